This is an optimization exercise on Yosys and OpenROAD, whose aim is small area, not a production implementation.
Only simulation tests tie the RTL to the original design; equivalence was not proved.
Runs are listed by start time; runs that overlapped did not see each other's results, and the first one shown may already differ from the original design.
Not every run is shown, and edits may drop behaviour that the tests do not exercise.
No driver is modelled on the clock port, so clocking that relies on it looks cheaper here than on a real chip.
Power and IR drop assume default switching activity.

==> design/flow/design.v <==
module hvsync_generator(
input       clk,
input       reset,
input [11:0]h_fporch,
input [11:0]h_sync,
input [11:0]h_bporch,
input [11:0]v_fporch,
input [11:0]v_sync,
input [11:0]v_bporch,
output     vga_hs,
output     vga_vs,
output     vga_blank,
output  reg[11:0]CounterY,
output  reg[11:0]CounterX
);
wire [11:0]h_total;
assign h_total = 11'd640+h_fporch+h_sync+h_bporch;
reg [11:0]h_counter;
reg VGA_HS_o;
reg VGA_BLANK_HS_o;
always @(posedge clk)begin
if (reset) h_counter <= 0;
else begin
if (h_counter  < (h_total-1) ) h_counter <= h_counter+1;
else h_counter <= 0;
end
end
reg hs_next, blank_hs_next;
always @(*)begin
{blank_hs_next,hs_next} = {VGA_BLANK_HS_o,VGA_HS_o};
case(h_counter)
                        0:{blank_hs_next,hs_next}=2'b01;
                 h_fporch:{blank_hs_next,hs_next}=2'b00;
          h_fporch+h_sync:{blank_hs_next,hs_next}=2'b01;
 h_fporch+h_sync+h_bporch:{blank_hs_next,hs_next}=2'b11;
endcase
end
always @(posedge clk)begin
if (reset) {VGA_BLANK_HS_o,VGA_HS_o} <= 2'b00;
else {VGA_BLANK_HS_o,VGA_HS_o} <= {blank_hs_next,hs_next};
end
wire hs_en = hs_next & ~VGA_HS_o;
wire [11:0]v_total;
assign v_total = 11'd480+v_fporch+v_sync+v_bporch;
reg [11:0]v_counter;
reg VGA_VS_o;
reg VGA_BLANK_VS_o;
always @(posedge clk)begin
if (reset) v_counter <= 0;
else if (hs_en) begin
if (v_counter < (v_total-1)) v_counter <= v_counter+1; 
else v_counter <= 0;
end
end
reg vs_next, blank_vs_next;
always @(*)begin
{blank_vs_next,vs_next} = {VGA_BLANK_VS_o,VGA_VS_o};
case(v_counter)
                        0:{blank_vs_next,vs_next}=2'b01;
                 v_fporch:{blank_vs_next,vs_next}=2'b00;
          v_fporch+v_sync:{blank_vs_next,vs_next}=2'b01;
 v_fporch+v_sync+v_bporch:{blank_vs_next,vs_next}=2'b11;
endcase
end
always @(posedge clk)begin
if (reset) {VGA_BLANK_VS_o,VGA_VS_o} <= 2'b00;
else if (hs_en) {VGA_BLANK_VS_o,VGA_VS_o} <= {blank_vs_next,vs_next};
end
assign vga_hs=VGA_HS_o;
assign vga_vs=VGA_VS_o;
assign vga_blank=VGA_BLANK_VS_o & VGA_BLANK_HS_o;
always @(posedge clk)begin
if (reset) CounterX <= 0;
else begin
if(!VGA_BLANK_HS_o)CounterX <= 0;
else CounterX <= CounterX+1;
end
end
always @(posedge clk)begin
if (reset) CounterY <= 0;
else if (hs_en) begin
if(!VGA_BLANK_VS_o)CounterY <= 0;
else CounterY <= CounterY+1;
end
end
endmodule
module main(
	output [3:0]VGA_R,
	output [3:0]VGA_G,
	output [3:0]VGA_B,
	input CLOCK_25,
	input reset,
	input [3:0]KEY,
	output VGA_HS,
	output VGA_VS
);
reg [9:0] ballX;
reg [8:0] ballY;
reg [8:0] PaddlePosition;
wire inDisplayArea;
wire [11:0] CounterX;
wire [11:0] CounterY;
	hvsync_generator vga0(
		.clk      (CLOCK_25),
		.reset    (reset),
		.h_fporch (12'd16),
		.h_sync   (12'd96),
		.h_bporch (12'd48),
		.v_fporch (12'd10),
		.v_sync   (12'd10),
		.v_bporch (12'd33),
		.vga_hs   (VGA_HS),
		.vga_vs   (VGA_VS),
		.vga_blank(inDisplayArea),
		.CounterY(CounterY),
		.CounterX(CounterX)
	);
wire paddle = (CounterX>=PaddlePosition+8) && (CounterX<=PaddlePosition+120) && (CounterY[8:3]==59);
wire border = (CounterX[9:3]==0) || (CounterX[9:3]==79) || (CounterY[8:3]==0) ;
wire BouncingObject = border | paddle;
reg start;
localparam stpoint = 180;
wire p =  CounterX >= stpoint +   0 && CounterX <= stpoint +   5 &&  CounterY >= 100 && CounterY <= 130 || CounterX >= stpoint + 5 &&  CounterX <= stpoint + 25 && ( CounterY >= 100 && CounterY <=105 || CounterY >=115 && CounterY <=120) ||(CounterX>= stpoint + 20 && CounterX <= stpoint + 25 && CounterY>=100 && CounterY <=120 );
wire a = (CounterX >= stpoint +  60 && CounterX <= stpoint +  65 ||  CounterX >= stpoint + 80 && CounterX <= stpoint + 85) && CounterY >= 100 && CounterY <= 130 || CounterX >= stpoint +60 &&  CounterX<=stpoint +85 && ( CounterY >=100 && CounterY <=105 || CounterY >=115 && CounterY <=120);
wire u = (CounterX >= stpoint + 120 && CounterX <= stpoint + 125 ||  CounterX >= stpoint + 140 && CounterX <= stpoint + 145) && CounterY >= 100 && CounterY <= 130 || CounterX >= stpoint + 125 &&  CounterX<= stpoint +145 &&  CounterY >=125 && CounterY <=130;
wire s =  CounterX >= stpoint + 180 && CounterX <= stpoint + 205 && (CounterY >= 100 && CounterY <=105 || CounterY >= 115 && CounterY <=120 || CounterY >= 125 && CounterY <= 130) || CounterX >= stpoint + 180 &&  CounterX<= stpoint + 185 && CounterY >=105 && CounterY <=115 || CounterX >= stpoint + 200 &&  CounterX<= stpoint + 205 && CounterY >=115 && CounterY <=125;
wire e =  CounterX >= stpoint + 240 && CounterX <= stpoint + 265 && (CounterY >= 100 && CounterY <=105 || CounterY >= 115 && CounterY <=120 || CounterY >= 125 && CounterY <= 130) || CounterX >= stpoint + 240 && CounterX <= stpoint + 245 && CounterY >= 100 && CounterY <= 130;
wire pause = (p | a | u | s | e ) & !start;
reg [16:0]speed;
wire nextpos = (speed == 0);
reg over;
always @(posedge CLOCK_25)
begin
	if (reset) begin
		speed <= 0;
		start <= 0;
	end else begin
		speed <= speed + 1;
		if(over) start <= 0;
		else if(~KEY[3]) start <= 1;
	end
end
reg [6:0]boost;  
reg [21:0]clock06s;
always @(posedge CLOCK_25)
begin
	if (reset) begin
		clock06s <= 0;
		boost <= 7'd1;
	end else begin
		clock06s <= clock06s + 1;
		if(clock06s == 0)
			if(boost != 5'd31)
				if(~KEY[0] & KEY[1] | KEY[0] & ~KEY[1] )
					boost <= boost + 1;
				else
					boost <= 1;
	end
end
reg [8:0] paddle_up;
reg [8:0] paddle_next;
always @(*)
begin
	paddle_up = PaddlePosition;
	if(~KEY[0])
		if(PaddlePosition  > (9'd511 - boost))
			paddle_up = 9'd511;
		else
			paddle_up = PaddlePosition + boost;
	paddle_next = paddle_up;
	if(~KEY[1])
		if(paddle_up  < boost)
			paddle_next = 0;
		else
			paddle_next = paddle_up - boost;
end
always @(posedge CLOCK_25)
begin
	if (reset)
		PaddlePosition <= 255;
	else if (nextpos) begin
		if(over)
			PaddlePosition <= 255;
		else if(start)
			PaddlePosition <= paddle_next;
	end
end
reg ball_inX, ball_inY;
always @(posedge CLOCK_25)
if (reset) ball_inX <= 0;
else begin
	if(ball_inX==0) ball_inX <= (CounterX==ballX) & ball_inY; else ball_inX <= !(CounterX==ballX+16);
end
always @(posedge CLOCK_25)
if (reset) ball_inY <= 0;
else begin
	if(ball_inY==0) ball_inY <= (CounterY==ballY); else ball_inY <= !(CounterY==ballY+16);
end
wire ball = ball_inX & ball_inY;
reg CollisionX1, CollisionX2, CollisionY1, CollisionY2;
always @(posedge CLOCK_25) if(reset | nextpos | over) CollisionX1<=0; else if(BouncingObject & (CounterX==ballX   ) & (CounterY==ballY+ 8)) CollisionX1<=1;
always @(posedge CLOCK_25) if(reset | nextpos | over) CollisionX2<=0; else if(BouncingObject & (CounterX==ballX+16) & (CounterY==ballY+ 8)) CollisionX2<=1;
always @(posedge CLOCK_25) if(reset | nextpos | over) CollisionY1<=0; else if(BouncingObject & (CounterX==ballX+ 8) & (CounterY==ballY   )) CollisionY1<=1;
always @(posedge CLOCK_25) if(reset | nextpos | over) CollisionY2<=0; else if(BouncingObject & (CounterX==ballX+ 8) & (CounterY==ballY+16)) CollisionY2<=1;
reg ball_dirX, ball_dirY;
always @(posedge CLOCK_25) 
begin
	if (reset)
	begin
		ballY <= 456; ballX <= 310; over <= 0;
		ball_dirX <= 0; ball_dirY <= 0;
	end
	else if (nextpos)
	begin
	if(ballY > 460)
	begin
		ballY <= 456; ballX <= 310; over <= 1;
	end
	else
	begin
		over <= 0;
		if(start)
		begin
			if(~(CollisionX1 & CollisionX2))
			begin
			if(CollisionY2)  
				ballX <= ballX + (ball_dirX ? -boost : boost);
			else
				ballX <= ballX + (ball_dirX ? -1 : 1);
				if(CollisionX2) ball_dirX <= 1; else if(CollisionX1) ball_dirX <= 0;
			end
			if(~(CollisionY1 & CollisionY2))
			begin
				ballY <= ballY + (ball_dirY ? -1 : 1);
				if(CollisionY2) ball_dirY <= 1; else if(CollisionY1) ball_dirY <= 0;
			end
		end
	end
	end
end
wire R = BouncingObject | ball | pause;
wire G = BouncingObject;
wire B = BouncingObject;
assign  VGA_R = {4{R}} & {4{inDisplayArea}};
assign  VGA_G = {4{G}} & {4{inDisplayArea}};
assign  VGA_B = {4{B}} & {4{inDisplayArea}};
endmodule
==> design/flow/run.sh <==
#!/bin/bash
# synth_recipe.tcl (not shown) runs the flow's synth.tcl, then flattens the netlist and writes it again
# the make line also repeats each setting of config.mk as NAME=value (left out here)
make -C /OpenROAD-flow-scripts/flow DESIGN_CONFIG=/design/flow/config.mk WORK_HOME=/design/flow/orfs CLKGATE_MAP_FILE= SYNTH_SCRIPT=/design/flow/synth_recipe.tcl finish
==> design/flow/config.mk <==
export PLATFORM = sky130hd
export DESIGN_NAME = main
export DESIGN_NICKNAME = main
export VERILOG_FILES = /design/flow/design.v
export SDC_FILE = /design/flow/constraint.sdc
export NUM_CORES = 4
export LEC_CHECK = 0
export CAP_MARGIN = 20
export CORE_MARGIN = 2
export CORE_UTILIZATION = 40
export SLEW_MARGIN = 20
==> design/flow/constraint.sdc <==
create_clock -name core_clock -period 40.0 [get_ports {CLOCK_25}]
set_input_delay 8.0000 -clock core_clock [delete_from_list [all_inputs] [get_ports {CLOCK_25}]]
set_output_delay 8.0000 -clock core_clock [all_outputs]
set_load 0.01 [all_outputs]
==> out/metrics.csv, run 1 <==
metric;value;unit
synthesis.area;9740;µm²
grt_setup_unrepaired;false;
grt_pass1_wl;38700;µm
wl_per_cell;14.7;µm
crit_family;compound AO/OA/AOI/OAI gates;
worst_pin_slew;0.942;ns
wl_met1;11200;µm
synth_top_family_by_area;simple AND/OR/NAND/NOR gates;
crit_type;flip-flop to primary output;
yosysSeqAreaShare;0.280;
grt_pass1_vias;8003;
cts_setup_buffers;0;
dr_wl_met3;731;µm
crit_buf_inv;2;
io_buffers;18;
p_per_area;34.5;nW/µm²
fmaxAchievable;83.5;MHz
grt_max_degree;73;
start_kind;flip-flop;
r2r_setup_slack;35.81;ns
grt_overflow;0;
clk_latency;0.43;ns
cp_slowest_cell;clkdlybuf4s50_1;
async_flop_share;0;
crit_path_max_fanout;8;
crit_chain;inv_1 -> ha_1 -> nand3_1 -> nand3_1 -> ha_1 -> nand4_1 -> nor2_1 -> a211oi_1 -> a22oi_1 -> o31ai_1 -> and2_1 -> clkdlybuf4s50_1;
p_int;0.255;mW
fillers;2462;
instances_no_fill;1562;
fin_nets;1311;
yosysTopAreaCell;dfxtp_1;
synth_top_area_frac;0.280;
critical_path_arrival;3.97;ns
p_leak;4.07;nW
drv_slew;0;
avgSynthCellArea;7.81;µm²
drc_errors;0;
antenna_found_initial;0;
switching_share;0.307;
pwr-share-clk;0.428;
numCtsBuffers;17;
period_minus_slack;11.97;ns
synth-xor-area-share;0.115;
numClockSinks;136;
ir_drop;0.0275;mV
yosys.area_share.simple;0.254;
start_util;0.404;
finalCritPeriodShare;0.299;
top_layer;met4;
die_w;160;µm
avgViaCountPerCell;5.48;
endpoint_kind;primary output;
hold_viol_final;0;
status;timing/DRC/antenna clean;
synth_compound_area_frac;0.178;
yosys-top-cells-area;dfxtp_1 28%, ha_1 9.8%, xnor2_1 7.3%, nor2_1 6.2%, xor2_1 4.2%;
critPathMaxStageDelay;0.60;ns
wl_met2;10600;µm
drtIter0Drc;508;
dp.cells;1530;
vias;8561;
slew_headroom;0.365;
maxCapViolCount;0;
synth_adder_area_share;0.106;
finClkSkew;0.0165;ns
rows;57;
fp.dieH;160;µm
postCtsHoldBufs;0;
n_antenna_cell;0;
htreeDepth;4;
r2r_start;boost[4]$_SDFFE_PP0P_;
holdWs;0.461;ns
cts_buffer_depth;2;
setup-violations-final;0;
seqPwrFrac;0.389;
switching_power;0.113;mW
synth_edf_count;0;
core;24100;µm²
die_area;25600;µm²
regArea;2720;µm²
gp_congestion;0.835;
cts_resized;0;
combPwrFrac;0.183;
cp.required;32.00;ns
syn-instance-count;1247;
grtUsageTotal;0.181;
root_buffer;clkbuf_16;
reg2regPathDepth;16;
synth_mux_area_frac;0.0104;
ys_warn_count;2;
worst-path-stages;12;
drtAntennaViolNets;0;
worstReg2RegEnd;PaddlePosition[8]$_SDFFE_PP0P_;
wirelength;23000;µm
ioPinCount;20;
crit_path_end;VGA_G[0];
dr.pass1.iters;6;
tritoncts;done;
critical_path.startpoint;PaddlePosition[3]$_SDFFE_PP1P_;
synth_seq_cells;136;
area_growth;9.48;%
path_clk_slew;0.06;ns
dp_hpwl;16600;µm
ys.flop_type;dfxtp_1;
ys_types;77;
p_total;0.368;mW
drive_gt1_frac;0.0444;
hp-class;flip-flop to flip-flop;
multi_input_area;6490;µm²
final.setup.tns;0;ns
-- sequential cells by signal, summed over array words and instances, names as in the netlist, 7 cells and up --
name / flops
boost: 7
vga0.v_counter: 12
ballY: 9
vga0.h_counter: 12
PaddlePosition: 9
ballX: 10
clock06s: 22
speed: 17
vga0.CounterX: 12
vga0.CounterY: 12
-- synth_stat cells (all sizes together) (12+ instances only) --
library cell  count
xor2             47
inv              72
nand4            32
nand2b           13
nor3             38
nand3            56
ha               76
or3              22
xnor2            81
o21ai            61
a211oi           14
and2             13
a21oi            51
clkbuf           42
and3             14
buf              20
a22oi            15
dfxtp           136
nand2            94
nor2            162
a21o             12
nor4             15
-- per-layer routing --
layer / track usage / vias up
met5: 0 / -
met4: 0.0606 / 0
met3: 0.0281 / 27
met2: 0.295 / 135
met1: 0.244 / 4007
li1: - / 4392
-- power groups by stage --
stage / logic (mW) / clock network, mW / registers [mW]
floorplan: 0.0543 / 0 / 0.144
global placement: 0.0656 / 0 / 0.146
detailed placement: 0.0670 / 0 / 0.146
CTS: 0.0673 / 0.161 / 0.143
global route: 0.0764 / 0.166 / 0.144
finish: 0.0674 / 0.158 / 0.143
-- cells by family after synthesis --
logic type / Yosys count
simple gates: 504
flops: 136
mux: 10
buf+inv: 134
xor+xnor: 128
fa+ha+maj: 80
compound gates: 254
other cells: 1
-- metrics by stage --
step            util  instance area [µm²]  setup WS, ns
2_1_floorplan      -                 9740         29.34
3_3_place_gp   0.418                10100         28.48
3_5_place_dp   0.418                10100         28.46
4_1_cts        0.442                10600         27.98
5_1_grt        0.442                10700         27.75
6_report       0.442                10700         28.03
-- worst min-delay path by stage --
| stage | start | to | slack, ns | depth (start not counted) |
|---|---|---|---|---|
| global route | speed[16]$_SDFF_PP0_ | speed[16]$_SDFF_PP0_ | 0.50 | 2 |
| floorplan | clock06s[0]$_SDFF_PP0_ | clock06s[0]$_SDFF_PP0_ | 0.43 | 1 |
| CTS | clock06s[0]$_SDFF_PP0_ | clock06s[0]$_SDFF_PP0_ | 0.47 | 1 |
| finish | clock06s[0]$_SDFF_PP0_ | clock06s[0]$_SDFF_PP0_ | 0.46 | 1 |
| detailed placement | clock06s[0]$_SDFF_PP0_ | clock06s[0]$_SDFF_PP0_ | 0.45 | 1 |
| global placement | clock06s[0]$_SDFF_PP0_ | clock06s[0]$_SDFF_PP0_ | 0.44 | 1 |
-- final cells by class --
type | count | area share
Clock inverter | 15 | 0.0147
Multi-Input combinational cell | 978 | 0.609
Tap cell | 324 | 0.0380
Clock buffer | 17 | 0.0399
Sequential cell | 136 | 0.255
Inverter | 72 | 0.0254
Timing Repair Buffer | 20 | 0.0178
-- cells in the final DEF, fill, tap and decap left out, types with 47 or more instances in the layout --
| cell type | count |
|---|---|
| xor2_1 | 47 |
| nor2_1 | 162 |
| ha_1 | 76 |
| nand2_1 | 94 |
| nand3_1 | 55 |
| inv_1 | 72 |
| a21oi_1 | 51 |
| dfxtp_1 | 136 |
| xnor2_1 | 81 |
| o21ai_0 | 57 |
==> run 2: changes to the inputs <==
==> design/flow/design.v (replaced) <==
module hvsync_generator(
	input            clk,
	input            reset,
	output reg [9:0] x,
	output reg [9:0] y,
	output           hblank,    
	output           vblank,    
	output           display,   
	output           hs,
	output           vs
);
function [9:0] inc10(input [9:0] v);
	integer i;
	reg c;
	begin
		c = 1'b1;
		for (i = 0; i < 10; i = i + 1) begin
			inc10[i] = v[i] ^ c;
			c = c & v[i];
		end
	end
endfunction
wire x640  = (x == 10'd640);
wire ystep = (x == 10'd975);
wire y480  = (y == 10'd480);
always @(posedge clk) begin
	if (reset) x <= 10'd639;
	else if (x640) x <= 10'd865;
	else x <= inc10(x);
end
always @(posedge clk) begin
	if (reset) y <= 10'd480;
	else if (ystep) begin
		if (y480) y <= 10'd972;
		else y <= inc10(y);
	end
end
assign hblank = x[9] & x[8];
assign vblank = y[9];
assign display = !(x[9] & (x[8] | x[7])) & !y[9] & !(y[8] & y[7] & y[6] & y[5]);
assign hs = !(x[9] & x[8] & ((x[7:4] == 4'b0111) | (x[7:6] == 2'b10) | (x[7:4] == 4'b1100)));
assign vs = !(y[9:5] == 5'b11110 && y[4:0] >= 5'd21 && y[4:0] <= 5'd30);
endmodule
module main(
	output [3:0]VGA_R,
	output [3:0]VGA_G,
	output [3:0]VGA_B,
	input CLOCK_25,
	input reset,
	input [3:0]KEY,
	output VGA_HS,
	output VGA_VS
);
function [10:0] add10(input [9:0] a, input [9:0] b, input ci);    
	integer i;
	reg c;
	begin
		c = ci;
		for (i = 0; i < 10; i = i + 1) begin
			add10[i] = a[i] ^ b[i] ^ c;
			c = (a[i] & b[i]) | (c & (a[i] ^ b[i]));
		end
		add10[10] = c;
	end
endfunction
function [7:0] sub7(input [6:0] a, input [6:0] b);    
	integer i;
	reg c;
	begin
		c = 1'b1;
		for (i = 0; i < 7; i = i + 1) begin
			sub7[i] = a[i] ^ ~b[i] ^ c;
			c = (a[i] & ~b[i]) | (c & (a[i] ^ ~b[i]));
		end
		sub7[7] = c;
	end
endfunction
function [6:0] sub6(input [5:0] a, input [5:0] b);
	integer i;
	reg c;
	begin
		c = 1'b1;
		for (i = 0; i < 6; i = i + 1) begin
			sub6[i] = a[i] ^ ~b[i] ^ c;
			c = (a[i] & ~b[i]) | (c & (a[i] ^ ~b[i]));
		end
		sub6[6] = c;
	end
endfunction
function [16:0] inc17(input [16:0] v, input ci);
	integer i;
	reg c;
	begin
		c = ci;
		for (i = 0; i < 17; i = i + 1) begin
			inc17[i] = v[i] ^ c;
			c = c & v[i];
		end
	end
endfunction
function [4:0] inc5(input [4:0] v, input ci);
	integer i;
	reg c;
	begin
		c = ci;
		for (i = 0; i < 5; i = i + 1) begin
			inc5[i] = v[i] ^ c;
			c = c & v[i];
		end
	end
endfunction
function ge10(input [9:0] v, input [9:0] k);
	integer i;
	reg r;
	begin
		r = 1'b1;
		for (i = 0; i < 10; i = i + 1)
			r = k[i] ? (v[i] & r) : (v[i] | r);
		ge10 = r;
	end
endfunction
function le10(input [9:0] v, input [9:0] k);
	integer i;
	reg r;
	begin
		r = 1'b1;
		for (i = 0; i < 10; i = i + 1)
			r = k[i] ? (!v[i] | r) : (!v[i] & r);
		le10 = r;
	end
endfunction
function rng(input [9:0] v, input [9:0] lo, input [9:0] hi);
	rng = ge10(v, lo) & le10(v, hi);
endfunction
wire [9:0] x, y;
wire hblank, vblank, display;
hvsync_generator vga0(
	.clk    (CLOCK_25),
	.reset  (reset),
	.x      (x),
	.y      (y),
	.hblank (hblank),
	.vblank (vblank),
	.display(display),
	.hs     (VGA_HS),
	.vs     (VGA_VS)
);
reg [9:0] ballX;
reg [8:0] ballY;
reg [8:0] PaddlePosition;
reg start, over;
reg [4:0] boost;
reg [16:0] tmr;
wire xl31 = &x[4:0];
wire nextpos = xl31 & (&tmr[11:0]);      
wire boosttick = xl31 & (&tmr);          
always @(posedge CLOCK_25) begin
	if (reset) tmr <= 17'h1ffff;
	else tmr <= inc17(tmr, xl31);
end
wire       eqxl = (x[2:0] == ballX[2:0]);
wire [7:0] dx   = sub7(x[9:3], ballX[9:3]);      
wire       dxz  = (dx[6:2] == 5'd0) & dx[7] & eqxl;
wire       ballX0 = (ballX == 10'd0);
wire ex0  = hblank ? ballX0 : (dxz & (dx[1:0] == 2'd0));
wire ex8  = !hblank & dxz & (dx[1:0] == 2'd1);
wire ex16 = !hblank & dxz & (dx[1:0] == 2'd2);
wire       eqyl = (y[2:0] == ballY[2:0]);
wire [6:0] dy   = sub6(y[8:3], ballY[8:3]);
wire       dyz  = (dy[5:2] == 4'd0) & dy[6] & eqyl;
wire       ballY0 = (ballY == 9'd0);
wire ey0  = vblank ? ballY0 : (dyz & (dy[1:0] == 2'd0));
wire ey8  = !vblank & dyz & (dy[1:0] == 2'd1);
wire ey16 = !vblank & dyz & (dy[1:0] == 2'd2);
wire [10:0] dps = add10(x, ~{1'b0, PaddlePosition}, 1'b1);
wire [9:0] dp = dps[9:0];
wire paddle = !hblank && !vblank && (y[8:3] == 6'd59) && dps[10] && ge10(dp, 10'd8) && le10(dp, 10'd120);
wire border = hblank || vblank || (x[9:3] == 7'd0) || (x[9:3] == 7'd79) || (y[8:3] == 6'd0);
wire BouncingObject = border | paddle;
wire [9:0] X = x;
wire [9:0] Y = y;
wire y100_130 = rng(Y, 100, 130);
wire y100_105 = rng(Y, 100, 105);
wire y115_120 = rng(Y, 115, 120);
wire y125_130 = rng(Y, 125, 130);
wire y100_120 = rng(Y, 100, 120);
wire y105_115 = rng(Y, 105, 115);
wire y115_125 = rng(Y, 115, 125);
wire p = rng(X, 180, 185) & y100_130 | rng(X, 185, 205) & (y100_105 | y115_120) | rng(X, 200, 205) & y100_120;
wire a = (rng(X, 240, 245) | rng(X, 260, 265)) & y100_130 | rng(X, 240, 265) & (y100_105 | y115_120);
wire u = (rng(X, 300, 305) | rng(X, 320, 325)) & y100_130 | rng(X, 305, 325) & y125_130;
wire s = rng(X, 360, 385) & (y100_105 | y115_120 | y125_130) | rng(X, 360, 365) & y105_115 | rng(X, 380, 385) & y115_125;
wire e = rng(X, 420, 445) & (y100_105 | y115_120 | y125_130) | rng(X, 420, 425) & y100_130;
wire pause = (p | a | u | s | e) & !start;
always @(posedge CLOCK_25)
	start <= !reset & !over & (start | ~KEY[3]);
wire btick = boosttick & (boost != 5'd31);
wire bkeep = KEY[0] ^ KEY[1];
wire [4:0] boost_inc = inc5(boost, btick & bkeep);
always @(posedge CLOCK_25)
	if (reset | (btick & !bkeep)) boost <= 5'd1;
	else boost <= boost_inc;
wire pen = nextpos & !over & start;
wire up = ~KEY[0] & pen;
wire dn = ~KEY[1] & pen;
wire psub = dn & ~up;
wire [4:0] pop = (boost & {5{up | dn}}) ^ {5{psub}};
wire [10:0] pa = add10({1'b0, PaddlePosition}, {{5{psub}}, pop}, psub);
wire pov = pa[9];    
wire [8:0] pclamp = {{4{up}}, {5{up}} & ~({5{dn}} & boost)};
wire [8:0] paddle_next = pov ? pclamp : ((up & dn) ? PaddlePosition : pa[8:0]);
always @(posedge CLOCK_25)
	if (reset | (nextpos & over)) PaddlePosition <= 9'd255;
	else PaddlePosition <= paddle_next;
reg ball_inX, ball_inY;
always @(posedge CLOCK_25)
	ball_inX <= !reset & (ball_inX ? !ex16 : (ex0 & ball_inY));
always @(posedge CLOCK_25)
	ball_inY <= !reset & (ball_inY ? !ey16 : ey0);
wire ball = ball_inX & ball_inY;
reg CollisionX1, CollisionX2, CollisionY1, CollisionY2;
wire cclr = nextpos | over;
always @(posedge CLOCK_25) CollisionX1 <= !cclr & (CollisionX1 | (BouncingObject & ex0  & ey8 ));
always @(posedge CLOCK_25) CollisionX2 <= !cclr & (CollisionX2 | (BouncingObject & ex16 & ey8 ));
always @(posedge CLOCK_25) CollisionY1 <= !cclr & (CollisionY1 | (BouncingObject & ex8  & ey0 ));
always @(posedge CLOCK_25) CollisionY2 <= !cclr & (CollisionY2 | (BouncingObject & ex8  & ey16));
reg ball_dirX, ball_dirY;
wire lost = ge10({1'b0, ballY}, 10'd461);
wire bload = reset | (nextpos & lost);
wire bmove = nextpos & !lost & start;
wire mvX = bmove & ~(CollisionX1 & CollisionX2);
wire mvY = bmove & ~(CollisionY1 & CollisionY2);
wire dmX = mvX & ball_dirX;
wire dmY = mvY & ball_dirY;
wire [4:0] stepx = (CollisionY2 ? boost : 5'd1) & {5{mvX}};
wire [10:0] bx = add10(ballX, {{5{dmX}}, stepx ^ {5{dmX}}}, dmX);
wire [10:0] by = add10({1'b0, ballY}, {1'b0, {8{dmY}}, mvY}, 1'b0);
always @(posedge CLOCK_25) begin
	if (bload) begin
		ballX <= 10'd310;
		ballY <= 9'd456;
	end else begin
		ballX <= bx[9:0];
		ballY <= by[8:0];
	end
end
always @(posedge CLOCK_25) begin
	if (reset) over <= 0;
	else if (nextpos) over <= lost;
end
always @(posedge CLOCK_25) begin
	if (reset) begin
		ball_dirX <= 0; ball_dirY <= 0;
	end else begin
		if (mvX) begin
			if (CollisionX2) ball_dirX <= 1; else if (CollisionX1) ball_dirX <= 0;
		end
		if (mvY) begin
			if (CollisionY2) ball_dirY <= 1; else if (CollisionY1) ball_dirY <= 0;
		end
	end
end
wire R = BouncingObject | ball | pause;
wire G = BouncingObject;
wire B = BouncingObject;
assign VGA_R = {4{R & display}};
assign VGA_G = {4{G & display}};
assign VGA_B = {4{B & display}};
endmodule
==> run 2 against run 1 <==
Against the previous run:
- clock power down 42%
- synthesized area down 42%
- power down 25%
- still clean
- cell area down 42%
- critical path depth up 6
- sequential cell count down 56
==> out/metrics.csv, run 2 <==
metric;value;unit
crit_family;adder cells;
syn-instance-count;633;
grt_pass1_wl;21400;µm
slew_headroom;0.466;
finClkSkew;0.00397;ns
fmaxAchievable;74.5;MHz
drive_gt1_frac;0.0744;
final_common_cell;dfxtp_1;
hp-class;flip-flop to flip-flop;
yosysTopAreaCell;dfxtp_1;
ys.flop_type;dfxtp_1;
drc_errors;0;
start_kind;flip-flop;
avgSynthCellArea;8.93;µm²
grt_pass1_vias;4420;
drv_slew;0;
cp_slowest_cell;clkdlybuf4s50_1;
gp_congestion;0.900;
hold_viol_final;0;
finalCritPeriodShare;0.335;
start_util;0.409;
setup-violations-final;0;
ir_drop;0.0374;mV
synth_top_area_frac;0.283;
p_total;0.276;mW
endpoint_kind;primary output;
cp.required;32.00;ns
numClockSinks;80;
path_clk_slew;0.06;ns
drtIter0Drc;234;
cts_setup_buffers;0;
area_growth;10.0;%
core;13800;µm²
root_buffer;clkbuf_16;
fin_nets;721;
regMostFlops;tmr;
rows;43;
yosysSeqAreaShare;0.283;
tritoncts;done;
grt_max_degree;35;
status;timing/DRC/antenna clean;
fp.dieH;123;µm
crit_path_max_fanout;8;
p_leak;2.59;nW
synth_commonest_cells;80 x dfxtp_1, 59 x nand2_1, 52 x inv_1;
cts_buffer_depth;2;
postCtsHoldBufs;0;
die_area;15100;µm²
async_flop_share;0;
avgViaCountPerCell;5.35;
grt_setup_unrepaired;false;
largest_reg_flops;17;
clk_latency;0.35;ns
pwr-share-clk;0.334;
io_buffers;18;
combPwrFrac;0.280;
yosysMostFrequentCell;dfxtp_1;
p_int;0.186;mW
yosys-top-cells-area;dfxtp_1 28%, fa_1 15%, ha_1 10%, nand2_1 3.9%, inv_1 3.5%;
critPathMaxStageDelay;0.66;ns
crit_buf_inv;4;
die_w;123;µm
maxCapViolCount;0;
htreeDepth;3;
grt_overflow;0;
final_cell_mix;80 x dfxtp_1, 59 x nand2_1, 52 x inv_1;
seqPwrFrac;0.386;
worst_path_most_repeated_cell;fa_1;
drtAntennaViolNets;0;
critical_path_arrival;5.41;ns
ys_warn_count;2;
crit_type;flip-flop to primary output;
wirelength;12400;µm
numCtsBuffers;9;
ys_types;62;
wl_per_cell;15.2;µm
switching_power;0.0904;mW
final.setup.tns;0;ns
switching_share;0.328;
worst_pin_slew;0.794;ns
synth_seq_cells;80;
dp_hpwl;9560;µm
grtUsageTotal;0.183;
period_minus_slack;13.41;ns
synth_edf_count;0;
crit_chain;inv_1 -> ha_1 -> inv_1 -> fa_1 -> fa_1 -> fa_1 -> fa_1 -> inv_1 -> fa_1 -> fa_1 -> fa_1 -> fa_1 -> ha_1 -> nand4b_1 -> nor3_1 -> nand3_1 -> a31oi_1 -> clkdlybuf4s50_1;
antenna_found_initial;0;
ioPinCount;20;
dr.pass1.iters;5;
synthesis.area;5650;µm²
p_per_area;44.4;nW/µm²
n_antenna_cell;0;
cts_resized;0;
vias;4346;
run 2: cell count changes after synthesis, sizes merged, moves of 23 or more:
cell    change
nor2      -115
xnor2      -67
dfxtp      -56
nand3      -42
xor2       -39
fa         +38
o21ai      -36
nand2      -35
ha         -30
a21oi      -25
clkbuf     -23
run 2: routing by layer:
metal / GRT usage / vias up / part of all wire
li1: - / 2162 / -
met1: 0.229 / 2099 / 0.47
met2: 0.310 / 71 / 0.48
met3: 0.0418 / 14 / 0.037
met4: 0.0632 / 0 / 0.018
met5: 0 / - / 0
run 2: stage by stage:
stage / instances / worst slack [ns] / hold WS, ns / instance area [µm²] / utilization
floorplan: 633 / 27.71 / 0.399 / 5650 / -
global placement: 796 / 26.87 / 0.444 / 5880 / 0.425
detailed placement: 796 / 26.80 / 0.444 / 5880 / 0.425
CTS: 812 / 26.52 / 0.457 / 6220 / 0.450
global route: 812 / 26.07 / 0.480 / 6220 / 0.450
finish: 812 / 26.59 / 0.447 / 6220 / 0.450
run 2: final timing paths:
check                            start                             end  slack, ns  cells after the start
hold reg to reg   vga0.x[0]$_SDFF_PP1_            vga0.x[0]$_SDFF_PP1_       0.45                      1
setup / recovery  vga0.x[0]$_SDFF_PP1_                        VGA_G[1]      26.59                     18
setup reg to reg  vga0.x[3]$_SDFF_PP1_  PaddlePosition[3]$_SDFFE_PP1P_      33.89                     20
hold / removal    vga0.x[0]$_SDFF_PP1_            vga0.x[0]$_SDFF_PP1_       0.45                      1
run 2: cells by family after synthesis:
family / Yosys count / synth area share
simple gates: 245 / 0.234
compound gates: 102 / 0.118
buf+inv: 89 / 0.0678
fa+ha+maj: 88 / 0.251
flops: 80 / 0.283
xor+xnor: 22 / 0.0341
mux: 7 / 0.0126
run 2: final cells by class:
class	instances	area [µm²]
Clock inverter	4	76.3
Clock buffer	12	256
Multi-Input combinational cell	464	3670
Tap cell	180	225
Inverter	52	195
Timing Repair Buffer	20	195
Fill cell	1332	7610
Sequential cell	80	1600
run 2: power groups by stage:
stage / Combinational, mW / Sequential (mW) / Clock [mW]
2_1_floorplan: 0.0647 / 0.100 / 0
3_3_place_gp: 0.0733 / 0.108 / 0
3_5_place_dp: 0.0775 / 0.108 / 0
4_1_cts: 0.0784 / 0.107 / 0.0947
5_1_grt: 0.0924 / 0.109 / 0.0979
6_report: 0.0773 / 0.106 / 0.0923
==> run 3: changes to the inputs <==
--- a/design/flow/config.mk
+++ b/design/flow/config.mk
@@ -7,5 +7,5 @@
 export LEC_CHECK = 0
 export CAP_MARGIN = 20
 export CORE_MARGIN = 2
-export CORE_UTILIZATION = 40
+export CORE_UTILIZATION = 70
 export SLEW_MARGIN = 20
==> run 3 against run 2 <==
Against the previous run:
- routed wire length shrank 5.3%
- clock power shrank 34%
- power shrank 11%
- critical path type unchanged
- synthesized area is the same
- utilization grew 32 points
==> out/metrics.csv, run 3 <==
metric;value;unit
status;timing/DRC/antenna clean;
yosysSeqAreaShare;0.283;
gp_congestion;0.909;
syn-instance-count;633;
ys_warn_count;2;
antenna_found_initial;0;
p_total;0.246;mW
fmaxAchievable;74.1;MHz
die_w;93.8;µm
crit_type;flip-flop to primary output;
wl_met1;5180;µm
fp.dieH;93.8;µm
slew_headroom;0.460;
root_buffer;clkbuf_8;
n_antenna_cell;0;
dp_hpwl;8930;µm
multi_input_area;3670;µm²
avgSynthCellArea;8.93;µm²
switching_share;0.381;
fin_nets;721;
wl_met2;5740;µm
numClockSinks;80;
cts_resized;0;
avgViaCountPerCell;6.02;
drv_slew;0;
final_cell_mix;80 x dfxtp_1, 59 x nand2_1, 52 x inv_1;
synth_top_area_frac;0.283;
clk_latency;0.36;ns
switching_power;0.0939;mW
instances_no_fill;734;
grt_overflow;0;
setup-violations-final;0;
combPwrFrac;0.323;
p_leak;2.53;nW
top_layer;met4;
setup_ws;26.50;ns
postCtsHoldBufs;0;
maxCapViolCount;0;
grt_setup_unrepaired;false;
path_clk_slew;0.09;ns
hp-class;flip-flop to flip-flop;
dp.cells;718;
drc_errors;0;
regArea;1600;µm²
io_buffers;18;
final_area;5980;µm²
synthesis.area;5650;µm²
htreeDepth;3;
final.setup.tns;0;ns
pre_cts_ws;26.83;ns
largest_reg_flops;17;
period_minus_slack;13.50;ns
synth_seq_cells;80;
drtIter0Drc;253;
synth_edf_count;0;
vias;4416;
fillers;566;
pwr-share-clk;0.247;
finClkSkew;0.0142;ns
start_util;0.727;
grt_pass1_vias;4228;
dr.pass1.iters;5;
cts_setup_buffers;0;
wl_per_cell;16.0;µm
wirelength;11700;µm
rows;32;
ir_drop;0.0346;mV
ys.flop_type;dfxtp_1;
worst_pin_slew;0.803;ns
yosys-top-cells-area;dfxtp_1 28%, fa_1 15%, ha_1 10%, nand2_1 3.9%, inv_1 3.5%;
area_growth;5.89;%
dr_wl_met3;470;µm
tritoncts;done;
holdWs;0.460;ns
async_flop_share;0;
endpoint_kind;primary output;
hold_viol_final;0;
die_area;8810;µm²
ys_types;62;
core;7770;µm²
postPlaceCellArea;5790;µm²
drive_gt1_frac;0.0759;
post-route-util;0.770;
critical_path_arrival;5.50;ns
start_kind;flip-flop;
grtUsageTotal;0.284;
yosysMostFrequentCell;dfxtp_1;
regMostFlops;tmr;
yosysTopAreaCell;dfxtp_1;
cp.required;32.00;ns
ioPinCount;20;
finalCritPeriodShare;0.337;
grt_max_degree;36;
crit_path_max_fanout;8;
final_common_cell;dfxtp_1;
numCtsBuffers;9;
p_int;0.153;mW
p_per_area;41.2;nW/µm²
seqPwrFrac;0.430;
cts_buffer_depth;2;
grt_pass1_wl;19700;µm
synth_commonest_cells;80 x dfxtp_1, 59 x nand2_1, 52 x inv_1;
drtAntennaViolNets;0;
## run 3: power by group through the flow
stage                     clock network [mW]  registers [mW]  logic (mW)
after floorplan                            0           0.100      0.0647
after global placement                     0           0.107      0.0730
after detailed placement                   0           0.108      0.0788
after CTS                             0.0621           0.106      0.0797
after global routing                  0.0650           0.109      0.0925
final                                 0.0609           0.106      0.0796
## run 3: layer usage
metal,global-route usage,vias to the layer above
met3,0.0449,25
met5,0,-
met1,0.362,2108
met2,0.483,115
met4,0.109,0
li1,-,2168
## run 3: final timing paths
check / from / to / slack (ns) / cells past startpoint
setup / recovery: vga0.x[0]$_SDFF_PP1_ / VGA_G[1] / 26.50 / 18
setup reg to reg: vga0.x[3]$_SDFF_PP1_ / PaddlePosition[2]$_SDFFE_PP1P_ / 33.91 / 20
hold / removal: vga0.x[0]$_SDFF_PP1_ / vga0.x[0]$_SDFF_PP1_ / 0.46 / 1
hold reg to reg: vga0.x[0]$_SDFF_PP1_ / vga0.x[0]$_SDFF_PP1_ / 0.46 / 1
## run 3: area by class of cell
| class | count | share of cell area |
|---|---|---|
| clock buffers | 9 | 0.0207 |
| well taps | 102 | 0.0213 |
| clock inverters | 7 | 0.0123 |
| multi-input cells | 464 | 0.613 |
| repair buffers | 20 | 0.0326 |
| inverters | 52 | 0.0326 |
| flip-flops and latches | 80 | 0.268 |
## run 3: cells by family after synthesis
group / Yosys count / synth area share
simple gates: 245 / 0.234
compound gates: 102 / 0.118
buf+inv: 89 / 0.0678
fa+ha+maj: 88 / 0.251
flops: 80 / 0.283
xor+xnor: 22 / 0.0341
mux: 7 / 0.0126
## run 3: critical path, cell delays in order (launching register included)
cell and delay (ns):
dfxtp_1 0.42, inv_1 0.09, ha_1 0.21, inv_1 0.07, fa_1 0.19, fa_1 0.20, fa_1 0.19, fa_1 0.16
inv_1 0.05, fa_1 0.38, fa_1 0.41, fa_1 0.40, fa_1 0.39, ha_1 0.30, nand4b_1 0.08, nor3_1 0.22
nand3_1 0.15, a31oi_1 0.55, clkdlybuf4s50_1 0.66
==> run 4: changes to the inputs <==
==> design/flow/flow/run.sh (new file) <==
#!/bin/bash
# Layout flow: the standard layout (standard.sh), except for the logic
# mapping in synthesis. Synthesis is the standard flow's own script (synth_recipe.tcl, so
# the registers keep their names and cells), with two changes:
#  - ABC maps the logic with flow/own.scr (deep AIG optimisation, then area
#    mapping) instead of ORFS's delay-oriented script;
#  - adders are not extracted into fa/ha cells first (ADDER_MAP_FILE empty),
#    so ABC sees and optimises all of the logic.
# Every tool's output goes to a log file in this folder.
set -euo pipefail
W=$(pwd)
export OWN_ABC_SCRIPT="$W/flow/own.scr"
{ head -n 1 synth_recipe.tcl; cat flow/abc_override.tcl; tail -n +2 synth_recipe.tcl; } > own_synth.tcl
make -C "$FLOW_HOME" DESIGN_CONFIG="$W/config.mk" WORK_HOME="$W/orfs" CLKGATE_MAP_FILE= \
	SYNTH_SCRIPT="$W/own_synth.tcl" ADDER_MAP_FILE= synth > "$W/synth_make.log" 2>&1
cp "$W/orfs/logs/sky130hd/main/base/1_2_yosys.log" "$W/own_synth_yosys.log" || true
bash standard.sh > "$W/standard_make.log" 2>&1
==> design/flow/flow/abc_override.tcl (new file) <==
# Run ABC's logic mapping with this flow's script instead of the one ORFS picks.
proc abc {args} {
  set i [lsearch -exact $args -script]
  if { $i >= 0 } {
    lset args [expr {$i + 1}] $::env(OWN_ABC_SCRIPT)
  }
  yosys abc {*}$args
}
==> design/flow/flow/own.scr (new file) <==
strash
&get -n
&deepsyn -I 4 -T 60
&put
dch -f
amap
topo
==> design/flow/standard.sh (new file) <==
#!/bin/bash
# synth_recipe.tcl (not shown) runs the flow's synth.tcl, then flattens the netlist and writes it again
# the make line also repeats each setting of config.mk as NAME=value (left out here)
make -C /OpenROAD-flow-scripts/flow DESIGN_CONFIG=/design/flow/config.mk WORK_HOME=/design/flow/orfs CLKGATE_MAP_FILE= SYNTH_SCRIPT=/design/flow/synth_recipe.tcl "${@:-finish}"
removed: design/flow/run.sh
==> run 4 against run 3 <==
Against the previous run:
- worst setup slack improved by 1.0 ns
- register-to-register slack got worse by 0.48 ns
- cell area decreased by 14%
- synthesized cell count increased by 11%
- synthesized area decreased by 17%
- clock skew decreased by 0.0067 ns
- via count increased by 19%
- sequential cell count unchanged
- combinational power decreased by 45%
==> out/metrics.csv, run 4 <==
metric;value;unit
start_util;0.731;
drc_errors;0;
grt_max_degree;35;
avgViaCountPerCell;6.54;
grt_pass1_vias;4833;
finalCritPeriodShare;0.313;
fillers;463;
synthesis.area;4700;µm²
start_kind;flip-flop;
cts_buffer_depth;2;
postCtsHoldBufs;0;
die_w;85.9;µm
hold_viol_final;0;
numCtsBuffers;9;
syn-instance-count;701;
rows;29;
clk_latency;0.36;ns
synth_top_area_frac;0.341;
ys_types;44;
largest_reg_flops;17;
htreeDepth;3;
gp_congestion;1.02;
worst_pin_slew;0.954;ns
dp_hpwl;9860;µm
cts_setup_buffers;0;
period_minus_slack;12.50;ns
grt_setup_unrepaired;false;
crit_type;flip-flop to primary output;
p_per_area;40.7;nW/µm²
synth_commonest_cells;161 x nor2_1, 96 x clkinv_1, 80 x dfxtp_1;
grt_overflow;0;
root_buffer;clkbuf_8;
p_total;0.209;mW
setup-violations-final;0;
maxCapViolCount;0;
yosysTopAreaCell;dfxtp_1;
io_buffers;18;
final_cell_mix;161 x nor2_1, 96 x clkinv_1, 80 x dfxtp_1;
final_common_cell;nor2_1;
crit_path_max_fanout;10;
status;timing/DRC/antenna clean;
cp.required;32.00;ns
yosysMostFrequentCell;nor2_1;
wirelength;13400;µm
final.setup.tns;0;ns
crit_chain;clkinv_1 -> nor2_1 -> nor2_1 -> o221ai_1 -> nor3b_1 -> nor2_1 -> a21oi_1 -> o211ai_1 -> and4b_1 -> a31oi_1 -> clkinv_1 -> a211oi_1 -> nor2_1 -> clkdlybuf4s50_1;
avgSynthCellArea;6.70;µm²
ys_warn_count;2;
grtUsageTotal;0.367;
ys.flop_type;dfxtp_1;
drv_slew;0;
numClockSinks;80;
drtAntennaViolNets;0;
dp.cells;786;
setup_ws;27.50;ns
synth_seq_cells;80;
tritoncts;done;
n_antenna_cell;0;
antenna_found_initial;0;
die_area;7380;µm²
fp.dieH;85.9;µm
regMostFlops;tmr;
cts_resized;0;
async_flop_share;0;
ir_drop;0.0314;mV
slew_headroom;0.360;
area_growth;9.40;%
pre_cts_ws;28.16;ns
synth_edf_count;0;
yosysSeqAreaShare;0.341;
p_leak;1.84;nW
fmaxAchievable;80.0;MHz
critPathMaxStageDelay;0.59;ns
cp_slowest_cell;dfxtp_1;
core;6420;µm²
endpoint_kind;primary output;
instances_no_fill;802;
grt_pass1_wl;21900;µm
path_clk_slew;0.08;ns
holdWs;0.494;ns
wl_per_cell;16.7;µm
yosys-top-cells-area;dfxtp_1 34%, nor2_1 13%, clkinv_1 7.7%, o21ai_0 7.6%, a21oi_1 4.0%;
finClkSkew;0.00756;ns
hp-class;flip-flop to flip-flop;
fin_nets;726;
vias;5249;
ioPinCount;20;
drive_gt1_frac;0.0221;
drtIter0Drc;475;
dr.pass1.iters;6;
worst_path_most_repeated_cell;nor2_1;
critical_path_arrival;4.50;ns
## run 4: changes by cell type after synthesis, sizes merged, moves of 13 or more
| cell | before | now |
|---|---|---|
| xnor2 | 14 | 1 |
| inv | 52 | 0 |
| clkinv | 0 | 96 |
| nor2 | 47 | 161 |
| o22ai | 1 | 24 |
| o21ai | 25 | 71 |
| fa | 42 | 0 |
| clkbuf | 19 | 0 |
| ha | 46 | 0 |
## run 4: area by class of cell
| class | instances | area, µm² | area share |
|---|---|---|---|
| sequential | 80 | 1600 | 0.312 |
| inverter | 96 | 360 | 0.0701 |
| clock inverter | 4 | 75.1 | 0.0146 |
| timing repair buffer | 18 | 180 | 0.0351 |
| multi-input combinational | 515 | 2660 | 0.518 |
| tap | 77 | 96.3 | 0.0187 |
| clock buffer | 12 | 165 | 0.0321 |
## run 4: kinds of logic (layout without fill, tap and decap cells)
| group | Yosys count | in the layout | share of synthesized area |
|---|---|---|---|
| simple gates | 300 | 300 | 0.280 |
| flops | 80 | 80 | 0.341 |
| compound gates | 214 | 214 | 0.284 |
| xor+xnor | 1 | 1 | 0.00187 |
| buf+inv | 106 | 130 | 0.0927 |
## run 4: final timing paths
check	slack [ns]	start	cells after the start	to
worst max-delay path	27.50	vga0.x[3]$_SDFF_PP1_	14	VGA_R[3]
worst min-delay path	0.49	over$_SDFFE_PP0N_	1	start$_DFF_P_
worst max register to register	33.43	vga0.x[3]$_SDFF_PP1_	28	PaddlePosition[5]$_SDFFE_PP1P_
worst min register to register	0.49	over$_SDFFE_PP0N_	1	start$_DFF_P_
## run 4: worst max-delay path, delay by kind of cell, from the launching register on
family	cells	cell delay (ns)
simple gates	6	1.27
compound gates	5	1.27
buf+inv	3	1.00
flops	1	0.59
## run 4: report_power, final
part,total [mW],internal (mW),switching (mW)
sequential,0.0944,0.0867,0.00774
clock,0.0714,0.0403,0.0311
combinational,0.0436,0.0152,0.0284
## run 4: metrics by stage
stage | utilization | area, µm²
3_3_place_gp | 0.763 | 4900
4_1_cts | 0.800 | 5140
6_report | 0.800 | 5140
5_1_grt | 0.800 | 5140
3_5_place_dp | 0.763 | 4900
2_1_floorplan | - | 4700
## run 4: routing by layer
layer | track usage | vias to the layer above | wire [µm]
met5 | 0 | - | 0
met4 | 0.157 | 0 | 505
met3 | 0.0770 | 66 | 947
met2 | 0.664 | 296 | 6610
met1 | 0.413 | 2386 | 5350
li1 | - | 2501 | -
==> run 5: changes to the inputs <==
--- a/design/flow/design.v
+++ b/design/flow/design.v
@@ -20,9 +20,9 @@
 		end
 	end
 endfunction
-wire x640  = (x == 10'd640);
+wire x640  = x[9] & ~x[8] & x[7];       
 wire ystep = (x == 10'd975);
-wire y480  = (y == 10'd480);
+wire y480  = ~y[9] & (&y[8:5]);         
 always @(posedge clk) begin
 	if (reset) x <= 10'd639;
 	else if (x640) x <= 10'd865;
--- a/design/flow/flow/run.sh
+++ b/design/flow/flow/run.sh
@@ -6,6 +6,8 @@
 #    mapping) instead of ORFS's delay-oriented script;
 #  - adders are not extracted into fa/ha cells first (ADDER_MAP_FILE empty),
 #    so ABC sees and optimises all of the logic.
+# The layout steps are standard.sh's, with two arguments set: clock tree
+# synthesis inserts no dummy loads, and the port buffers are buf_1 cells.
 # Every tool's output goes to a log file in this folder.
 set -euo pipefail
 W=$(pwd)
@@ -14,4 +16,6 @@
 make -C "$FLOW_HOME" DESIGN_CONFIG="$W/config.mk" WORK_HOME="$W/orfs" CLKGATE_MAP_FILE= \
 	SYNTH_SCRIPT="$W/own_synth.tcl" ADDER_MAP_FILE= synth > "$W/synth_make.log" 2>&1
 cp "$W/orfs/logs/sky130hd/main/base/1_2_yosys.log" "$W/own_synth_yosys.log" || true
+export CTS_ARGS="-sink_clustering_enable -repair_clock_nets -dont_use_dummy_load"
+export BUFFER_PORTS_ARGS="-buffer_cell sky130_fd_sc_hd__buf_1"
 bash standard.sh > "$W/standard_make.log" 2>&1
==> run 5 against run 4 <==
Against the previous run:
- non-clock buffer count rose by 1
- first-iteration DRC count grew 22%
- die area hardly changed
- utilization decreased by 3.5 points
- maximum frequency is 7.2% higher
- critical path type is now input port to flip-flop
- largest cell class unchanged
- highest routed layer unchanged
==> out/metrics.csv, run 5 <==
metric;value;unit
wl_per_cell;16.1;µm
hold_viol_final;0;
root_buffer;clkbuf_8;
multi_input_area;2650;µm²
worst_pin_slew;0.900;ns
numClockSinks;80;
avgViaCountPerCell;6.47;
maxCapViolCount;0;
drive_gt1_frac;0.0138;
cts_setup_buffers;0;
critical_path_arrival;11.91;ns
synthesis.area;4690;µm²
setup-violations-final;0;
ys.flop_type;dfxtp_1;
final_cell_mix;166 x nor2_1, 97 x clkinv_1, 80 x dfxtp_1;
grtUsageTotal;0.359;
n_antenna_cell;0;
drtAntennaViolNets;0;
fp.dieH;85.9;µm
fillers;505;
async_flop_share;0;
r2r_start;vga0.x[2]$_SDFF_PP1_;
io_buffers;18;
syn-instance-count;706;
wl_met2;6070;µm
grt_pass1_vias;4701;
avgSynthCellArea;6.65;µm²
crit_path_max_fanout;7;
tritoncts;done;
period_minus_slack;11.67;ns
synth_commonest_cells;166 x nor2_1, 97 x clkinv_1, 80 x dfxtp_1;
htreeDepth;3;
dr_wl_met3;1170;µm
crit_path_end;PaddlePosition[2]$_SDFFE_PP1P_;
drtIter0Drc;580;
instances_no_fill;801;
area_growth;4.69;%
drv_slew;0;
gp_congestion;0.975;
ys_warn_count;2;
grt_max_degree;28;
vias;5185;
start_kind;input port;
crit_type;input port to flip-flop;
ioPinCount;20;
largest_reg_flops;17;
endpoint_kind;flip-flop;
status;timing/DRC/antenna clean;
finClkSkew;0.0280;ns
top_layer;met4;
dp.cells;792;
numCtsBuffers;9;
dr.pass1.iters;22;
antenna_found_initial;0;
synth_seq_cells;80;
synth_top_area_frac;0.341;
r2r_setup_slack;32.95;ns
start_util;0.731;
regArea;1600;µm²
final.setup.tns;0;ns
clk_latency;0.37;ns
drc_errors;0;
yosysSeqAreaShare;0.341;
ir_drop;0.0480;mV
p_per_area;60.4;nW/µm²
slew_headroom;0.395;
grt_pass1_wl;21400;µm
cts_resized;0;
wirelength;12900;µm
dp_hpwl;9620;µm
critical_path.startpoint;KEY[0];
p_leak;1.73;nW
synth_edf_count;0;
ys_types;43;
hp-class;flip-flop to flip-flop;
yosysMostFrequentCell;nor2_1;
die_area;7380;µm²
cts_buffer_depth;2;
fmaxAchievable;85.7;MHz
rows;29;
wl_met1;5250;µm
die_w;85.9;µm
cp.required;40.24;ns
fin_nets;732;
core;6420;µm²
yosys-top-cells-area;dfxtp_1 34%, nor2_1 13%, clkinv_1 7.8%, o21ai_0 6.7%, nand2_1 4.3%;
grt_overflow;0;
postCtsHoldBufs;0;
worstReg2RegEnd;ballX[9]$_SDFF_PP0_;
yosysTopAreaCell;dfxtp_1;
final_common_cell;nor2_1;
finalCritPeriodShare;0.292;
grt_setup_unrepaired;false;
reg2regPathDepth;28;
path_clk_slew;0.08;ns
regMostFlops;tmr;
[run 5: changes by cell type in the layout (fill, tap and decap cells not counted), sizes merged, moves of 4 or more]
cell,change
buf,+19
clkdlybuf4s50,-18
nor3,+14
o21a,-11
o21ai,-8
o22ai,-6
o31ai,+6
a211oi,-5
nand2,+5
nor2,+5
o211ai,-4
[run 5: worst min path at each step]
stage | from | to | slack (ns) | depth (start not counted)
6_report | CollisionY1$_DFF_P_ | CollisionY1$_DFF_P_ | 0.46 | 2
5_1_grt | CollisionY1$_DFF_P_ | CollisionY1$_DFF_P_ | 0.48 | 2
4_1_cts | CollisionY1$_DFF_P_ | CollisionY1$_DFF_P_ | 0.46 | 2
3_5_place_dp | CollisionY1$_DFF_P_ | CollisionY1$_DFF_P_ | 0.44 | 2
3_3_place_gp | CollisionY1$_DFF_P_ | CollisionY1$_DFF_P_ | 0.44 | 2
2_1_floorplan | start$_DFF_P_ | start$_DFF_P_ | 0.43 | 2
[run 5: layer usage]
layer	track usage	vias to the layer above
li1	-	2521
met1	0.453	2299
met2	0.610	297
met3	0.0703	68
met4	0.131	0
met5	0	-
[run 5: cells by family (layout without fill, tap and decap cells)]
logic type             Yosys count  count (layout)  synth area share
AND/OR/NAND/NOR                323             323             0.300
AO/OA/AOI/OAI                  195             195             0.263
buffers and inverters          107             125            0.0935
flip-flops                      80              80             0.341
XOR/XNOR                         1               1           0.00187
[run 5: power by group]
group          internal (mW)  total (mW)  switching (mW)
combinational         0.0461       0.129          0.0831
clock                 0.0201      0.0469          0.0267
sequential            0.0987       0.121          0.0219
[run 5: cell type report]
cell class	instances	area share
multi-input combinational	519	0.540
sequential	80	0.326
inverter	97	0.0741
clock buffer	9	0.0252
tap	77	0.0196
timing repair buffer	19	0.0153
[run 5: through the flow]
stage | util | setup WS (ns) | cell area, µm² | total power [mW] | hold WS, ns
5_1_grt | 0.765 | 28.00 | 4910 | 0.317 | 0.483
3_5_place_dp | 0.746 | 28.25 | 4790 | 0.246 | 0.444
4_1_cts | 0.765 | 28.59 | 4910 | 0.292 | 0.462
6_report | 0.765 | 28.33 | 4910 | 0.297 | 0.464
2_1_floorplan | - | 29.26 | 4690 | 0.212 | 0.426
3_3_place_gp | 0.746 | 28.43 | 4790 | 0.240 | 0.444
[run 5: critical path: stages]
cell	delay, ns
buf_1	0.21
nor2_1	0.15
nor2_1	0.27
nand3_1	0.21
o22ai_1	0.25
o21ai_0	0.22
nor4_1	0.31
a21oi_1	0.11
nor2_1	0.13
o21ai_0	0.12
nor2_1	0.16
o21ai_0	0.17
nor3_1	0.65
a21oi_1	0.13
nor3_1	0.35
clkinv_1	0.24
o32a_1	0.23
==> run 6: changes to the inputs <==
--- a/design/flow/design.v
+++ b/design/flow/design.v
@@ -175,7 +175,7 @@
 wire [10:0] dps = add10(x, ~{1'b0, PaddlePosition}, 1'b1);
 wire [9:0] dp = dps[9:0];
 wire paddle = !hblank && !vblank && (y[8:3] == 6'd59) && dps[10] && ge10(dp, 10'd8) && le10(dp, 10'd120);
-wire border = hblank || vblank || (x[9:3] == 7'd0) || (x[9:3] == 7'd79) || (y[8:3] == 6'd0);
+wire border = hblank || vblank || (x[9:3] == 7'd0) || (x[9] & (&x[6:3])) || (y[8:3] == 6'd0);
 wire BouncingObject = border | paddle;
 wire [9:0] X = x;
 wire [9:0] Y = y;
@@ -201,17 +201,16 @@
 	if (reset | (btick & !bkeep)) boost <= 5'd1;
 	else boost <= boost_inc;
 wire pen = nextpos & !over & start;
-wire up = ~KEY[0] & pen;
-wire dn = ~KEY[1] & pen;
+wire up = ~KEY[0];
+wire dn = ~KEY[1];
 wire psub = dn & ~up;
-wire [4:0] pop = (boost & {5{up | dn}}) ^ {5{psub}};
-wire [10:0] pa = add10({1'b0, PaddlePosition}, {{5{psub}}, pop}, psub);
+wire [10:0] pa = add10({1'b0, PaddlePosition}, {{5{psub}}, boost ^ {5{psub}}}, psub);
 wire pov = pa[9];    
 wire [8:0] pclamp = {{4{up}}, {5{up}} & ~({5{dn}} & boost)};
-wire [8:0] paddle_next = pov ? pclamp : ((up & dn) ? PaddlePosition : pa[8:0]);
+wire [8:0] paddle_next = !(up | dn) ? PaddlePosition : pov ? pclamp : (up & dn) ? PaddlePosition : pa[8:0];
 always @(posedge CLOCK_25)
 	if (reset | (nextpos & over)) PaddlePosition <= 9'd255;
-	else PaddlePosition <= paddle_next;
+	else if (pen) PaddlePosition <= paddle_next;
 reg ball_inX, ball_inY;
 always @(posedge CLOCK_25)
 	ball_inX <= !reset & (ball_inX ? !ex16 : (ex0 & ball_inY));
@@ -230,18 +229,16 @@
 wire bmove = nextpos & !lost & start;
 wire mvX = bmove & ~(CollisionX1 & CollisionX2);
 wire mvY = bmove & ~(CollisionY1 & CollisionY2);
-wire dmX = mvX & ball_dirX;
-wire dmY = mvY & ball_dirY;
-wire [4:0] stepx = (CollisionY2 ? boost : 5'd1) & {5{mvX}};
-wire [10:0] bx = add10(ballX, {{5{dmX}}, stepx ^ {5{dmX}}}, dmX);
-wire [10:0] by = add10({1'b0, ballY}, {1'b0, {8{dmY}}, mvY}, 1'b0);
+wire [4:0] stepx = CollisionY2 ? boost : 5'd1;
+wire [10:0] bx = add10(ballX, {{5{ball_dirX}}, stepx ^ {5{ball_dirX}}}, ball_dirX);
+wire [10:0] by = add10({1'b0, ballY}, {1'b0, {8{ball_dirY}}, 1'b1}, 1'b0);
 always @(posedge CLOCK_25) begin
 	if (bload) begin
 		ballX <= 10'd310;
 		ballY <= 9'd456;
 	end else begin
-		ballX <= bx[9:0];
-		ballY <= by[8:0];
+		if (mvX) ballX <= bx[9:0];
+		if (mvY) ballY <= by[8:0];
 	end
 end
 always @(posedge CLOCK_25) begin
==> design/flow/flow/own.scr (replaced) <==
strash
&get -n
&deepsyn -T 600
&put
balance -l
resub -K 6 -l
rewrite -l
resub -K 6 -N 2 -l
refactor -l
resub -K 8 -l
balance -l
resub -K 8 -N 2 -l
rewrite -l
resub -K 10 -l
rewrite -z -l
resub -K 10 -N 2 -l
balance -l
resub -K 12 -l
refactor -z -l
resub -K 12 -N 2 -l
rewrite -z -l
balance -l
dch -f
amap
topo
==> run 6 against run 5 <==
Against the previous run:
- highest routed layer unchanged
- final cell count down 3.5%
- critical endpoint is now VGA_R[3]
- first-iteration DRC count down 5.7%
- combinational power down 27%
- global-route usage down 1.1 points
- sequential power down 11%
- register-to-register slack better by 2.0 ns
- worst hold slack better by 0.016 ns
- still clean on timing, DRC and antenna
- die area down 2.9%
- power down 16%
- largest power group is now registers
- sequential share of layout area up 0.97 points
- utilization down 0.94 points
==> out/metrics.csv, run 6 <==
metric;value;unit
ys.flop_type;dfxtp_1;
cp_slowest_cell;dfxtp_1;
hold_depth;2;
grt_pass1_wl;20500;µm
finalCritPeriodShare;0.307;
grt_pass1_vias;4457;
status;timing/DRC/antenna clean;
gp_congestion;1.01;
drtIter0Drc;547;
fin_nets;704;
period_minus_slack;12.26;ns
numClockSinks;80;
r2r_start;vga0.x[3]$_SDFF_PP1_;
clk_latency;0.36;ns
async_flop_share;0;
vias;5040;
hp-start;CollisionX2$_DFF_P_;
maxCapViolCount;0;
avgViaCountPerCell;6.52;
syn-instance-count;678;
setup_ws;27.74;ns
drc_errors;0;
core;6310;µm²
critPathMaxStageDelay;0.66;ns
yosysMostFrequentCell;nor2_1;
ys_warn_count;2;
largest_reg_flops;17;
yosys-top-cells-area;dfxtp_1 35%, nor2_1 14%, clkinv_1 8.0%, o21ai_0 7.7%, nand2_1 3.9%;
antenna_found_initial;0;
p_leak;1.69;nW
dr.pass1.iters;8;
rows;29;
pwr-share-clk;0.188;
grtUsageTotal;0.349;
cts_resized;0;
numCtsBuffers;9;
reg2regPathDepth;18;
worstReg2RegEnd;ballX[9]$_SDFFE_PP0P_;
combPwrFrac;0.380;
die_area;7160;µm²
final_cell_mix;173 x nor2_1, 97 x clkinv_1, 80 x dfxtp_1;
endpoint_kind;primary output;
die_w;84.6;µm
p_int;0.145;mW
synth_top_area_frac;0.352;
synth_seq_cells;80;
area_growth;4.84;%
wl_per_cell;15.7;µm
cts_setup_buffers;0;
p_per_area;52.2;nW/µm²
regMostFlops;tmr;
cts_buffer_depth;2;
final_common_cell;nor2_1;
cp.required;32.00;ns
postCtsHoldBufs;0;
pre_cts_ws;27.75;ns
switching_share;0.419;
yosysTopAreaCell;dfxtp_1;
htreeDepth;3;
start_kind;flip-flop;
start_util;0.721;
yosysSeqAreaShare;0.352;
synth_edf_count;0;
critical_path_arrival;4.26;ns
tritoncts;done;
r2r_setup_slack;34.97;ns
worst_pin_slew;0.983;ns
ys_types;38;
crit_chain;clkinv_1 -> nor2_1 -> nor2_1 -> o311ai_0 -> o21ai_0 -> o21ai_0 -> nor4_1 -> a2111oi_0 -> nor2b_1 -> a31oi_1 -> buf_1;
io_buffers;18;
fmaxAchievable;81.6;MHz
crit_type;flip-flop to primary output;
finClkSkew;0.0315;ns
instances_no_fill;773;
grt_max_degree;28;
dp_hpwl;9040;µm
hp-class;flip-flop to flip-flop;
fp.dieH;84.6;µm
fillers;523;
drive_gt1_frac;0.0144;
path_clk_slew;0.08;ns
grt_setup_unrepaired;false;
ir_drop;0.0489;mV
avgSynthCellArea;6.71;µm²
wirelength;12100;µm
synth_commonest_cells;173 x nor2_1, 97 x clkinv_1, 80 x dfxtp_1;
seqPwrFrac;0.433;
setup-violations-final;0;
switching_power;0.104;mW
drtAntennaViolNets;0;
grt_overflow;0;
hold-path-endpoint;CollisionX2$_DFF_P_;
final.setup.tns;0;ns
drv_slew;0;
post-route-util;0.756;
holdWs;0.480;ns
root_buffer;clkbuf_8;
hold_viol_final;0;
crit_path_max_fanout;13;
synthesis.area;4550;µm²
slew_headroom;0.328;
ioPinCount;20;
dp.cells;764;
n_antenna_cell;0;
## run 6: final cells by class
class	instances	area [µm²]	share of cell area
tap	77	96.3	0.0202
clock buffer	9	124	0.0260
timing repair buffer	19	75.1	0.0157
multi-input combinational	491	2510	0.526
sequential	80	1600	0.336
inverter	97	364	0.0763
## run 6: worst max-delay path, delay by kind of cell (launching register included)
family / cells / cell delay, ns
compound gates: 5 / 1.85
simple gates: 4 / 0.78
flops: 1 / 0.66
buf+inv: 2 / 0.60
## run 6: cells by family (layout without fill, tap and decap cells)
kind of cell           Yosys count  in the layout  synth area share
and+or+nand+nor                290            290             0.271
buffers and inverters          107            125            0.0965
DFF                             80             80             0.352
AOI/OAI and AO/OA              201            201             0.280
## run 6: layer usage
layer	share of wire	GRT usage	wire length, µm	up-vias
met5	0	0	0	-
met4	0.040	0.133	484	0
met3	0.098	0.0728	1190	66
met2	0.44	0.547	5270	282
met1	0.43	0.474	5170	2261
li1	-	-	-	2431
## run 6: worst max path at each step
stage	end	slack, ns	depth (start not counted)	from
after floorplan	PaddlePosition[7]$_SDFFE_PP1P_	28.54	19	KEY[0]
after global placement	PaddlePosition[7]$_SDFFE_PP1P_	27.90	21	KEY[0]
after detailed placement	PaddlePosition[7]$_SDFFE_PP1P_	27.75	21	KEY[0]
after CTS	VGA_R[2]	27.95	11	vga0.x[4]$_SDFF_PP1_
after global routing	PaddlePosition[7]$_SDFFE_PP1P_	27.35	21	KEY[0]
final	VGA_R[3]	27.74	11	vga0.x[4]$_SDFF_PP1_
## run 6: power groups by stage
stage               clock network [mW]  registers (mW)  logic (mW)
floorplan                            0           0.104      0.0708
global placement                     0           0.108      0.0871
detailed placement                   0           0.109      0.0903
CTS                             0.0465           0.107      0.0910
global route                    0.0491           0.109       0.105
finish                          0.0467           0.108      0.0945
## run 6: through the flow
stage,area [µm²],power (mW)
2_1_floorplan,4550,0.174
3_3_place_gp,4650,0.195
3_5_place_dp,4650,0.199
4_1_cts,4770,0.244
5_1_grt,4770,0.263
6_report,4770,0.249
==> run 7: changes to the inputs <==
--- a/design/flow/flow/run.sh
+++ b/design/flow/flow/run.sh
@@ -3,7 +3,8 @@
 # mapping in synthesis. Synthesis is the standard flow's own script (synth_recipe.tcl, so
 # the registers keep their names and cells), with two changes:
 #  - ABC maps the logic with flow/own.scr (deep AIG optimisation, then area
-#    mapping) instead of ORFS's delay-oriented script;
+#    mapping) instead of ORFS's delay-oriented script, four times with
+#    different random seeds, keeping the smallest result;
 #  - adders are not extracted into fa/ha cells first (ADDER_MAP_FILE empty),
 #    so ABC sees and optimises all of the logic.
 # The layout steps are standard.sh's, with two arguments set: clock tree
@@ -11,7 +12,12 @@
 # Every tool's output goes to a log file in this folder.
 set -euo pipefail
 W=$(pwd)
-export OWN_ABC_SCRIPT="$W/flow/own.scr"
+OWN_ABC_SCRIPTS=""
+for seed in 0 1 2 3; do
+	sed "s/SEED/$seed/" flow/own.scr > "$W/own_abc_$seed.scr"
+	OWN_ABC_SCRIPTS="$OWN_ABC_SCRIPTS $W/own_abc_$seed.scr"
+done
+export OWN_ABC_SCRIPTS
 { head -n 1 synth_recipe.tcl; cat flow/abc_override.tcl; tail -n +2 synth_recipe.tcl; } > own_synth.tcl
 make -C "$FLOW_HOME" DESIGN_CONFIG="$W/config.mk" WORK_HOME="$W/orfs" CLKGATE_MAP_FILE= \
 	SYNTH_SCRIPT="$W/own_synth.tcl" ADDER_MAP_FILE= synth > "$W/synth_make.log" 2>&1
==> design/flow/flow/abc_override.tcl (replaced) <==
# Run ABC's logic mapping with this flow's scripts instead of the one ORFS
# picks: once per script in OWN_ABC_SCRIPTS (the same optimisation with
# different random seeds), keeping the result with the smallest cell area.
proc abc {args} {
  set i [lsearch -exact $args -script]
  if { $i < 0 } {
    yosys abc {*}$args
    return
  }
  set best -1
  yosys design -save own_abc_in
  foreach script $::env(OWN_ABC_SCRIPTS) {
    yosys design -load own_abc_in
    lset args [expr {$i + 1}] $script
    yosys abc {*}$args
    set rpt [tee -q -s result.string stat -liberty [lindex $::env(LIB_FILES) 0]]
    if { ![regexp {Chip area for module[^:]*:\s*([0-9.]+)} $rpt -> area] } {
      error "no area in stat output"
    }
    puts "own abc: $script gives area $area"
    if { $best < 0 || $area < $best } {
      set best $area
      yosys design -save own_abc_best
    }
  }
  yosys design -load own_abc_best
  puts "own abc: kept area $best"
}
--- a/design/flow/flow/own.scr
+++ b/design/flow/flow/own.scr
@@ -1,6 +1,6 @@
 strash
 &get -n
-&deepsyn -T 600
+&deepsyn -T 150 -S SEED
 &put
 balance -l
 resub -K 6 -l
@@ -20,6 +20,6 @@
 resub -K 12 -N 2 -l
 rewrite -z -l
 balance -l
-dch -f
-amap
+dch -f -p
+amap -A 8 -F 2
 topo
==> run 7 against run 6 <==
Against the previous run:
- highest routed layer unchanged
- worst hold slack got worse by 0.016 ns
- utilization grew 0.18 points
- sequential power hardly changed
- power is 2.4% lower
- largest power group unchanged
- combinational power down 7.2%
- non-clock buffer count is 1 higher
- count of clock-buffer cells in the layout unchanged
- synthesized cell count decreased by 1.6%
- synthesized area up 0.69%
- register-to-register slack improved by 0.25 ns
- critical path type is now input port to flip-flop
- critical path depth increased by 9
- clock power is 1% higher
- largest cell class unchanged
==> out/metrics.csv, run 7 <==
metric;value;unit
status;timing/DRC/antenna clean;
final_common_cell;nor2_1;
largest_reg_flops;17;
seqPwrFrac;0.444;
dr.pass1.iters;7;
async_flop_share;0;
yosysTopAreaCell;dfxtp_1;
post-route-util;0.758;
tritoncts;done;
grt_overflow;0;
p_per_area;50.5;nW/µm²
start_kind;input port;
ioPinCount;20;
slew_headroom;0.430;
final_cell_mix;149 x nor2_1, 90 x clkinv_1, 80 x dfxtp_1;
dp.cells;754;
ir_drop;0.0462;mV
start_util;0.722;
numClockSinks;80;
rows;29;
root_buffer;clkbuf_8;
drv_slew;0;
antenna_found_initial;0;
hold_depth;1;
ys_warn_count;2;
avgViaCountPerCell;6.56;
hp-class;flip-flop to flip-flop;
drtIter0Drc;551;
reg2regPathDepth;18;
cts_resized;0;
grt_max_degree;26;
pre_cts_ws;28.24;ns
postPlaceCellArea;4690;µm²
cts_setup_buffers;0;
finalCritPeriodShare;0.288;
fin_nets;694;
grt_pass1_wl;20700;µm
p_leak;1.71;nW
dp_hpwl;9270;µm
cp_slowest_cell;a221oi_1;
wl_per_cell;16.6;µm
finClkSkew;0.00969;ns
regMostFlops;tmr;
endpoint_kind;flip-flop;
io_buffers;18;
yosysSeqAreaShare;0.349;
hold_viol_final;0;
setup-violations-final;0;
worst-path-stages;20;
instances_no_fill;763;
synth_commonest_cells;149 x nor2_1, 90 x clkinv_1, 80 x dfxtp_1;
final_area;4810;µm²
clk_latency;0.35;ns
p_int;0.143;mW
avgSynthCellArea;6.87;µm²
setup_ws;28.47;ns
htreeDepth;3;
regArea;1600;µm²
grt_setup_unrepaired;false;
holdWs;0.464;ns
switching_share;0.413;
postCtsHoldBufs;0;
crit_family;compound AO/OA/AOI/OAI gates;
period_minus_slack;11.53;ns
combPwrFrac;0.361;
path_clk_slew;0.08;ns
worst_path_most_repeated_cell;nor2_1;
fillers;523;
synth_top_area_frac;0.349;
die_area;7210;µm²
cp.required;40.23;ns
p_total;0.243;mW
critical_path_arrival;11.76;ns
gp_congestion;1.01;
fp.dieH;84.9;µm
critPathMaxStageDelay;0.48;ns
ys.flop_type;dfxtp_1;
syn-instance-count;667;
maxCapViolCount;0;
cts_buffer_depth;2;
synth_seq_cells;80;
crit_path_max_fanout;13;
drc_errors;0;
die_w;84.9;µm
synthesis.area;4580;µm²
ys_types;43;
crit_buf_inv;4;
wirelength;12600;µm
vias;5006;
final.setup.tns;0;ns
multi_input_area;2570;µm²
drive_gt1_frac;0.0160;
drtAntennaViolNets;0;
worst_pin_slew;0.846;ns
yosys-top-cells-area;dfxtp_1 35%, nor2_1 12%, clkinv_1 7.4%, o21ai_0 7.1%, a21oi_1 3.8%;
yosysMostFrequentCell;nor2_1;
switching_power;0.100;mW
n_antenna_cell;0;
grtUsageTotal;0.352;
crit_chain;buf_1 -> nor2_1 -> a21oi_1 -> nor2_1 -> a21oi_1 -> a21oi_1 -> or2_0 -> o221ai_1 -> clkinv_1 -> o22ai_1 -> nor2_1 -> o21a_1 -> a221oi_1 -> clkinv_1 -> nand2_1 -> nor2_1 -> clkinv_1 -> nor2_1 -> nor3_1 -> a21oi_1;
numCtsBuffers;9;
synth_edf_count;0;
grt_pass1_vias;4551;
pwr-share-clk;0.195;
crit_type;input port to flip-flop;
fmaxAchievable;86.7;MHz
core;6350;µm²
area_growth;4.97;%
==> run 7: routing by layer <==
layer | share of wire | track usage | vias to the layer above
met5 | 0 | 0 | -
met4 | 0.037 | 0.160 | 0
met3 | 0.076 | 0.0613 | 41
met2 | 0.48 | 0.600 | 251
met1 | 0.41 | 0.435 | 2291
li1 | - | - | 2423
==> run 7: path summary, 6_finish.rpt <==
path | slack (ns) | to | startpoint
worst max-delay path | 28.47 | PaddlePosition[6]$_SDFFE_PP1P_ | KEY[0]
worst min-delay path | 0.46 | vga0.x[0]$_SDFF_PP1_ | vga0.x[0]$_SDFF_PP1_
worst max register to register | 35.22 | boost[2]$_SDFF_PP0_ | vga0.x[3]$_SDFF_PP1_
worst min register to register | 0.46 | vga0.x[0]$_SDFF_PP1_ | vga0.x[0]$_SDFF_PP1_
==> run 7: power groups by stage <==
stage	registers (mW)	clock network, mW	logic (mW)
global route	0.109	0.0501	0.0972
floorplan	0.103	0	0.0660
CTS	0.107	0.0471	0.0849
global placement	0.108	0	0.0812
detailed placement	0.109	0	0.0844
finish	0.108	0.0474	0.0877
==> run 7: kinds of logic after synthesis <==
kind of cell    synth area share
flops                      0.349
compound gates             0.303
buf+inv                   0.0901
simple gates               0.257
==> run 7: layout make-up <==
class,instances,area share
multi-input combinational,487,0.534
sequential,80,0.333
inverter,90,0.0702
clock buffer,9,0.0257
tap,77,0.0200
timing repair buffer,20,0.0172
==> run 8: changes to the inputs <==
==> design/flow/flow/run.sh (replaced) <==
#!/bin/bash
# Layout flow: the standard layout (standard.sh), except for the logic
# mapping in synthesis. Synthesis is the standard flow's own script (synth_recipe.tcl, so
# the registers keep their names and cells), with two changes:
#  - ABC maps the logic with flow/own.scr (deep AIG optimisation, then area
#    mapping) instead of ORFS's delay-oriented script;
#  - adders are not extracted into fa/ha cells first (ADDER_MAP_FILE empty),
#    so ABC sees and optimises all of the logic.
# The synthesis runs four times in parallel, each with its own random seed
# for the AIG optimisation, and the run with the smallest cell area is kept
# as the synthesis of the layout.
# The layout steps are standard.sh's, with two arguments set: clock tree
# synthesis inserts no dummy loads, and the port buffers are buf_1 cells.
# Every tool's output goes to a log file in this folder.
set -euo pipefail
W=$(pwd)
{ head -n 1 synth_recipe.tcl; cat flow/abc_override.tcl; tail -n +2 synth_recipe.tcl; } > own_synth.tcl
SEEDS="0 1 2 3"
pids=""
for seed in $SEEDS; do
	sed "s/SEED/$seed/" flow/own.scr > "$W/own_abc_$seed.scr"
	OWN_ABC_SCRIPT="$W/own_abc_$seed.scr" make -C "$FLOW_HOME" DESIGN_CONFIG="$W/config.mk" \
		WORK_HOME="$W/synth_$seed" CLKGATE_MAP_FILE= SYNTH_SCRIPT="$W/own_synth.tcl" \
		ADDER_MAP_FILE= synth > "$W/synth_make_$seed.log" 2>&1 &
	pids="$pids $!"
done
for p in $pids; do wait "$p" || true; done
best=""
best_area=""
for seed in $SEEDS; do
	d="$W/synth_$seed"
	[ -f "$d/results/sky130hd/main/base/1_synth.odb" ] || continue
	a=$(grep "Chip area for module" "$d/reports/sky130hd/main/base/synth_stat.txt" | awk '{print $NF}')
	echo "seed $seed: synthesis area $a" >> "$W/synth_choice.log"
	if [ -z "$best" ] || awk -v a="$a" -v b="$best_area" 'BEGIN { exit !(a < b) }'; then
		best=$seed
		best_area=$a
	fi
done
[ -n "$best" ] || { echo "no synthesis run finished" >> "$W/synth_choice.log"; exit 1; }
echo "kept seed $best" >> "$W/synth_choice.log"
cp -a "$W/synth_$best" "$W/orfs"
export CTS_ARGS="-sink_clustering_enable -repair_clock_nets -dont_use_dummy_load"
export BUFFER_PORTS_ARGS="-buffer_cell sky130_fd_sc_hd__buf_1"
bash standard.sh > "$W/standard_make.log" 2>&1
==> design/flow/flow/abc_override.tcl (replaced) <==
# Run ABC's logic mapping with this flow's script instead of the one ORFS picks.
proc abc {args} {
  set i [lsearch -exact $args -script]
  if { $i >= 0 } {
    lset args [expr {$i + 1}] $::env(OWN_ABC_SCRIPT)
  }
  yosys abc {*}$args
}
--- a/design/flow/flow/own.scr
+++ b/design/flow/flow/own.scr
@@ -1,6 +1,6 @@
 strash
 &get -n
-&deepsyn -T 150 -S SEED
+&deepsyn -T 600 -S SEED
 &put
 balance -l
 resub -K 6 -l
==> run 8 against run 7 <==
Against the previous run:
- worst setup slack got worse by 1.2 ns
- via count is 1.2% lower
- clock skew is 0.015 ns higher
- cell area down 0.68%
- non-clock buffer count shrank 1
- synthesized area decreased by 0.55%
- worst hold slack improved by 0.0093 ns
- count of clock-buffer cells in the layout unchanged
- sequential share of layout area is 0.23 points higher
- largest cell class unchanged
- largest power group unchanged
==> out/metrics.csv, run 8 <==
metric;value;unit
clk_latency;0.35;ns
tritoncts;done;
grt_pass1_wl;20500;µm
die_w;84.7;µm
fp.dieH;84.7;µm
avgSynthCellArea;6.91;µm²
final_common_cell;nor2_1;
reg2regPathDepth;21;
cts_buffer_depth;2;
cp_slowest_cell;nor4_1;
switching_share;0.426;
ir_drop;0.0443;mV
cts_setup_buffers;0;
ys_warn_count;2;
status;timing/DRC/antenna clean;
dp_hpwl;9040;µm
core;6310;µm²
synthesis.area;4560;µm²
numCtsBuffers;9;
p_total;0.270;mW
finClkSkew;0.0245;ns
worst_path_most_repeated_cell;nor2_1;
maxCapViolCount;0;
dr.pass1.iters;7;
worst_pin_slew;0.814;ns
drc_errors;0;
path_clk_slew;0.09;ns
p_leak;1.69;nW
crit_path_max_fanout;10;
slew_headroom;0.452;
combPwrFrac;0.412;
wl_per_cell;16.2;µm
root_buffer;clkbuf_8;
numClockSinks;80;
p_per_area;56.6;nW/µm²
grt_setup_unrepaired;false;
grt_overflow;0;
grt_max_degree;27;
rows;29;
hp-class;flip-flop to flip-flop;
fin_nets;686;
switching_power;0.115;mW
drtIter0Drc;526;
critical_path.startpoint;KEY[0];
syn-instance-count;660;
drtAntennaViolNets;0;
pre_cts_ws;27.19;ns
vias;4944;
crit_family;compound AO/OA/AOI/OAI gates;
setup-violations-final;0;
yosysTopAreaCell;dfxtp_1;
hold_viol_final;0;
htreeDepth;3;
cp.required;40.26;ns
start_kind;input port;
synth_commonest_cells;145 x nor2_1, 97 x clkinv_1, 80 x dfxtp_1;
n_antenna_cell;0;
yosysSeqAreaShare;0.351;
avgViaCountPerCell;6.55;
ys.flop_type;dfxtp_1;
setup_ws;27.31;ns
die_area;7170;µm²
cts_resized;0;
critPathMaxStageDelay;0.54;ns
synth_seq_cells;80;
synth_edf_count;0;
yosys-top-cells-area;dfxtp_1 35%, nor2_1 12%, clkinv_1 8.0%, o21ai_0 7.4%, a21oi_1 4.6%;
fmaxAchievable;78.8;MHz
largest_reg_flops;17;
seqPwrFrac;0.417;
gp_congestion;0.952;
drv_slew;0;
wirelength;12200;µm
crit_buf_inv;4;
crit_chain;buf_1 -> clkinv_1 -> a22oi_1 -> nor2_1 -> o22ai_1 -> clkinv_1 -> o22ai_1 -> nor2_1 -> o21ai_0 -> nor2b_1 -> a222oi_1 -> clkinv_1 -> o21ai_0 -> o21a_1 -> nor4_1 -> a21oi_1 -> nand2_1 -> o2111ai_1 -> nor2_1 -> o221ai_1 -> nor2_1 -> a21oi_1 -> o21ai_0;
p_int;0.155;mW
postCtsHoldBufs;0;
r2r_setup_slack;34.22;ns
endpoint_kind;flip-flop;
hold_depth;1;
io_buffers;18;
grtUsageTotal;0.350;
period_minus_slack;12.69;ns
regMostFlops;tmr;
yosysMostFrequentCell;nor2_1;
async_flop_share;0;
antenna_found_initial;0;
ioPinCount;20;
area_growth;4.83;%
grt_pass1_vias;4550;
r2r_start;vga0.x[2]$_SDFF_PP1_;
worstReg2RegEnd;PaddlePosition[7]$_SDFFE_PP1P_;
final.setup.tns;0;ns
synth_top_area_frac;0.351;
crit_type;input port to flip-flop;
finalCritPeriodShare;0.317;
pwr-share-clk;0.171;
drive_gt1_frac;0.0147;
start_util;0.722;
ys_types;40;
hold-path-endpoint;start$_DFF_P_;
hp-start;over$_SDFFE_PP0P_;
critical_path_arrival;12.95;ns
final_cell_mix;145 x nor2_1, 97 x clkinv_1, 80 x dfxtp_1;
## run 8: changes by cell type in the layout (fill, tap and decap cells not counted), moves of 4 or more
cell	before	now
nand2_1	44	32
a21oi_1	35	42
clkinv_1	90	97
o221ai_1	8	15
a211oi_1	12	8
a221oi_1	10	6
nor2_1	149	145
nor3_1	28	24
## run 8: worst register-to-register path, delay by kind of cell, from the launching register on
family                 cells  cell delay, ns
AND/OR/NAND/NOR           13            3.19
AO/OA/AOI/OAI              6            1.39
buffers and inverters      2            0.63
flip-flops                 1            0.48
## run 8: routing by layer
metal,vias up,routed length [µm],global-route usage,part of all wire
met1,2266,5300,0.443,0.43
met2,221,5670,0.581,0.46
met3,45,875,0.0718,0.072
met4,0,352,0.143,0.029
li1,2412,-,-,-
met5,-,0,0,0
## run 8: cell families after synthesis
logic type,Yosys count,synth area share
flops,80,0.351
simple gates,252,0.239
compound gates,221,0.314
buf+inv,107,0.0963
## run 8: how the worst max path moves through the flow
stage / endpoint / slack, ns / cells after the start
final: PaddlePosition[7]$_SDFFE_PP1P_ / 27.31 / 23
after CTS: PaddlePosition[7]$_SDFFE_PP1P_ / 27.50 / 23
after detailed placement: PaddlePosition[7]$_SDFFE_PP1P_ / 27.19 / 23
after global placement: PaddlePosition[7]$_SDFFE_PP1P_ / 27.35 / 23
after global routing: PaddlePosition[7]$_SDFFE_PP1P_ / 26.77 / 23
after floorplan: PaddlePosition[7]$_SDFFE_PP1P_ / 28.46 / 24
## run 8: final cells by class
cell class | count | area, µm²
Multi-Input combinational cell | 473 | 2520
Sequential cell | 80 | 1600
Clock buffer | 9 | 124
Fill cell | 523 | 1540
Inverter | 97 | 364
Timing Repair Buffer | 19 | 75.1
Tap cell | 77 | 96.3
## run 8: stage by stage
step / cells / cell area, µm² / utilization / hold slack (ns)
2_1_floorplan: 660 / 4560 / - / 0.412
3_3_place_gp: 746 / 4650 / 0.737 / 0.445
3_5_place_dp: 746 / 4650 / 0.737 / 0.461
4_1_cts: 755 / 4780 / 0.757 / 0.478
5_1_grt: 755 / 4780 / 0.757 / 0.481
6_report: 755 / 4780 / 0.757 / 0.474
## run 8: power groups by stage
stage / Clock, mW / Combinational (mW) / Sequential [mW]
5_1_grt: 0.0496 / 0.125 / 0.115
2_1_floorplan: 0 / 0.0858 / 0.107
3_5_place_dp: 0 / 0.107 / 0.114
4_1_cts: 0.0462 / 0.108 / 0.112
6_report: 0.0463 / 0.111 / 0.113
3_3_place_gp: 0 / 0.103 / 0.113
==> run 9: changes to the inputs <==
--- a/design/flow/flow/run.sh
+++ b/design/flow/flow/run.sh
@@ -11,6 +11,8 @@
 # as the synthesis of the layout.
 # The layout steps are standard.sh's, with two arguments set: clock tree
 # synthesis inserts no dummy loads, and the port buffers are buf_1 cells.
+# After clock tree synthesis, flow/leaf_resize.tcl downsizes the leaf clock
+# buffers to clkbuf_4 where the clock-pin slew stays within 100 ps.
 # Every tool's output goes to a log file in this folder.
 set -euo pipefail
 W=$(pwd)
@@ -42,4 +44,9 @@
 cp -a "$W/synth_$best" "$W/orfs"
 export CTS_ARGS="-sink_clustering_enable -repair_clock_nets -dont_use_dummy_load"
 export BUFFER_PORTS_ARGS="-buffer_cell sky130_fd_sc_hd__buf_1"
+bash standard.sh cts > "$W/standard_make_cts.log" 2>&1
+R="$W/orfs/results/sky130hd/main/base"
+ODB="$R/4_1_cts.odb" SDC="$R/4_cts.sdc" LEAF_SLEW_LIMIT=0.100 \
+	openroad -no_init -exit flow/leaf_resize.tcl > "$W/leaf_resize.log" 2>&1
+rm -f "$R/4_cts.odb"
 bash standard.sh > "$W/standard_make.log" 2>&1
==> design/flow/flow/leaf_resize.tcl (new file) <==
# Downsize the leaf clock buffers of the clock tree (the buffers the root
# clock buffer drives) from clkbuf_8 to clkbuf_4 wherever the worst slew at
# the clock pins the buffer drives stays within LEAF_SLEW_LIMIT (ns), as
# estimated from placement. Reads and rewrites the database given in ODB.
set P $::env(FLOW_HOME)/platforms/sky130hd
read_lef $P/lef/sky130_fd_sc_hd.tlef
read_lef $P/lef/sky130_fd_sc_hd_merged.lef
read_liberty $P/lib/sky130_fd_sc_hd__tt_025C_1v80.lib
read_db $::env(ODB)
read_sdc $::env(SDC)
source $P/setRC.tcl
set_propagated_clock [all_clocks]
estimate_parasitics -placement

set limit $::env(LEAF_SLEW_LIMIT)
set block [ord::get_db_block]
set small [[ord::get_db] findMaster sky130_fd_sc_hd__clkbuf_4]
set cnet [[$block findBTerm CLOCK_25] getNet]
set roots {}
foreach it [$cnet getITerms] { if {[$it isInputSignal]} { lappend roots [$it getInst] } }

proc out_net {inst} {
  foreach it [$inst getITerms] { if {[$it isOutputSignal]} { return [$it getNet] } }
  return ""
}
proc worst_sink_slew {net} {
  set worst 0
  foreach it [$net getITerms] {
    if {[$it isInputSignal]} {
      set pin [get_pins [$it getName]]
      foreach p {slew_max_rise slew_max_fall} {
        set s [get_property $pin $p]
        if {$s > $worst} { set worst $s }
      }
    }
  }
  return $worst
}

set n 0
if {[llength $roots] == 1} {
  set root [lindex $roots 0]
  foreach it [[out_net $root] getITerms] {
    set leaf [$it getInst]
    if {$leaf == $root || ![$it isInputSignal]} continue
    set old [$leaf getMaster]
    if {[$old getName] ne "sky130_fd_sc_hd__clkbuf_8"} continue
    $leaf swapMaster $small
    set s [worst_sink_slew [out_net $leaf]]
    if {$s > $limit} {
      $leaf swapMaster $old
      puts "leaf [$leaf getName]: kept clkbuf_8 (clkbuf_4 would give $s ns)"
    } else {
      incr n
      puts "leaf [$leaf getName]: clkbuf_4, worst clock-pin slew $s ns"
    }
  }
}
puts "downsized $n leaf clock buffers"
write_db $::env(ODB)
==> run 9 against run 8 <==
Against the previous run:
- critical path depth fell by 3
- sequential share of layout area barely moved
- sequential power barely moved
- sequential cell count did not move
- non-clock buffer count did not move
- die area rose by 0.15%
- worst setup slack improved by 0.52 ns
- synthesized area rose by 0.16%
- clock skew rose by 0.012 ns
- largest cell class unchanged
==> out/metrics.csv, run 9 <==
metric;value;unit
ys.flop_type;dfxtp_1;
synth_seq_cells;80;
seqPwrFrac;0.432;
ir_drop;0.0482;mV
tritoncts;done;
avgViaCountPerCell;6.60;
rows;29;
die_w;84.8;µm
clk_latency;0.38;ns
endpoint_kind;flip-flop;
area_growth;4.55;%
synth_commonest_cells;146 x nor2_1, 97 x clkinv_1, 80 x dfxtp_1;
finClkSkew;0.0368;ns
synth_edf_count;0;
worst_pin_slew;0.904;ns
cts_resized;0;
core;6310;µm²
grt_setup_unrepaired;false;
fin_nets;685;
hold_viol_final;0;
final_common_cell;nor2_1;
period_minus_slack;12.17;ns
critPathMaxStageDelay;0.43;ns
numCtsBuffers;9;
grt_pass1_wl;20700;µm
yosysTopAreaCell;dfxtp_1;
drc_errors;0;
htreeDepth;3;
start_kind;input port;
yosysMostFrequentCell;nor2_1;
p_int;0.147;mW
crit_path_max_fanout;8;
p_per_area;53.6;nW/µm²
path_clk_slew;0.07;ns
io_buffers;18;
dr.pass1.iters;6;
grt_max_degree;23;
ioPinCount;20;
yosys-top-cells-area;dfxtp_1 35%, nor2_1 12%, clkinv_1 8.0%, o21ai_0 7.1%, a21oi_1 4.4%;
gp_congestion;0.988;
vias;4977;
root_buffer;clkbuf_8;
final.setup.tns;0;ns
worst_path_most_repeated_cell;o21ai_0;
die_area;7180;µm²
cp.required;40.27;ns
yosysSeqAreaShare;0.351;
async_flop_share;0;
instances_no_fill;754;
fmaxAchievable;82.2;MHz
pre_cts_ws;27.54;ns
antenna_found_initial;1;
grt_overflow;0;
numClockSinks;80;
final_cell_mix;146 x nor2_1, 97 x clkinv_1, 80 x dfxtp_1;
switching_share;0.426;
slew_headroom;0.393;
start_util;0.723;
setup-violations-final;0;
p_leak;1.65;nW
drive_gt1_frac;0.0148;
cp_slowest_cell;a211oi_1;
syn-instance-count;659;
n_antenna_cell;0;
hp-class;flip-flop to flip-flop;
dp.cells;745;
status;timing/DRC/antenna clean;
drtIter0Drc;579;
wl_per_cell;16.5;µm
dp_hpwl;9120;µm
drtAntennaViolNets;0;
critical_path_arrival;12.44;ns
grt_pass1_vias;4615;
wirelength;12500;µm
avgSynthCellArea;6.93;µm²
cts_setup_buffers;0;
crit_chain;buf_1 -> clkinv_1 -> o22ai_1 -> nand2_1 -> a222oi_1 -> a31oi_1 -> o21ai_0 -> clkinv_1 -> o21ai_0 -> o21ai_0 -> nand2_1 -> o21ai_0 -> o22a_1 -> nand4b_1 -> nor2_1 -> clkinv_1 -> a211oi_1 -> o211ai_1 -> o21bai_1 -> xnor2_1;
combPwrFrac;0.393;
synthesis.area;4570;µm²
setup_ws;27.83;ns
switching_power;0.109;mW
finalCritPeriodShare;0.304;
ys_warn_count;2;
ys_types;41;
fp.dieH;84.8;µm
postCtsHoldBufs;0;
cts_buffer_depth;2;
drv_slew;0;
largest_reg_flops;17;
crit_type;input port to flip-flop;
maxCapViolCount;0;
synth_top_area_frac;0.351;
grtUsageTotal;0.352;
regMostFlops;tmr;
pwr-share-clk;0.175;
==> run 9: area by class of cell <==
class,count,area [µm²]
Clock buffer,9,111
Multi-Input combinational cell,472,2520
Sequential cell,80,1600
Timing Repair Buffer,19,75.1
Tap cell,77,96.3
Fill cell,543,1540
Inverter,97,364
==> run 9: final timing paths <==
path | to | slack (ns) | cells after the start | startpoint
worst max-delay path | PaddlePosition[0]$_SDFFE_PP1P_ | 27.83 | 20 | KEY[0]
worst min-delay path | ball_inY$_DFF_P_ | 0.47 | 2 | ball_inY$_DFF_P_
worst max register to register | ballX[8]$_SDFFE_PP1P_ | 35.21 | 18 | vga0.x[3]$_SDFF_PP1_
worst min register to register | ball_inY$_DFF_P_ | 0.47 | 2 | ball_inY$_DFF_P_
==> run 9: logic make-up (layout without fill, tap and decap cells) <==
logic type	count (synthesis)	count (layout)	share of synthesized area
and+or+nand+nor	245	245	0.233
DFF	80	80	0.351
xor gates and xnor gates	1	1	0.00192
AOI/OAI and AO/OA	226	226	0.318
buffers and inverters	107	125	0.0962
==> run 9: stage by stage <==
| step | total power [mW] | instance area, µm² | util | hold slack (ns) |
|---|---|---|---|---|
| floorplan | 0.182 | 4570 | - | 0.400 |
| global placement | 0.204 | 4660 | 0.738 | 0.456 |
| detailed placement | 0.208 | 4660 | 0.738 | 0.461 |
| CTS | 0.254 | 4790 | 0.758 | 0.472 |
| global route | 0.271 | 4770 | 0.756 | 0.498 |
| finish | 0.256 | 4770 | 0.756 | 0.473 |
==> run 9: worst max-delay path, delay by kind of cell <==
family / cells / cell delay (ns)
AO/OA/AOI/OAI: 11 / 2.59
buffers and inverters: 4 / 0.90
AND/OR/NAND/NOR: 4 / 0.73
XOR/XNOR: 1 / 0.21
==> run 9: layer usage <==
metal  wire length [µm]  part of all wire  global-route usage  up-vias
met3               1090             0.087              0.0796       53
met5                 13            0.0010                   0        -
met4                410             0.033               0.152        2
met1               5210              0.42               0.435     2260
met2               5730              0.46               0.588      253
li1                   -                 -                   -     2409
==> run 9: power groups by stage <==
| stage | Combinational (mW) | Clock (mW) | Sequential, mW |
|---|---|---|---|
| 6_report | 0.100 | 0.0448 | 0.110 |
| 5_1_grt | 0.112 | 0.0471 | 0.112 |
| 4_1_cts | 0.0974 | 0.0466 | 0.110 |
| 3_5_place_dp | 0.0962 | 0 | 0.112 |
| 3_3_place_gp | 0.0930 | 0 | 0.111 |
| 2_1_floorplan | 0.0765 | 0 | 0.105 |

[afterwards: timing with drivers on the ports]
The flow's constraints put no driver on any port. The routed layouts listed below were extracted and timed again, unchanged, in two steps.
Step 1: set_driving_cell puts a clkbuf_16 on CLOCK_25 and a buf_2 on each other input, an assumption about the parent block.
Step 2 moves the port delays by t, midway between the first and last clock arrival at a register: inputs arrive t later, outputs are due t later. That takes back most of the time a late clock gives input paths.
Slacks: no drivers / after step 1 / after step 2; pairs: no drivers / after step 1.
run	shift t [ns]	slack for setup (ns)	hold WS [ns]	slew at the worst register clock pin (ns)	cell pins on the clock port's net
run 1	0.464	28.029 / 27.985 / 28.448	0.461 / 0.461 / 0.461	0.07 / 0.07	1
run 2	0.381	26.586 / 26.548 / 26.778	0.447 / 0.447 / 0.447	0.06 / 0.06	1
run 3	0.392	26.502 / 26.466 / 26.764	0.460 / 0.460 / 0.460	0.10 / 0.10	1
run 4	0.385	27.497 / 27.466 / 27.851	0.494 / 0.494 / 0.494	0.09 / 0.09	1
run 5	0.383	28.333 / 28.339 / 27.956	0.464 / 0.464 / 0.464	0.09 / 0.09	1
run 6	0.379	27.739 / 27.705 / 27.531	0.480 / 0.480 / 0.480	0.09 / 0.09	1
run 7	0.382	28.466 / 28.477 / 28.095	0.464 / 0.464 / 0.464	0.08 / 0.08	1
run 8	0.374	27.312 / 27.319 / 26.945	0.474 / 0.474 / 0.474	0.09 / 0.09	1
run 9	0.390	27.832 / 27.838 / 27.447	0.473 / 0.473 / 0.473	0.11 / 0.11	1
After both steps every run listed still meets setup and hold. The setup slack of run 9, which loses most, moves by +0.006 ns with the drivers and by -0.385 ns with both steps.
